This design comes from an exercise in tuning for small area on the open sky130 flow, not from production work. The RTL was checked by simulation tests, not by an equivalence proof against the original design. Runs are listed by start time; runs that overlapped did not see each other's results, and the first one shown may already differ from the original design. Not every run is shown, and edits may drop behaviour that the tests do not exercise. Power and IR drop assume default switching activity.

[flow/config.mk]
export PLATFORM = sky130hd
export DESIGN_NAME = DS18B20
export DESIGN_NICKNAME = DS18B20
export VERILOG_FILES = /design/flow/design.v
export SDC_FILE = /design/flow/constraint.sdc
export NUM_CORES = 4
export LEC_CHECK = 0
export CAP_MARGIN = 20
export CORE_MARGIN = 2
export CORE_UTILIZATION = 40
export SLEW_MARGIN = 20
[flow/constraint.sdc]
create_clock -name core_clock -period 20.0 [get_ports {clk}]
set_input_delay 4.0000 -clock core_clock [delete_from_list [all_inputs] [get_ports {clk}]]
set_output_delay 4.0000 -clock core_clock [all_outputs]
set_load 0.01 [all_outputs]
[flow/design.v]
module Binary_to_BCD(
   input[7:0] binary,
   output reg[3:0] Hundreds,
   output reg[3:0] Tens,
   output reg[3:0] Ones
   );
integer i;
always@(binary) begin
    Hundreds = 4'd0;
    Tens = 4'd0;
    Ones = 4'd0;
    for(i=7;i>=0;i=i-1) begin
        if(Hundreds >= 5)
           Hundreds = Hundreds + 3;
        if(Tens >=5 )
            Tens = Tens + 3;
        if(Ones >= 5)
            Ones = Ones + 3;
        Hundreds = Hundreds<<1;
        Hundreds[0] = Tens[3];
        Tens = Tens<<1;
        Tens[0]=Ones[3];
        Ones = Ones<<1;
        Ones[0] = binary[i];
    end
end
endmodule
module LCD(
		sys_clk,
		sys_rst_n,
		Num1,
		Num2,
		Num3,
		Num4,
		DIO,
		SCLK,
		RCLK
		);
input sys_clk,sys_rst_n;
input[7:0] Num1;
input[7:0] Num2;
input[7:0] Num3;
input[7:0] Num4;
output reg DIO;
output reg SCLK;
output reg RCLK;
reg[31:0] count_5us;
reg clk;
always@(posedge sys_clk or negedge sys_rst_n) begin
	if(!sys_rst_n) begin
		count_5us<='b0;
		clk<='b0;
	end
	else begin
		if(count_5us<='d500_000) begin
			count_5us<=count_5us+1'b1;
			clk<=~clk;
		end
		else begin
			count_5us<='b0;
		end
	end
end
wire lcd_en = (count_5us<='d500_000) && !clk;
localparam S00     = 5'h00;
localparam S01     = 5'h01;
localparam S10     = 5'h03;
localparam S11     = 5'h02;
localparam S20     = 5'h06;
localparam S21     = 5'h07;
localparam S30     = 5'h05;
localparam S31     = 5'h04;
localparam S7      = 5'h0C;
localparam WRITE0  = 5'h0D;
localparam WRITE1  = 5'h0F;
localparam WRITE2  = 5'h0E;
localparam WRITE3  = 5'h0A;
localparam WRITE4  = 5'h0B;
localparam WRITE5  = 5'h09;
localparam WRITE6  = 5'h08;
localparam WRITE7  = 5'h18;
function [7:0] lut;
	input [7:0] n;
	case(n)
	8'd0:  lut='hc0;
	8'd1:  lut='hf9;
	8'd2:  lut='ha4;
	8'd3:  lut='hb0;
	8'd4:  lut='h99;
	8'd5:  lut='h92;
	8'd6:  lut='h82;
	8'd7:  lut='hf8;
	8'd8:  lut='h80;
	8'd9:  lut='h90;
	8'd10: lut='hc6; 
	default: lut='hff;
	endcase
endfunction
reg[7:0] state;
reg[7:0] next_state,next_state2;
reg[7:0] write_data;
reg[7:0] write_data_cycle;
reg[7:0] write_cycle;
always @(posedge sys_clk or negedge sys_rst_n) begin
	if(!sys_rst_n) begin
		state<=S00;
		DIO<='b0;
		SCLK<='b0;
		RCLK<='b0;
		write_cycle<='b0;
		write_data_cycle<='d0;
		next_state<=S00;
		next_state2<=S00;
		write_data<='b0;
	end
	else if(lcd_en) begin
		case(state)
		S00: begin
			write_data<=lut(Num1);
			state<=WRITE0;
			next_state2<=S01;
		end
		S01: begin
			write_data<=1;
			state<=WRITE0;
			next_state2<=WRITE1;	 
			next_state<=S10;
		end
		S10: begin
			write_data<=lut(Num2);
			state<=WRITE0;
			next_state2<=S11;
		end
		S11: begin
			write_data<=2;
			state<=WRITE0;
			next_state2<=WRITE1;
			next_state<=S20;
		end
		S20: begin
			write_data<=lut(Num3) & (~'h80);
			state<=WRITE0;
			next_state2<=S21;
		end
		S21: begin
			write_data<=4;
			state<=WRITE0;
			next_state2<=WRITE1;
			next_state<=S30;
		end
		S30: begin
			write_data<=lut(Num4);
			state<=WRITE0;
			next_state2<=S31;
		end
		S31: begin
			write_data<=8;
			state<=WRITE0;
			next_state2<=WRITE1;
			next_state<=S00;
		end
		WRITE0: begin
			DIO<=write_data['d7-write_data_cycle];
			case(write_cycle)
				0: begin
					write_cycle<=write_cycle+1'b1;
				end
				1: begin
					SCLK<=1'b0;
					write_cycle<=write_cycle+1'b1;
				end
				2: begin
					SCLK<=1'b1;
					write_cycle<='b0;
					if(write_data_cycle=='d7) begin
						write_data_cycle<='b0;
						state<=next_state2;
					end
					else begin
						write_data_cycle<=write_data_cycle+1'b1;
					end
				end
			endcase
		end
		WRITE1: begin
			RCLK<=1'b0;
			state<=WRITE2;
		end
		WRITE2: begin
			RCLK<=1'b1;
			state<=WRITE3;
		end
		WRITE3: begin
			state<=next_state;
		end
		endcase
	end
end
endmodule
module DS18B20(
  input             clk,                 
  input             rst_n,               
  input             one_wire_in,         
  output reg        one_wire_oe,         
  output     [15:0] temperature,         
  output reg [7:0]  LED,
  output            DIO,
  output            SCLK,
  output            RCLK
);
wire sys_rst_n = rst_n;
wire sys_clk   = clk;
reg [31:0] led_cnt;
always @(negedge sys_rst_n or posedge sys_clk) begin
	if(!sys_rst_n) begin
		led_cnt<='b0;
	end
	else begin
		if(led_cnt<'d50_000_000) begin
			led_cnt<=led_cnt+1'b1;
		end
		else led_cnt<='b0;
	end
end
always @(negedge sys_rst_n or posedge sys_clk) begin
	if(!sys_rst_n) begin
		LED<='b10101010;
	end
	else begin
		if(led_cnt=='b1) begin
			LED<=LED+1'b1;
		end
	end
end
reg [5:0] cnt;
always @ (posedge clk, negedge rst_n)
  if (!rst_n)
    cnt <= 0;
  else
    if (cnt == 49)
      cnt <= 0;
    else
      cnt <= cnt + 1'b1;
wire tick_1us = (cnt == 25);
reg [19:0] cnt_1us;
reg cnt_1us_clear;
always @ (posedge clk, negedge rst_n)
  if (!rst_n)
    cnt_1us <= 0;
  else if (tick_1us)
  begin
    if (cnt_1us_clear)
      cnt_1us <= 0;
    else
      cnt_1us <= cnt_1us + 1'b1;
  end
parameter S00     = 5'h00;
parameter S0      = 5'h01;
parameter S1      = 5'h03;
parameter S2      = 5'h02;
parameter S3      = 5'h06;
parameter S4      = 5'h07;
parameter S5      = 5'h05;
parameter S6      = 5'h04;
parameter S7      = 5'h0C;
parameter WRITE0  = 5'h0D;
parameter WRITE1  = 5'h0F;
parameter WRITE00 = 5'h0E;
parameter WRITE01 = 5'h0A;
parameter READ0   = 5'h0B;
parameter READ1   = 5'h09;
parameter READ2   = 5'h08;
parameter READ3   = 5'h18;
reg [4:0] state;
reg [15:0] temperature_buf;             
reg [5:0] step;                         
reg [3:0] bit_valid;                    
always @(posedge clk, negedge rst_n)
begin
  if (!rst_n)
  begin
    one_wire_oe     <= 1'b0;
    step            <= 0;
    bit_valid       <= 0;
    state           <= S00;
    cnt_1us_clear   <= 1'b0;
    temperature_buf <= 16'h001F;
  end
  else if (tick_1us)
  begin
    case (state)
      S00 : begin
              temperature_buf <= 16'h001F;
              state           <= S0;
            end
      S0 :  begin
              cnt_1us_clear <= 1;
              one_wire_oe  <= 1'b1;
              state         <= S1;
            end
      S1 :  begin
              cnt_1us_clear <= 0;
              if (cnt_1us == 500)
              begin
                cnt_1us_clear <= 1;
                one_wire_oe  <= 1'b0;
                state         <= S2;
              end
            end
      S2 :  begin
              cnt_1us_clear <= 0;
              if (cnt_1us == 100)
              begin
                cnt_1us_clear <= 1;
                state         <= S3;
              end
            end
      S3 :  if (~one_wire_in)
              state <= S4;
            else if (one_wire_in)
              state <= S0;
      S4 :  begin
              cnt_1us_clear <= 0;
              if (cnt_1us == 400)
              begin
                cnt_1us_clear <= 1;
                state         <= S5;
              end
            end
      S5 :  begin
              if      (step == 0)        
              begin
                step  <= step + 1'b1;
                state <= WRITE0;
              end
              else if (step == 1)
              begin
                step  <= step + 1'b1;
                state <= WRITE0;
              end
              else if (step == 2)
              begin
                one_wire_oe <= 1'b1;
                step         <= step + 1'b1;
                state        <= WRITE01;
              end
              else if (step == 3)
              begin
                one_wire_oe <= 1'b1;
                step         <= step + 1'b1;
                state        <= WRITE01;
              end
              else if (step == 4)
              begin
                step  <= step + 1'b1;
                state <= WRITE0;
              end
              else if (step == 5)
              begin
                step  <= step + 1'b1;
                state <= WRITE0;
              end
              else if (step == 6)
              begin
                one_wire_oe <= 1'b1;
                step         <= step + 1'b1;
                state        <= WRITE01;
              end
              else if (step == 7)
              begin
                one_wire_oe <= 1'b1;
                step         <= step + 1'b1;
                state        <= WRITE01;
              end
              else if (step == 8)        
              begin
                step  <= step + 1'b1;
                state <= WRITE0;
              end
              else if (step == 9)
              begin
                step  <= step + 1'b1;
                state <= WRITE0;
              end
              else if (step == 10)
              begin
                one_wire_oe <= 1'b1;
                step         <= step + 1'b1;
                state        <= WRITE01;
              end
              else if (step == 11)
              begin
                step  <= step + 1'b1;
                state <= WRITE0;
              end
              else if (step == 12)
              begin
                step  <= step + 1'b1;
                state <= WRITE0;
              end
              else if (step == 13)
              begin
                step  <= step + 1'b1;
                state <= WRITE0;
              end
              else if (step == 14)
              begin
                one_wire_oe <= 1'b1;
                step         <= step + 1'b1;
                state        <= WRITE01;
              end
              else if (step == 15)
              begin
                step  <= step + 1'b1;
                state <= WRITE0;
              end
              else if (step == 16)
              begin
                one_wire_oe <= 1'b0;
                step         <= step + 1'b1;
                state        <= S6;
              end
              else if (step == 17)       
              begin
                step  <= step + 1'b1;
                state <= WRITE0;
              end
              else if (step == 18)
              begin
                step  <= step + 1'b1;
                state <= WRITE0;
              end
              else if (step == 19)
              begin
                one_wire_oe <= 1'b1;
                step         <= step + 1'b1;
                state        <= WRITE01;
              end
              else if (step == 20)
              begin
                step  <= step + 1'b1;
                state <= WRITE01;
                one_wire_oe <= 1'b1;
              end
              else if (step == 21)
              begin
                step  <= step + 1'b1;
                state <= WRITE0;
              end
              else if (step == 22)
              begin
                step  <= step + 1'b1;
                state <= WRITE0;
              end
              else if (step == 23)
              begin
                one_wire_oe <= 1'b1;
                step         <= step + 1'b1;
                state        <= WRITE01;
              end
              else if (step == 24)
              begin
                one_wire_oe <= 1'b1;
                step         <= step + 1'b1;
                state        <= WRITE01;
              end
              else if (step == 25)       
              begin
                step  <= step + 1'b1;
                state <= WRITE0;
              end
              else if (step == 26)
              begin
                one_wire_oe <= 1'b1;
                step         <= step + 1'b1;
                state        <= WRITE01;
              end
              else if (step == 27)
              begin
                one_wire_oe <= 1'b1;
                step         <= step + 1'b1;
                state        <= WRITE01;
              end
              else if (step == 28)
              begin
                one_wire_oe <= 1'b1;
                step         <= step + 1'b1;
                state        <= WRITE01;
              end
              else if (step == 29)
              begin
                one_wire_oe <= 1'b1;
                step         <= step + 1'b1;
                state        <= WRITE01;
              end
              else if (step == 30)
              begin
                one_wire_oe <= 1'b1;
                step         <= step + 1'b1;
                state        <= WRITE01;
              end
              else if (step == 31)
              begin
                step  <= step + 1'b1;
                state <= WRITE0;
              end
              else if (step == 32)
              begin
                one_wire_oe <= 1'b1;
                step         <= step + 1'b1;
                state        <= WRITE01;
              end
              else if (step == 33)
              begin
                step  <= step + 1'b1;
                state <= S7;
              end
            end
      S6 :  begin
              cnt_1us_clear <= 0;
              if (cnt_1us == 750000 | one_wire_in)
              begin
                cnt_1us_clear <= 1;
                state         <= S0;
              end
            end
      S7 :  begin
              if      (step == 34)
              begin
                bit_valid    <= 0;
                one_wire_oe <= 1'b1;
                step         <= step + 1'b1;
                state        <= READ0;
              end
              else if (step == 35)
              begin
                bit_valid    <= bit_valid + 1'b1;
                one_wire_oe <= 1'b1;
                step         <= step + 1'b1;
                state        <= READ0;
              end
              else if (step == 36)
              begin
                bit_valid    <= bit_valid + 1'b1;
                one_wire_oe <= 1'b1;
                step         <= step + 1'b1;
                state        <= READ0;
              end
              else if (step == 37)
              begin
                bit_valid    <= bit_valid + 1'b1;
                one_wire_oe <= 1'b1;
                step         <= step + 1'b1;
                state        <= READ0;
              end
              else if (step == 38)
              begin
                bit_valid    <= bit_valid + 1'b1;
                one_wire_oe <= 1'b1;
                step         <= step + 1'b1;
                state        <= READ0;
              end
              else if (step == 39)
              begin
                bit_valid    <= bit_valid + 1'b1;
                one_wire_oe <= 1'b1;
                step         <= step + 1'b1;
                state        <= READ0;
              end
              else if (step == 40)
              begin
                bit_valid    <= bit_valid + 1'b1;
                one_wire_oe <= 1'b1;
                step         <= step + 1'b1;
                state        <= READ0;
              end
              else if (step == 41)
              begin
                bit_valid    <= bit_valid + 1'b1;
                one_wire_oe <= 1'b1;
                step         <= step + 1'b1;
                state        <= READ0;
              end
              else if (step == 42)
              begin
                bit_valid    <= bit_valid + 1'b1;
                one_wire_oe <= 1'b1;
                step         <= step + 1'b1;
                state        <= READ0;
              end
              else if (step == 43)
              begin
                bit_valid    <= bit_valid + 1'b1;
                one_wire_oe <= 1'b1;
                step         <= step + 1'b1;
                state        <= READ0;
              end
              else if (step == 44)
              begin
                bit_valid    <= bit_valid + 1'b1;
                one_wire_oe <= 1'b1;
                step         <= step + 1'b1;
                state        <= READ0;
              end
              else if (step == 45)
              begin
                bit_valid    <= bit_valid + 1'b1;
                one_wire_oe <= 1'b1;
                step         <= step + 1'b1;
                state        <= READ0;
              end
              else if (step == 46)
              begin
                bit_valid    <= bit_valid + 1'b1;
                one_wire_oe <= 1'b1;
                step         <= step + 1'b1;
                state        <= READ0;
              end
              else if (step == 47)
              begin
                bit_valid    <= bit_valid + 1'b1;
                one_wire_oe <= 1'b1;
                step         <= step + 1'b1;
                state        <= READ0;
              end
              else if (step == 48)
              begin
                bit_valid    <= bit_valid + 1'b1;
                one_wire_oe <= 1'b1;
                step         <= step + 1'b1;
                state        <= READ0;
              end
              else if (step == 49)
              begin
                bit_valid    <= bit_valid + 1'b1;
                one_wire_oe <= 1'b1;
                step         <= step + 1'b1;
                state        <= READ0;
              end
              else if (step == 50)
              begin
                step  <= 0;
                state <= S0;
              end
            end
      WRITE0 :
            begin
              cnt_1us_clear <= 0;
              one_wire_oe  <= 1'b1;
              if (cnt_1us == 80)
              begin
                cnt_1us_clear <= 1;
                one_wire_oe  <= 1'b0;
                state         <= WRITE00;
              end
            end
      WRITE00 :
              state <= S5;
      WRITE01 :
              state <= WRITE1;
      WRITE1 :
            begin
              cnt_1us_clear <= 0;
              one_wire_oe  <= 1'b0;
              if (cnt_1us == 80)
              begin
                cnt_1us_clear <= 1;
                state         <= S5;
              end
            end
      READ0 : state <= READ1;
      READ1 :
            begin
              cnt_1us_clear <= 0;
              one_wire_oe  <= 1'b0;
              if (cnt_1us == 10)
              begin
                cnt_1us_clear <= 1;
                state         <= READ2;
              end
            end
      READ2 :
            begin
              temperature_buf[bit_valid] <= one_wire_in;
              state                      <= READ3;
            end
      READ3 :
            begin
              cnt_1us_clear <= 0;
              if (cnt_1us == 55)
              begin
                cnt_1us_clear <= 1;
                state         <= S7;
              end
            end
      default : state <= S00;
    endcase
  end
end
wire [15:0] t_buf = temperature_buf & 16'h07FF;
assign temperature[3:0]   = ((t_buf[3:0]>=10)?(t_buf[3:0]-10):t_buf[3:0])>>1;
Binary_to_BCD U_Binary_to_BCD_1(.binary(t_buf[11:4]),
											.Hundreds(),
											.Tens(temperature[11:8]),
											.Ones(temperature[7:4])
											);
assign temperature[15:12] = temperature_buf[12] ? 1 : 0;    
LCD U_LCD_1(
		.sys_clk(sys_clk),
		.sys_rst_n(sys_rst_n),
		.Num1(8'd10),
		.Num2({4'd0, temperature[3:0]}),
		.Num3({4'd0, temperature[7:4]}),
		.Num4({4'd0, temperature[11:8]}),
		.DIO(DIO),
		.SCLK(SCLK),
		.RCLK(RCLK)
		);
endmodule
[flow/run.sh]
#!/bin/bash
# synth_recipe.tcl (not shown) runs the flow's synth.tcl, then flattens the netlist and writes it again
# the make line also repeats each setting of config.mk as NAME=value (left out here)
make -C /OpenROAD-flow-scripts/flow DESIGN_CONFIG=/design/flow/config.mk WORK_HOME=/design/flow/orfs CLKGATE_MAP_FILE= SYNTH_SCRIPT=/design/flow/synth_recipe.tcl finish
==> flow_summary.ini, run 1 <==
[sta]
fin_setup_tns_ps = 0
setup_ws_ps = 10520
rsz0062_at_grt = false
min_period_ps = 9480
period_share_pct = 47.4
worst_pin_slew_ps = 1000
setup_viol = 0
hold_viol = 0
max_slew_margin_pct = 32.9
skew_ps = 14.2
slew_violations = 0
max_freq_ghz = 0.105

[grt]
grt_max_degree = 97
antenna_found_initial = 0
grt_pass1_vias = 7694
overflow = 0
grt_use_total_pct = 16.4
grt_pass1_wl_um = 36800

[status]
status = finished clean

[finish]
syn_to_final_growth_pct = 10.9
layout-drive-gt1-share_pct = 6.78
antenna_cells = 0
final_common_cell = dfrtp_1
mostFrequentLayoutCells = dfrtp_1 (157), nor2_1 (147), nand2_1 (111)
final_nets = 1253

[synth]
synth_edf_count = 0
synth_cell_types = 80
yosysWarningCount = 3
synth-main-ff-cell = dfrtp_1
synthCells = 1186
ys_seq_area_share_pct = 40.4
syn_avg_cell_area_um2 = 8.69
ys_seq_elements = 166
synthArstFlopShare_pct = 100
syn_area_um2 = 10300

[placed_design]
gp_congestion = 0.879
pre_cts_ws_ps = 10960
io_buffers = 27
dp_hpwl_um = 15000

[routing]
via_per_inst = 5.35
drt-total-wl_um = 21400
drt-initial-drc-count = 617
first_pass_iters = 7
wl_per_cell_um = 13.9
drc = 0
vias = 8234
ant_nets = 0

[critical_path]
cp.required_ps = 16000
cp_max_fo = 8
arrival_ps = 5480
startpoint_type = flop
worst_path_most_repeated_cell = ha_1
critPathCaptureType = output port
critPathMaxStageDelay_ps = 490
critical_path_class = flop to output port
cp_num_buf_inv = 4
crit_chain = inv_1, ha_1, o21ai_0, xnor2_1, ha_1, nand2b_1, a32oi_4, xnor2_1, inv_1, ha_1, nand2b_1, a21oi_2, xnor2_1, ha_1, nand2b_1, a221oi_1, o32ai_2, a21oi_2, and2_4, inv_1, clkdlybuf4s50_1
crit_family = compound AO/OA/AOI/OAI gates
critPathSlowestCell = clkdlybuf4s50_1

[floorplan]
core_area_um2 = 25300
io_pins = 31
num_rows = 58
die_area_um2 = 27100
fp.dieW_um = 164
initial_core_util_pct = 40.8
die_y_um = 164

[clock_tree]
cts_resized = 0
numCtsBuffers = 17
postCtsHoldBufs = 0
clock_latency_ps = 440
cts_tree = built
post_cts.repair.setup_buffers = 0
cts-root-buf = clkbuf_16
clkTransAtPathRegs_ps = 70
cts.sink_count = 166
htreeDepth = 4
ctsLongestPathBuffers = 2

[min_path]
holdCritPathClass = flop to flop

[flow_run]
cap_viol_max_count = 0
==> cells in the mapped netlist, types with 4 or more instances <==
cell | n | share of area (%)
mux2i_1 | 10 | 0.97
o21ai_0 | 88 | 4.3
nand3b_1 | 7 | 0.51
nor2b_1 | 11 | 0.67
and3_1 | 19 | 1.2
nor3_1 | 35 | 1.7
o22ai_1 | 6 | 0.36
nor3b_1 | 4 | 0.29
mux2_2 | 12 | 1.3
dfrtp_1 | 157 | 38
o31ai_1 | 7 | 0.51
a31oi_1 | 19 | 1.2
a22oi_1 | 6 | 0.44
nand4b_1 | 6 | 0.51
nand2b_1 | 13 | 0.79
or3_1 | 12 | 0.73
and2_1 | 5 | 0.30
a21oi_1 | 58 | 2.8
dfstp_2 | 9 | 2.3
nand4_1 | 18 | 1.1
o221ai_1 | 5 | 0.43
a32oi_1 | 4 | 0.34
nand3_1 | 56 | 2.7
buf_4 | 4 | 0.29
nand2_1 | 111 | 4.0
xnor2_1 | 38 | 3.2
or2_2 | 8 | 0.49
xor2_1 | 37 | 3.1
or4_1 | 5 | 0.36
a211oi_1 | 5 | 0.36
clkbuf_1 | 50 | 1.8
and4_1 | 4 | 0.34
ha_1 | 54 | 6.6
nor4_1 | 20 | 1.2
a21o_1 | 7 | 0.51
inv_1 | 56 | 2.0
nor2_1 | 147 | 5.4
==> path summary, 6_finish.rpt <==
kind,from,end,slack (ps),cells after the start
max,temperature_buf[9]$_DFFE_PN0P_,temperature[6],10520,21
min,U_LCD_1.write_cycle[7]$_DFFE_PN0P_,U_LCD_1.write_cycle[7]$_DFFE_PN0P_,370,0
max reg2reg,temperature_buf[9]$_DFFE_PN0P_,U_LCD_1.write_data[3]$_DFFE_PN0P_,14710,22
min reg2reg,U_LCD_1.write_cycle[7]$_DFFE_PN0P_,U_LCD_1.write_cycle[7]$_DFFE_PN0P_,370,0
max in group asynchronous,rst_n,temperature_buf[12]$_DFFE_PN0P_,14920,2
min in group asynchronous,rst_n,U_LCD_1.write_cycle[3]$_DFFE_PN0P_,3650,1
==> flip-flops by register name, indices dropped and copies added, names as in the netlist, 3 cells and up <==
| signal | flops |
|---|---|
| state | 5 |
| led_cnt | 32 |
| LED | 8 |
| step | 6 |
| bit_valid | 4 |
| cnt_1us | 20 |
| U_LCD_1.write_cycle | 8 |
| U_LCD_1.write_data | 8 |
| U_LCD_1.next_state2 | 4 |
| U_LCD_1.state | 4 |
| U_LCD_1.next_state | 3 |
| U_LCD_1.write_data_cycle | 8 |
| cnt | 6 |
| temperature_buf | 12 |
| U_LCD_1.count_5us | 32 |
==> per-stage QoR <==
| step | utilization, % | area, um2 | instances | hold WS, ps |
|---|---|---|---|---|
| after detailed placement | 42.9 | 10800 | 1507 | 359 |
| final | 45.2 | 11400 | 1539 | 370 |
| after global placement | 42.9 | 10800 | 1507 | 357 |
| after global routing | 45.2 | 11400 | 1539 | 385 |
| after CTS | 45.2 | 11400 | 1539 | 377 |
| after floorplan | - | 10400 | 1207 | 421 |
==> metal layers <==
layer	up-vias	share of wire, %	global-route usage [%]
li1	4183	-	-
met1	3906	50	23.1
met2	127	46	26.2
met3	18	2.9	2.91
met4	0	1.1	4.07
met5	-	0	0
==> logic make-up after synthesis <==
family                   after synthesis  synth area share, %
AND/OR/NAND/NOR                      490                 23.0
AO/OA/AOI/OAI                        254                 15.7
flip-flops                           166                 40.4
buffers and inverters                118                 4.61
XOR/XNOR                              75                 6.38
adder cells (fa/ha/maj)               54                 6.56
multiplexers                          28                 3.28
other                                  1               0.0364
==> final cells by class <==
type,count,area (um2)
Fill cell,2421,13800
Multi-Input combinational cell,923,5740
Sequential cell,166,4170
Clock buffer,17,425
Tap cell,330,413
Timing Repair Buffer,29,287
Inverter,59,221
Clock inverter,15,175
Power of run 1 is not shown: the default activity estimate is doubtful for this run.
==> inputs of run 2 (changes only) <==
==> flow/design.v (replaced) <==
module Binary_to_BCD(
   input[7:0] binary,
   output reg[3:0] Hundreds,
   output reg[3:0] Tens,
   output reg[3:0] Ones
   );
integer i;
always@(binary) begin
    Hundreds = 4'd0;
    Tens = 4'd0;
    Ones = 4'd0;
    for(i=7;i>=0;i=i-1) begin
        if(Hundreds >= 5)
           Hundreds = Hundreds + 3;
        if(Tens >=5 )
            Tens = Tens + 3;
        if(Ones >= 5)
            Ones = Ones + 3;
        Hundreds = Hundreds<<1;
        Hundreds[0] = Tens[3];
        Tens = Tens<<1;
        Tens[0]=Ones[3];
        Ones = Ones<<1;
        Ones[0] = binary[i];
    end
end
endmodule
module LCD(
		sys_clk,
		sys_rst_n,
		Num2,
		Num3,
		Num4,
		DIO,
		SCLK,
		RCLK
		);
input sys_clk,sys_rst_n;
input[3:0] Num2;
input[3:0] Num3;
input[3:0] Num4;
output reg DIO;
output reg SCLK;
output reg RCLK;
localparam [18:0] LFSR_RST   = 19'h56192;   
localparam [18:0] LFSR_PAUSE = 19'h2b0c9;   
reg [18:0] lfsr;
reg clk;
wire pause = (lfsr == LFSR_PAUSE);
always @(posedge sys_clk or negedge sys_rst_n) begin
	if(!sys_rst_n) begin
		lfsr <= LFSR_RST;
		clk  <= 1'b0;
	end
	else begin
		lfsr <= {lfsr[17:0], lfsr[18] ^ lfsr[6] ^ pause};
		if (!pause)
			clk <= ~clk;
	end
end
wire lcd_en = !pause && !clk;
function [7:0] lut;
	input [3:0] n;
	case(n)
	4'd0:  lut=8'hc0;
	4'd1:  lut=8'hf9;
	4'd2:  lut=8'ha4;
	4'd3:  lut=8'hb0;
	4'd4:  lut=8'h99;
	4'd5:  lut=8'h92;
	4'd6:  lut=8'h82;
	4'd7:  lut=8'hf8;
	4'd8:  lut=8'h80;
	4'd9:  lut=8'h90;
	4'd10: lut=8'hc6; 
	default: lut=8'hff;
	endcase
endfunction
reg [1:0] d;
reg       b;
reg [2:0] k;
reg [1:0] wc;
reg [3:0] dv;      
wire [7:0] seg = lut(dv);
wire dbit = b ? (k == ~{1'b0, d}) : (seg[~k] & !(d == 2'd2 && k == 3'd0));
always @(posedge sys_clk or negedge sys_rst_n) begin
	if(!sys_rst_n) begin
		d  <= 2'd0;
		b  <= 1'b1;
		k  <= 3'd3;
		wc <= 2'd3;
		DIO  <= 1'b0;
		SCLK <= 1'b0;
		RCLK <= 1'b0;
	end
	else if(lcd_en) begin
		if (wc != 2'd3) begin
			DIO <= dbit;
			if (wc == 2'd1) SCLK <= 1'b0;
			if (wc == 2'd2) SCLK <= 1'b1;
			if (wc == 2'd2) begin
				wc <= (k == 3'd7) ? 2'd3 : 2'd0;
				k  <= k + 1'b1;
			end
			else
				wc <= wc + 1'b1;
		end
		else begin
			if (!b || k == 3'd3) begin
				b  <= ~b;
				k  <= 3'd0;
				wc <= 2'd0;
			end
			else
				k <= k + 1'b1;
			if (b && k == 3'd0) RCLK <= 1'b0;
			if (b && k == 3'd1) RCLK <= 1'b1;
			if (b && k == 3'd2) d <= d + 1'b1;
		end
	end
end
always @(posedge sys_clk)
	if (lcd_en && wc == 2'd3 && b && k == 3'd3)
		case (d)
		2'd0: dv <= 4'd10;
		2'd1: dv <= Num2;
		2'd2: dv <= Num3;
		default: dv <= Num4;
		endcase
endmodule
module DS18B20(
  input             clk,                 
  input             rst_n,               
  input             one_wire_in,         
  output reg        one_wire_oe,         
  output     [15:0] temperature,         
  output reg [7:0]  LED,
  output            DIO,
  output            SCLK,
  output            RCLK
);
reg [25:0] led_lfsr;
wire led_step = (led_lfsr == 26'ha97ac3);
always @(posedge clk, negedge rst_n)
  if (!rst_n) begin
    led_lfsr <= 26'h254bd61;
    LED      <= 8'b10101010;
  end
  else begin
    led_lfsr <= {led_lfsr[24:0], led_lfsr[25] ^ led_lfsr[4] ^ led_step};
    if (led_step)
      LED <= LED + 1'b1;
  end
reg [5:0] div;
wire tick_1us = (div == 6'h0e);
always @(posedge clk, negedge rst_n)
  if (!rst_n)
    div <= 6'h04;
  else
    div <= {div[4:0], div[5] ^ div[4] ^ tick_1us};
localparam KP = 2'd0, KW = 2'd1, K6 = 2'd2, KR = 2'd3;
reg [1:0]  kind;
reg [1:0]  sub;
reg [3:0]  idx;         
reg        ph;          
reg [19:0] cnt;
reg [12:0] tbuf;        
function hit;
  input [19:0] c;
  input [19:0] k;
  hit = ((c & k) == k);
endfunction
wire [15:0] wword = ph ? 16'hBECC : 16'h44CC;
wire        wb    = wword[idx];
wire        last  = (idx == 4'd15);
wire        slow0 = (kind == KW) && !wb;      
always @(posedge clk, negedge rst_n)
begin
  if (!rst_n)
  begin
    kind        <= KR;           
    sub         <= 2'd3;
    idx         <= 4'd15;
    ph          <= 1'b0;
    cnt         <= 20'd72;
    one_wire_oe <= 1'b0;
    tbuf        <= 13'h001F;
  end
  else if (tick_1us)
  begin
    cnt <= cnt + 1'b1;
    case (kind)
      KP: case (sub)
            2'd0: begin one_wire_oe <= 1'b1; sub <= 2'd1; end
            2'd1: if (hit(cnt, 502)) begin one_wire_oe <= 1'b0; sub <= 2'd2; end
            2'd2: if (hit(cnt, 605)) begin
                    if (one_wire_in) begin cnt <= 0; sub <= 2'd0; end
                    else sub <= 2'd3;
                  end
            2'd3: if (hit(cnt, 1007)) begin kind <= KW; cnt <= 0; sub <= 2'd0; end
          endcase
      K6: if (one_wire_in || hit(cnt, 750001)) begin kind <= KP; cnt <= 0; end
      default:   
          case (sub)
            2'd0: if (!slow0 || cnt[0]) begin one_wire_oe <= 1'b1; sub <= 2'd1; end
            2'd1: if (slow0 ? hit(cnt, 82) : cnt[1]) begin
                    one_wire_oe <= 1'b0;
                    sub <= (kind == KR) ? 2'd2 : 2'd3;
                  end
            2'd2: if (hit(cnt, 14)) begin
                    case (idx)
                      4'd0:  tbuf[0]  <= one_wire_in;
                      4'd1:  tbuf[1]  <= one_wire_in;
                      4'd2:  tbuf[2]  <= one_wire_in;
                      4'd3:  tbuf[3]  <= one_wire_in;
                      4'd4:  tbuf[4]  <= one_wire_in;
                      4'd5:  tbuf[5]  <= one_wire_in;
                      4'd6:  tbuf[6]  <= one_wire_in;
                      4'd7:  tbuf[7]  <= one_wire_in;
                      4'd8:  tbuf[8]  <= one_wire_in;
                      4'd9:  tbuf[9]  <= one_wire_in;
                      4'd10: tbuf[10] <= one_wire_in;
                      4'd12: tbuf[12] <= one_wire_in;
                      default: ;
                    endcase
                    sub <= 2'd3;
                  end
            2'd3: if (kind == KR ? (last ? hit(cnt, 72) : hit(cnt, 71))
                                 : (last ? hit(cnt, 84) : hit(cnt, 83))) begin
                    idx <= idx + 1'b1;
                    cnt <= 0;
                    sub <= 2'd0;
                    if (last) begin
                      if (kind == KR) kind <= KP;
                      else begin
                        kind <= ph ? KR : K6;
                        ph   <= ~ph;
                      end
                    end
                  end
          endcase
    endcase
  end
end
wire [3:0] lo = tbuf[3:0];
assign temperature[3:0]   = ((lo>=10)?(lo-4'd10):lo)>>1;
Binary_to_BCD U_Binary_to_BCD_1(.binary({1'b0, tbuf[10:4]}),
                                .Hundreds(),
                                .Tens(temperature[11:8]),
                                .Ones(temperature[7:4])
                                );
assign temperature[15:12] = {3'b000, tbuf[12]};    
LCD U_LCD_1(
    .sys_clk(clk),
    .sys_rst_n(rst_n),
    .Num2(temperature[3:0]),
    .Num3(temperature[7:4]),
    .Num4(temperature[11:8]),
    .DIO(DIO),
    .SCLK(SCLK),
    .RCLK(RCLK)
    );
endmodule
==> flow_summary.ini, run 2 <==
[status]
status = finished clean

[grt]
grt_pass1_vias = 4658
antenna_found_initial = 0
grt_max_degree = 86
grt_use_total_pct = 15.3
overflow = 0
grt_pass1_wl_um = 21700

[synth]
synth_top_area_share_pct = 25.9
ys_seq_elements = 123
yosysWarningCount = 3
synth_edf_count = 4
synthAdderAreaFrac_pct = 8.11
yosys.area.top_type = dfrtp_1
ys_top_cells_by_area = dfrtp_1 (26%), dfstp_2 (18%), ha_1 (8.1%)
synth_cell_types = 69
synth-compound-area-share_pct = 12.6
synthTopCellsByCount = dfrtp_1 (67), nand2_1 (57), dfstp_2 (45)
synth_top_family_by_area = simple AND/OR/NAND/NOR gates
syn_area_um2 = 6480
synth-simple-area-share_pct = 17.7
yosysMostFrequentCell = dfrtp_1
synth-main-ff-cell = dfrtp_1
synth_xor_area_share_pct = 4.05
synthArstFlopShare_pct = 91.1
syn_avg_cell_area_um2 = 10.3
synth_mux_area_share_pct = 5.73
ys_seq_area_share_pct = 48.1
synthCells = 629

[routing]
drt-total-wl_um = 12600
ant_nets = 0
via_per_inst = 5.22
wl_per_cell_um = 14.2
vias = 4649
drt-initial-drc-count = 283
drc = 0
first_pass_iters = 4

[floorplan]
die_y_um = 131
num_rows = 46
fp.dieW_um = 131
io_pins = 31
initial_core_util_pct = 40.8
die_area_um2 = 17200
core_area_um2 = 15900

[critical_path]
r2r_start = tbuf[9]$_DFFE_PN0P_
critPathCaptureType = output port
worst_r2r_path_depth = 28
critical_path_class = flop to output port
cp_max_fo = 6
startpoint_type = flop
arrival_ps = 6200
r2r-end = U_LCD_1.seg[0]$_DFF_P_
rrSetupSlack_ps = 13250
cp.required_ps = 16000

[pwr]
p_total_uw = 657
peakVddDrop_v = 0.0000648
leakagePower_nw = 3.19
p_per_area_nw_per_um2 = 86.4

[clock_tree]
ctsLongestPathBuffers = 2
clock_latency_ps = 410
postCtsHoldBufs = 0
cts-root-buf = clkbuf_16
post_cts.repair.setup_buffers = 0
cts_resized = 0
clkTransAtPathRegs_ps = 50
htreeDepth = 4
cts_tree = built
cts.sink_count = 123
numCtsBuffers = 17

[finish]
largest_reg_flops = 26
antenna_cells = 0
stdcell_count = 890
final_common_cell = dfrtp_1
layout-drive-gt1-share_pct = 16.6
largest-register = led_lfsr
final_nets = 706
mostFrequentLayoutCells = dfrtp_1 (67), nand2_1 (57), dfstp_2 (45)
multi_input_area_um2 = 3140
syn_to_final_growth_pct = 17.3
seq_area_um2 = 3120
fillers = 1437
top_regs = led_lfsr x26, cnt x20, U_LCD_1.lfsr x19

[sta]
setup_ws_ps = 9800
max_freq_ghz = 0.0980
skew_ps = 7.70
rsz0062_at_grt = false
min_period_ps = 10200
max_slew_margin_pct = 31.9
slew_violations = 0
fin_setup_tns_ps = 0
period_share_pct = 51.0
setup_viol = 0
worst_pin_slew_ps = 1020
hold_viol = 0

[placed_design]
pre_cts_ws_ps = 10290
post-place-cells = 858
gp_congestion = 0.874
io_buffers = 26
dp_hpwl_um = 8810

[min_path]
min_to = led_lfsr[6]$_DFF_PN1_
holdCritPathClass = flop to flop
min_delay_path_depth = 0
holdCritStartpoint = led_lfsr[5]$_DFF_PN1_

[flow_run]
cap_viol_max_count = 0
-- run 2: where the power goes --
part,internal (mW),switching (mW),total [mW],leakage [nW]
logic,0.0314,0.0365,0.0680,1.46
registers,0.252,0.00192,0.254,1.41
clock network,0.227,0.108,0.335,0.317
total,0.510,0.147,0.657,3.19
-- run 2: cell families after synthesis --
logic type                 Yosys count
AOI/OAI and AO/OA                  122
xor gates and xnor gates            30
adders and majority gates           42
buffers and inverters               57
DFF                                123
muxes                               33
other                                1
and+or+nand+nor                    221
-- run 2: worst max-delay path by stage --
stage / from / to
2_1_floorplan: tbuf[9]$_DFFE_PN0P_ / temperature[5]
3_3_place_gp: tbuf[9]$_DFFE_PN0P_ / temperature[5]
3_5_place_dp: tbuf[9]$_DFFE_PN0P_ / temperature[5]
4_1_cts: tbuf[9]$_DFFE_PN0P_ / temperature[5]
5_1_grt: tbuf[9]$_DFFE_PN0P_ / temperature[5]
6_report: tbuf[9]$_DFFE_PN0P_ / temperature[5]
-- run 2: area by class of cell --
| class | instances | area share [%] |
|---|---|---|
| multi-input cells | 452 | 41.3 |
| well taps | 216 | 3.55 |
| clock buffers | 24 | 6.61 |
| clock inverters | 8 | 2.02 |
| repair buffers | 27 | 3.54 |
| inverters | 40 | 1.97 |
| flip-flops and latches | 123 | 41.0 |
-- run 2: worst max-delay path, cell delays in order, from the launching register on --
cell,delay [ps]
dfrtp_1,380
inv_1,150
ha_1,170
inv_1,40
ha_1,250
a21oi_1,290
xnor2_1,210
inv_1,130
ha_1,290
and2b_1,220
nor3_1,360
nor3_1,180
xnor2_1,230
ha_1,280
nor2b_1,340
nor2_1,130
o31a_1,130
a211oi_1,250
xnor2_1,210
ha_1,310
nand2b_1,90
and4_1,240
nand2b_1,200
xnor2_1,160
clkdlybuf4s50_1,550
-- run 2: layer usage --
layer / track usage [%] / up-vias / part of all wire, %
met3: 4.13 / 23 / 3.7
met5: 0 / - / 0
met4: 5.92 / 0 / 1.8
met2: 25.6 / 86 / 47
met1: 18.7 / 2252 / 47
li1: - / 2288 / -
-- run 2: through the flow --
step | utilization (%) | cell area, um2 | hold slack, ps
after global placement | 43.7 | 6940 | 352
after CTS | 47.8 | 7600 | 368
after global routing | 47.9 | 7600 | 369
after floorplan | - | 6490 | 347
final | 47.9 | 7600 | 366
after detailed placement | 43.7 | 6940 | 352
==> inputs of run 3 (changes only) <==
--- a/flow/design.v
+++ b/flow/design.v
@@ -1,29 +1,40 @@
 module Binary_to_BCD(
-   input[7:0] binary,
-   output reg[3:0] Hundreds,
-   output reg[3:0] Tens,
-   output reg[3:0] Ones
+   input  [6:0] binary,
+   output [3:0] Tens,
+   output [3:0] Ones
    );
-integer i;
-always@(binary) begin
-    Hundreds = 4'd0;
-    Tens = 4'd0;
-    Ones = 4'd0;
-    for(i=7;i>=0;i=i-1) begin
-        if(Hundreds >= 5)
-           Hundreds = Hundreds + 3;
-        if(Tens >=5 )
-            Tens = Tens + 3;
-        if(Ones >= 5)
-            Ones = Ones + 3;
-        Hundreds = Hundreds<<1;
-        Hundreds[0] = Tens[3];
-        Tens = Tens<<1;
-        Tens[0]=Ones[3];
-        Ones = Ones<<1;
-        Ones[0] = binary[i];
-    end
-end
+wire [5:0] y = binary[6:1];
+wire [2:0] r;
+wire [3:0] q;
+assign r[0] = (y==6'd1) | (y==6'd3) | (y==6'd6) | (y==6'd8) | (y==6'd11) | (y==6'd13) |
+    (y==6'd16) | (y==6'd18) | (y==6'd21) | (y==6'd23) | (y==6'd26) | (y==6'd28) |
+    (y==6'd31) | (y==6'd33) | (y==6'd36) | (y==6'd38) | (y==6'd41) | (y==6'd43) |
+    (y==6'd46) | (y==6'd48) | (y==6'd51) | (y==6'd53) | (y==6'd56) | (y==6'd58) |
+    (y==6'd61) | (y==6'd63);
+assign r[1] = (y==6'd2) | (y==6'd3) | (y==6'd7) | (y==6'd8) | (y==6'd12) | (y==6'd13) |
+    (y==6'd17) | (y==6'd18) | (y==6'd22) | (y==6'd23) | (y==6'd27) | (y==6'd28) |
+    (y==6'd32) | (y==6'd33) | (y==6'd37) | (y==6'd38) | (y==6'd42) | (y==6'd43) |
+    (y==6'd47) | (y==6'd48) | (y==6'd52) | (y==6'd53) | (y==6'd57) | (y==6'd58) |
+    (y==6'd62) | (y==6'd63);
+assign r[2] = (y==6'd4) | (y==6'd9) | (y==6'd14) | (y==6'd19) | (y==6'd24) | (y==6'd29) |
+    (y==6'd34) | (y==6'd39) | (y==6'd44) | (y==6'd49) | (y==6'd54) | (y==6'd59);
+assign q[0] = (y==6'd5) | (y==6'd6) | (y==6'd7) | (y==6'd8) | (y==6'd9) | (y==6'd15) |
+    (y==6'd16) | (y==6'd17) | (y==6'd18) | (y==6'd19) | (y==6'd25) | (y==6'd26) |
+    (y==6'd27) | (y==6'd28) | (y==6'd29) | (y==6'd35) | (y==6'd36) | (y==6'd37) |
+    (y==6'd38) | (y==6'd39) | (y==6'd45) | (y==6'd46) | (y==6'd47) | (y==6'd48) |
+    (y==6'd49) | (y==6'd55) | (y==6'd56) | (y==6'd57) | (y==6'd58) | (y==6'd59);
+assign q[1] = (y==6'd10) | (y==6'd11) | (y==6'd12) | (y==6'd13) | (y==6'd14) | (y==6'd15) |
+    (y==6'd16) | (y==6'd17) | (y==6'd18) | (y==6'd19) | (y==6'd30) | (y==6'd31) |
+    (y==6'd32) | (y==6'd33) | (y==6'd34) | (y==6'd35) | (y==6'd36) | (y==6'd37) |
+    (y==6'd38) | (y==6'd39) | (y==6'd60) | (y==6'd61) | (y==6'd62) | (y==6'd63);
+assign q[2] = (y==6'd20) | (y==6'd21) | (y==6'd22) | (y==6'd23) | (y==6'd24) | (y==6'd25) |
+    (y==6'd26) | (y==6'd27) | (y==6'd28) | (y==6'd29) | (y==6'd30) | (y==6'd31) |
+    (y==6'd32) | (y==6'd33) | (y==6'd34) | (y==6'd35) | (y==6'd36) | (y==6'd37) |
+    (y==6'd38) | (y==6'd39);
+assign q[3] = (y==6'd40) | (y==6'd41) | (y==6'd42) | (y==6'd43) | (y==6'd44) | (y==6'd45) |
+    (y==6'd46) | (y==6'd47) | (y==6'd48) | (y==6'd49);
+assign Ones = {r, binary[0]};
+assign Tens = q;
 endmodule
 module LCD(
 		sys_clk,
@@ -61,20 +72,9 @@
 wire lcd_en = !pause && !clk;
 function [7:0] lut;
 	input [3:0] n;
-	case(n)
-	4'd0:  lut=8'hc0;
-	4'd1:  lut=8'hf9;
-	4'd2:  lut=8'ha4;
-	4'd3:  lut=8'hb0;
-	4'd4:  lut=8'h99;
-	4'd5:  lut=8'h92;
-	4'd6:  lut=8'h82;
-	4'd7:  lut=8'hf8;
-	4'd8:  lut=8'h80;
-	4'd9:  lut=8'h90;
-	4'd10: lut=8'hc6; 
-	default: lut=8'hff;
-	endcase
+	lut = n[3] ? (n[1] ? 8'hc6 : n[0] ? 8'h90 : 8'h80) :     
+	      n[2] ? (n[1] ? (n[0] ? 8'hf8 : 8'h82) : (n[0] ? 8'h92 : 8'h99)) :
+	             (n[1] ? (n[0] ? 8'hb0 : 8'ha4) : (n[0] ? 8'hf9 : 8'hc0));
 endfunction
 reg [1:0] d;
 reg       b;
@@ -132,7 +132,7 @@
   input             clk,                 
   input             rst_n,               
   input             one_wire_in,         
-  output reg        one_wire_oe,         
+  output            one_wire_oe,         
   output     [15:0] temperature,         
   output reg [7:0]  LED,
   output            DIO,
@@ -183,7 +183,6 @@
     idx         <= 4'd15;
     ph          <= 1'b0;
     cnt         <= 20'd72;
-    one_wire_oe <= 1'b0;
     tbuf        <= 13'h001F;
   end
   else if (tick_1us)
@@ -191,8 +190,8 @@
     cnt <= cnt + 1'b1;
     case (kind)
       KP: case (sub)
-            2'd0: begin one_wire_oe <= 1'b1; sub <= 2'd1; end
-            2'd1: if (hit(cnt, 502)) begin one_wire_oe <= 1'b0; sub <= 2'd2; end
+            2'd0: sub <= 2'd1;
+            2'd1: if (hit(cnt, 502)) sub <= 2'd2;
             2'd2: if (hit(cnt, 605)) begin
                     if (one_wire_in) begin cnt <= 0; sub <= 2'd0; end
                     else sub <= 2'd3;
@@ -202,11 +201,9 @@
       K6: if (one_wire_in || hit(cnt, 750001)) begin kind <= KP; cnt <= 0; end
       default:   
           case (sub)
-            2'd0: if (!slow0 || cnt[0]) begin one_wire_oe <= 1'b1; sub <= 2'd1; end
-            2'd1: if (slow0 ? hit(cnt, 82) : cnt[1]) begin
-                    one_wire_oe <= 1'b0;
+            2'd0: if (!slow0 || cnt[0]) sub <= 2'd1;
+            2'd1: if (slow0 ? hit(cnt, 82) : cnt[1])
                     sub <= (kind == KR) ? 2'd2 : 2'd3;
-                  end
             2'd2: if (hit(cnt, 14)) begin
                     case (idx)
                       4'd0:  tbuf[0]  <= one_wire_in;
@@ -242,10 +239,10 @@
     endcase
   end
 end
+assign one_wire_oe = (sub == 2'd1);
 wire [3:0] lo = tbuf[3:0];
 assign temperature[3:0]   = ((lo>=10)?(lo-4'd10):lo)>>1;
-Binary_to_BCD U_Binary_to_BCD_1(.binary({1'b0, tbuf[10:4]}),
-                                .Hundreds(),
+Binary_to_BCD U_Binary_to_BCD_1(.binary(tbuf[10:4]),
                                 .Tens(temperature[11:8]),
                                 .Ones(temperature[7:4])
                                 );
==> flow/flow/run.sh (new file) <==
#!/bin/bash
# Layout flow: the standard layout (standard.sh) with two changes.
# 1. Synthesis skips ORFS's adder extraction (extract_fa, which also turns
#    the XOR/AND pairs of decoders into half-adder cells that ABC cannot
#    optimise) and ABC maps with the area-oriented script flow/area.abc
#    (deep AIG resynthesis, then area-only mapping) instead of the speed
#    script. The registers are the same as in the standard synthesis.
# 2. Ports are buffered with buf_1 cells (buffer_ports -buffer_cell).
# Logs: flow_synth.log (script generation), standard_flow.log (make), and
# ORFS's per-step logs under orfs/logs/.
set -euo pipefail
W=$(cd "$(dirname "${BASH_SOURCE[0]}")/.." && pwd)
cd "$W"
mkdir -p "$W/flow_synth"
python3 - "$W" > "$W/flow_synth.log" 2>&1 <<'P'
import os, sys
w = sys.argv[1]
src = open(os.path.join(os.environ["FLOW_HOME"], "scripts", "synth.tcl")).read()
old = '[dont_use_adder_kinds] ne "none"\n}'
assert src.count(old) == 1, "adder step not found"
src = src.replace(old, '[dont_use_adder_kinds] ne "none" && 0\n}')
pre = "source $::env(SCRIPTS_DIR)/synth_preamble.tcl"
assert src.count(pre) == 1, "preamble not found"
src = src.replace(pre, pre + "\nlset abc_args 1 %s/flow/area.abc" % w)
open(os.path.join(w, "flow_synth", "synth.tcl"), "w").write(src)
b = open(os.path.join(w, "synth_recipe.tcl")).read()
line = "source $::env(SCRIPTS_DIR)/synth.tcl"
assert b.count(line) == 1, "synth_recipe.tcl changed"
b = b.replace(line, "source %s/flow_synth/synth.tcl" % w)
open(os.path.join(w, "flow_synth", "synth_recipe.tcl"), "w").write(b)
print("synthesis scripts written")
P
bash standard.sh SYNTH_SCRIPT="$W/flow_synth/synth_recipe.tcl" \
  BUFFER_PORTS_ARGS="-buffer_cell sky130_fd_sc_hd__buf_1" \
  finish > "$W/standard_flow.log" 2>&1
==> flow/flow/area.abc (new file) <==
&get -n
&st
&deepsyn -J 150 -T 240
&nf -a -R 1000
&put
==> flow/standard.sh (new file) <==
#!/bin/bash
# synth_recipe.tcl (not shown) runs the flow's synth.tcl, then flattens the netlist and writes it again
# the make line also repeats each setting of config.mk as NAME=value (left out here)
make -C /OpenROAD-flow-scripts/flow DESIGN_CONFIG=/design/flow/config.mk WORK_HOME=/design/flow/orfs CLKGATE_MAP_FILE= SYNTH_SCRIPT=/design/flow/synth_recipe.tcl "${@:-finish}"
--- a/flow/config.mk
+++ b/flow/config.mk
@@ -8,4 +8,5 @@
 export CAP_MARGIN = 20
 export CORE_MARGIN = 2
 export CORE_UTILIZATION = 40
+export CTS_BUF_LIST = sky130_fd_sc_hd__clkbuf_4
 export SLEW_MARGIN = 20
removed: flow/run.sh
==> flow_summary.ini, run 3 <==
[finish]
design_area_um2 = 5520
final_core_util_pct = 45.9
largest-register = led_lfsr
antenna_cells = 0
final_common_cell = dfrtp_1
top_regs = led_lfsr x26, cnt x20, U_LCD_1.lfsr x19
fillers = 1137
syn_to_final_growth_pct = 12.3
final_nets = 502
stdcell_count = 659
layout-drive-gt1-share_pct = 14.8
largest_reg_flops = 26
mostFrequentLayoutCells = dfrtp_1 (66), nor2_1 (60), nand2_1 (48)

[clock_tree]
cts_resized = 0
post_cts.repair.setup_buffers = 0
numCtsBuffers = 17
cts.sink_count = 115
htreeDepth = 4
clkTransAtPathRegs_ps = 100
cts_tree = built
ctsLongestPathBuffers = 2
postCtsHoldBufs = 0
cts-root-buf = clkbuf_4
clock_latency_ps = 500

[pwr]
leakagePower_nw = 2.30
p_per_area_nw_per_um2 = 80.3
p_total_uw = 443
peakVddDrop_v = 0.0000457

[synth]
syn_area_um2 = 4910
synth-main-ff-cell = dfrtp_1
synth_mux_area_share_pct = 2.52
synthAdderAreaFrac_pct = 0
synth-compound-area-share_pct = 10.1
ys_seq_area_share_pct = 60.1
yosysWarningCount = 2
yosys.area.top_type = dfrtp_1
synthTopCellsByCount = dfrtp_1 (66), nor2_1 (60), nand2_1 (48)
synth_edf_count = 4
ys_top_cells_by_area = dfrtp_1 (34%), dfstp_2 (24%), nor2_1 (4.6%)
synth_cell_types = 50
synth_top_family_by_area = simple AND/OR/NAND/NOR gates
synthCells = 455
ys_seq_elements = 115
yosysMostFrequentCell = dfrtp_1
synth-simple-area-share_pct = 20.9
syn_avg_cell_area_um2 = 10.8
synth_xor_area_share_pct = 4.28
synth_top_area_share_pct = 33.6
synthArstFlopShare_pct = 96.5

[placed_design]
io_buffers = 26
pre_cts_ws_ps = 13150
post_dp_cell_area_um2 = 5180
dp_hpwl_um = 5920
post-place-cells = 627
gp_congestion = 0.825

[status]
status = finished clean

[sta]
whs_ps = 370
skew_ps = 13.4
max_freq_ghz = 0.135
rsz0062_at_grt = false
fin_setup_tns_ps = 0
slew_violations = 0
setup_ws_ps = 12610
max_slew_margin_pct = 33.1
setup_viol = 0
period_share_pct = 36.9
worst_pin_slew_ps = 1000
min_period_ps = 7390
hold_viol = 0

[floorplan]
io_pins = 31
num_rows = 40
initial_core_util_pct = 40.9
die_y_um = 115
fp.dieW_um = 115
die_area_um2 = 13200
core_area_um2 = 12000

[critical_path]
crit_chain = nor2b_1, nor2_1, nand3_1, nand2_1, a21oi_1, a311oi_1, clkinv_1, nor4b_1, o311ai_0, a31oi_1, xnor2_1, buf_1
crit_family = simple AND/OR/NAND/NOR gates
cp_max_fo = 8
critical_path_class = flop to output port
critPathSlowestCell = dfrtp_1
startpoint_type = flop
critPathMaxStageDelay_ps = 450
critPathCaptureType = output port
cp_num_buf_inv = 2
arrival_ps = 3390
cp.required_ps = 16000

[routing]
first_pass_iters = 4
vias = 3440
wl_per_cell_um = 13.1
drc = 0
via_per_inst = 5.22
ant_nets = 0
drt-total-wl_um = 8660
drt-initial-drc-count = 198

[grt]
grt_max_degree = 67
grt_use_total_pct = 14.6
grt_pass1_vias = 3347
grt_pass1_wl_um = 15300
antenna_found_initial = 0
overflow = 0

[min_path]
holdCritPathClass = flop to flop

[flow_run]
cap_viol_max_count = 0
run 3: cell types whose count changed after synthesis, moves of 12 or more:
cell,previous run,this run
inv_1,40,0
clkinv_1,0,16
nand3_1,24,12
mux2_2,20,0
ha_1,42,0
nor2_1,42,60
o21ai_0,38,16
run 3: cell type report:
type / instances / area [um2] / share of cell area (%)
clock buffers: 20 / 150 / 2.72
repair buffers: 27 / 109 / 1.97
flip-flops and latches: 115 / 2950 / 53.6
clock inverters: 12 / 186 / 3.38
well taps: 147 / 184 / 3.33
inverters: 16 / 60.1 / 1.09
multi-input cells: 322 / 1870 / 33.9
run 3: routing by layer:
metal / part of all wire (%) / up-vias / GRT usage (%)
li1: - / 1698 / -
met2: 48 / 45 / 23.0
met5: 0 / - / 0
met1: 47 / 1682 / 18.9
met3: 3.9 / 15 / 4.85
met4: 1.5 / 0 / 5.86
run 3: path summary, 6_finish.rpt:
check,from,to,slack (ps),cells past startpoint
max in group asynchronous,rst_n,led_lfsr[17]$_DFF_PN0_,15260,2
worst min register to register,led_lfsr[11]$_DFF_PN1_,led_lfsr[12]$_DFF_PN1_,370,0
worst max register to register,div[2]$_DFF_PN1_,cnt[19]$_DFFE_PN0N_,15880,15
min in group asynchronous,rst_n,U_LCD_1.SCLK$_DFFE_PN0P_,3530,1
worst min-delay path,led_lfsr[11]$_DFF_PN1_,led_lfsr[12]$_DFF_PN1_,370,0
worst max-delay path,tbuf[9]$_DFFE_PN0P_,temperature[5],12610,12
run 3: power by group:
part | switching (mW) | internal [mW] | leakage (nW)
Clock | 0.0820 | 0.114 | 0.175
Combinational | 0.00853 | 0.00262 | 0.766
Sequential | 0.000854 | 0.235 | 1.36
Total | 0.0914 | 0.352 | 2.30
run 3: cell families after synthesis:
family,Yosys count
simple gates,207
flops,115
compound gates,76
xor+xnor,24
buf+inv,21
mux,11
other cells,1
==> inputs of run 4 (changes only) <==
--- a/flow/design.v
+++ b/flow/design.v
@@ -163,11 +163,11 @@
 reg [1:0]  sub;
 reg [3:0]  idx;         
 reg        ph;          
-reg [19:0] cnt;
+reg [12:0] cnt;         
 reg [12:0] tbuf;        
 function hit;
-  input [19:0] c;
-  input [19:0] k;
+  input [12:0] c;
+  input [12:0] k;
   hit = ((c & k) == k);
 endfunction
 wire [15:0] wword = ph ? 16'hBECC : 16'h44CC;
@@ -182,7 +182,7 @@
     sub         <= 2'd3;
     idx         <= 4'd15;
     ph          <= 1'b0;
-    cnt         <= 20'd72;
+    cnt         <= 13'd72;
     tbuf        <= 13'h001F;
   end
   else if (tick_1us)
@@ -198,7 +198,17 @@
                   end
             2'd3: if (hit(cnt, 1007)) begin kind <= KW; cnt <= 0; sub <= 2'd0; end
           endcase
-      K6: if (one_wire_in || hit(cnt, 750001)) begin kind <= KP; cnt <= 0; end
+      K6: if (one_wire_in || ((idx & 4'hB) == 4'hB && sub[0] && ph && hit(cnt, 13'h11B1))) begin    
+            kind <= KP; cnt <= 0; sub <= 2'd0; idx <= 4'd0; ph <= 1'b1;
+          end
+          else if (cnt == 13'h1FFF) begin
+            ph <= ~ph;
+            if (ph) begin
+              sub <= sub + 1'b1;
+              if (sub == 2'd3)
+                idx <= idx + 1'b1;
+            end
+          end
       default:   
           case (sub)
             2'd0: if (!slow0 || cnt[0]) sub <= 2'd1;
@@ -231,7 +241,7 @@
                       if (kind == KR) kind <= KP;
                       else begin
                         kind <= ph ? KR : K6;
-                        ph   <= ~ph;
+                        ph   <= 1'b0;      
                       end
                     end
                   end
@@ -239,7 +249,7 @@
     endcase
   end
 end
-assign one_wire_oe = (sub == 2'd1);
+assign one_wire_oe = (sub == 2'd1) && (kind != K6);
 wire [3:0] lo = tbuf[3:0];
 assign temperature[3:0]   = ((lo>=10)?(lo-4'd10):lo)>>1;
 Binary_to_BCD U_Binary_to_BCD_1(.binary(tbuf[10:4]),
--- a/flow/flow/run.sh
+++ b/flow/flow/run.sh
@@ -6,6 +6,8 @@
 #    (deep AIG resynthesis, then area-only mapping) instead of the speed
 #    script. The registers are the same as in the standard synthesis.
 # 2. Ports are buffered with buf_1 cells (buffer_ports -buffer_cell).
+# 3. Clock tree synthesis uses clkbuf_8 buffers and inserts no dummy loads
+#    (CTS's skew-balancing load cells); its other options are ORFS's.
 # Logs: flow_synth.log (script generation), standard_flow.log (make), and
 # ORFS's per-step logs under orfs/logs/.
 set -euo pipefail
@@ -32,4 +34,5 @@
 P
 bash standard.sh SYNTH_SCRIPT="$W/flow_synth/synth_recipe.tcl" \
   BUFFER_PORTS_ARGS="-buffer_cell sky130_fd_sc_hd__buf_1" \
+  CTS_ARGS="-sink_clustering_enable -repair_clock_nets -buf_list sky130_fd_sc_hd__clkbuf_8 -dont_use_dummy_load" \
   finish > "$W/standard_flow.log" 2>&1
==> flow/flow/area.abc (replaced) <==
&get -n
&st
&deepsyn -J 300 -T 400
&nf -a -R 1000
&put
--- a/flow/config.mk
+++ b/flow/config.mk
@@ -8,5 +8,4 @@
 export CAP_MARGIN = 20
 export CORE_MARGIN = 2
 export CORE_UTILIZATION = 40
-export CTS_BUF_LIST = sky130_fd_sc_hd__clkbuf_4
 export SLEW_MARGIN = 20
==> flow_summary.ini, run 4 <==
[placed_design]
post-place-cells = 603
dp_hpwl_um = 6180
io_buffers = 26
gp_congestion = 0.862
post_dp_cell_area_um2 = 4970
pre_cts_ws_ps = 13510

[synth]
synth_top_area_share_pct = 31.4
yosysWarningCount = 2
synth-simple-area-share_pct = 21.0
ys_top_cells_by_area = dfrtp_1 (31%), dfstp_2 (25%), nand2_1 (3.6%)
synth_top_family_by_area = simple AND/OR/NAND/NOR gates
synth-compound-area-share_pct = 11.6
yosys.area.top_type = dfrtp_1
yosysMostFrequentCell = dfrtp_1
synth_cell_types = 51
synth_edf_count = 4
synthArstFlopShare_pct = 96.3
synth_mux_area_share_pct = 2.87
ys_seq_elements = 108
syn_avg_cell_area_um2 = 10.8
syn_area_um2 = 4700
ys_seq_area_share_pct = 59.1
synthAdderAreaFrac_pct = 0
synthCells = 434
synthTopCellsByCount = dfrtp_1 (59), dfstp_2 (45), nand2_1 (45)
synth-main-ff-cell = dfrtp_1
synth_xor_area_share_pct = 3.35

[critical_path]
r2r_start = div[2]$_DFF_PN1_
crit_start = tbuf[8]$_DFFE_PN0P_
crit_end = temperature[6]
cp.required_ps = 16000
cp_max_fo = 8
r2r-end = idx[3]$_DFFE_PN1P_
startpoint_type = flop
critical_path_class = flop to output port
arrival_ps = 2920
rrSetupSlack_ps = 16300
critPathCaptureType = output port
worst_r2r_path_depth = 15

[finish]
fillers = 1069
final_nets = 474
syn_to_final_growth_pct = 8.36
design_area_um2 = 5090
final_common_cell = dfrtp_1
largest-register = led_lfsr
stdcell_count = 612
top_regs = led_lfsr x26, U_LCD_1.lfsr x19, cnt x13
layout-drive-gt1-share_pct = 12.2
mostFrequentLayoutCells = dfrtp_1 (59), dfstp_2 (45), nand2_1 (45)
antenna_cells = 0
final_core_util_pct = 44.4
largest_reg_flops = 26

[pwr]
p_per_area_nw_per_um2 = 64.7
peakVddDrop_v = 0.0000322
leakagePower_nw = 2.03
p_total_uw = 330

[floorplan]
num_rows = 39
io_pins = 31
die_area_um2 = 12600
die_y_um = 112
initial_core_util_pct = 41.0
core_area_um2 = 11500
fp.dieW_um = 112

[flow_run]
cap_viol_max_count = 0

[min_path]
holdCritPathClass = flop to flop

[sta]
period_share_pct = 34.6
skew_ps = 28.8
slew_violations = 0
worst_pin_slew_ps = 746
setup_ws_ps = 13080
min_period_ps = 6920
max_slew_margin_pct = 50.3
fin_setup_tns_ps = 0
setup_viol = 0
max_freq_ghz = 0.145
whs_ps = 367
hold_viol = 0
rsz0062_at_grt = false

[routing]
wl_per_cell_um = 14.4
vias = 3328
ant_nets = 0
first_pass_iters = 5
via_per_inst = 5.44
drc = 0
drt-total-wl_um = 8820
drt-initial-drc-count = 272

[clock_tree]
post_cts.repair.setup_buffers = 0
postCtsHoldBufs = 0
cts-root-buf = clkbuf_8
ctsLongestPathBuffers = 2
clock_latency_ps = 360
htreeDepth = 3
cts_tree = built
cts.sink_count = 108
clkTransAtPathRegs_ps = 90
numCtsBuffers = 9
cts_resized = 0

[grt]
grt_max_degree = 63
overflow = 0
antenna_found_initial = 0
grt_pass1_vias = 3301
grt_pass1_wl_um = 15100
grt_use_total_pct = 14.6

[status]
status = finished clean
[run 4: cell types whose count changed in the layout (fill, tap and decap cells not counted), moves of 5 or more]
cell       change
clkbuf_4      -20
bufinv_16      -5
clkbuf_8       +9
clkinv_1       -5
dfrtp_1        -7
xor2_1         -5
nor2_1        -16
[run 4: logic make-up after synthesis]
kind of cell,Yosys count
flip-flops,108
buffers and inverters,19
other,1
AND/OR/NAND/NOR,192
multiplexers,12
XOR/XNOR,18
AO/OA/AOI/OAI,84
[run 4: worst min-delay path by stage]
stage	startpoint	end	slack, ps	cells after the start
finish	div[0]$_DFF_PN0_	div[1]$_DFF_PN0_	370	0
global placement	U_LCD_1.lfsr[10]$_DFF_PN0_	U_LCD_1.lfsr[11]$_DFF_PN0_	350	0
CTS	U_LCD_1.lfsr[13]$_DFF_PN1_	U_LCD_1.lfsr[14]$_DFF_PN1_	370	0
floorplan	div[0]$_DFF_PN0_	div[1]$_DFF_PN0_	350	0
global route	U_LCD_1.lfsr[13]$_DFF_PN1_	U_LCD_1.lfsr[14]$_DFF_PN1_	380	0
detailed placement	U_LCD_1.lfsr[11]$_DFF_PN0_	U_LCD_1.lfsr[12]$_DFF_PN0_	360	0
[run 4: area by class of cell]
class | instances | area, um2 | area share, %
Clock buffer | 9 | 124 | 2.43
Inverter | 14 | 52.6 | 1.03
Multi-Input combinational cell | 310 | 1840 | 36.2
Sequential cell | 108 | 2780 | 54.6
Tap cell | 143 | 179 | 3.51
Timing Repair Buffer | 28 | 116 | 2.28
[run 4: power breakdown]
group          internal [mW]  leakage [nW]  switching (mW)
clock                 0.0406        0.0647          0.0640
combinational       0.000454         0.699         0.00485
sequential             0.220          1.27               0
[run 4: per-layer routing]
layer	part of all wire, %	GRT usage [%]
met1	49	19.8
met2	45	22.5
met3	4.2	3.35
met4	2.1	6.34
met5	0	0
[run 4: critical path, cell delays in order, from the launching register on]
cell	delay [ps]
dfrtp_1	450
nor2b_1	320
o211ai_1	150
o311a_1	140
a21boi_0	200
o221ai_1	230
xnor2_1	340
o311a_1	240
a21oi_1	50
mux2_1	310
buf_1	140
==> inputs of run 5 (changes only) <==
--- a/flow/config.mk
+++ b/flow/config.mk
@@ -5,7 +5,7 @@
 export SDC_FILE = /design/flow/constraint.sdc
 export NUM_CORES = 4
 export LEC_CHECK = 0
-export CAP_MARGIN = 20
+export CAP_MARGIN = 0
 export CORE_MARGIN = 2
 export CORE_UTILIZATION = 40
-export SLEW_MARGIN = 20
+export SLEW_MARGIN = 0
==> flow_summary.ini, run 5 <==
[critical_path]
startpoint_type = flop
r2r-end = idx[3]$_DFFE_PN1P_
critPathSlowestCell = dfrtp_1
cp_max_fo = 8
worst_path_most_repeated_cell = o311a_1
rrSetupSlack_ps = 16300
cp.required_ps = 16000
crit_family = compound AO/OA/AOI/OAI gates
r2r_start = div[2]$_DFF_PN1_
worst_r2r_path_depth = 15
arrival_ps = 2920
cp_num_buf_inv = 1
critPathMaxStageDelay_ps = 450
crit_chain = nor2b_1, o211ai_1, o311a_1, a21boi_0, o221ai_1, xnor2_1, o311a_1, a21oi_1, mux2_1, buf_1
critPathCaptureType = output port
critical_path_class = flop to output port

[min_path]
holdCritPathClass = flop to flop
min_delay_path_depth = 0
min_to = div[1]$_DFF_PN0_
holdCritStartpoint = div[0]$_DFF_PN0_

[synth]
synth_top_area_share_pct = 31.4
yosysMostFrequentCell = dfrtp_1
syn_area_um2 = 4700
synth-compound-area-share_pct = 11.6
synth_mux_area_share_pct = 2.87
synthArstFlopShare_pct = 96.3
synth_edf_count = 4
syn_avg_cell_area_um2 = 10.8
synthAdderAreaFrac_pct = 0
ys_top_cells_by_area = dfrtp_1 (31%), dfstp_2 (25%), nand2_1 (3.6%)
synth_cell_types = 51
ys_seq_elements = 108
synthTopCellsByCount = dfrtp_1 (59), dfstp_2 (45), nand2_1 (45)
synth-simple-area-share_pct = 21.0
synthCells = 434
synth_xor_area_share_pct = 3.35
yosysWarningCount = 2
synth-main-ff-cell = dfrtp_1
synth_top_family_by_area = simple AND/OR/NAND/NOR gates
ys_seq_area_share_pct = 59.1
yosys.area.top_type = dfrtp_1

[finish]
top_regs = led_lfsr x26, U_LCD_1.lfsr x19, cnt x13
mostFrequentLayoutCells = dfrtp_1 (59), dfstp_2 (45), nand2_1 (45)
final_core_util_pct = 44.4
layout-drive-gt1-share_pct = 12.2
final_nets = 474
final_common_cell = dfrtp_1
syn_to_final_growth_pct = 8.36
antenna_cells = 0
fillers = 1069
largest-register = led_lfsr
largest_reg_flops = 26

[clock_tree]
ctsLongestPathBuffers = 2
post_cts.repair.setup_buffers = 0
clkTransAtPathRegs_ps = 90
clock_latency_ps = 360
numCtsBuffers = 9
cts-root-buf = clkbuf_8
cts_tree = built
cts_resized = 0
htreeDepth = 3
postCtsHoldBufs = 0
cts.sink_count = 108

[sta]
max_freq_ghz = 0.145
hold_viol = 0
max_slew_margin_pct = 50.3
skew_ps = 28.8
fin_setup_tns_ps = 0
period_share_pct = 34.6
worst_pin_slew_ps = 746
slew_violations = 0
setup_ws_ps = 13080
whs_ps = 367
setup_viol = 0
min_period_ps = 6920
rsz0062_at_grt = false

[floorplan]
fp.dieW_um = 112
die_y_um = 112
die_area_um2 = 12600
num_rows = 39
initial_core_util_pct = 41.0
io_pins = 31
core_area_um2 = 11500

[routing]
vias = 3328
ant_nets = 0
via_per_inst = 5.44
drt-total-wl_um = 8820
drc = 0
drt-initial-drc-count = 272
wl_per_cell_um = 14.4
first_pass_iters = 5

[placed_design]
io_buffers = 26
gp_congestion = 0.862
pre_cts_ws_ps = 13510
dp_hpwl_um = 6180

[pwr]
leakagePower_nw = 2.03
peakVddDrop_v = 0.0000322
p_per_area_nw_per_um2 = 64.7

[grt]
grt_pass1_wl_um = 15100
grt_max_degree = 63
grt_use_total_pct = 14.6
antenna_found_initial = 0
overflow = 0
grt_pass1_vias = 3301

[flow_run]
cap_viol_max_count = 0

[status]
status = finished clean
-- run 5: cell counts in the layout (fill, tap and decap cells not counted) --
No cell type changed its count.
-- run 5: metrics by stage --
stage,instances,area (um2),total power [mW]
final,612,5090,0.330
after detailed placement,603,4970,0.229
after floorplan,437,4710,0.225
after global placement,603,4970,0.229
after CTS,612,5090,0.334
after global routing,612,5090,0.342
-- run 5: area by class of cell --
cell class,count,area (um2),share of cell area [%]
well taps,143,179,3.51
multi-input cells,310,1840,36.2
inverters,14,52.6,1.03
repair buffers,28,116,2.28
flip-flops and latches,108,2780,54.6
clock buffers,9,124,2.43
-- run 5: metal layers --
layer	vias to the layer above	global-route usage, %	part of all wire [%]
li1	1618	-	-
met1	1609	19.8	49
met2	83	22.5	45
met3	18	3.35	4.2
met4	0	6.34	2.1
met5	-	0	0
-- run 5: report_power, final --
group | leakage, nW | switching [mW] | internal, mW
clock network | 0.0647 | 0.0640 | 0.0406
logic | 0.699 | 0.00485 | 0.000454
registers | 1.27 | 0 | 0.220
-- run 5: logic make-up after synthesis --
logic type / count (synthesis)
and+or+nand+nor: 192
DFF: 108
AOI/OAI and AO/OA: 84
buffers and inverters: 19
xor gates and xnor gates: 18
muxes: 12
other: 1
-- run 5: worst max-delay path by stage --
stage | slack [ps] | to | cells past startpoint | startpoint
floorplan | 13840 | temperature[6] | 9 | tbuf[8]$_DFFE_PN0P_
global placement | 13670 | temperature[6] | 10 | tbuf[8]$_DFFE_PN0P_
detailed placement | 13510 | temperature[6] | 10 | tbuf[8]$_DFFE_PN0P_
CTS | 13110 | temperature[6] | 10 | tbuf[8]$_DFFE_PN0P_
global route | 12900 | temperature[6] | 10 | tbuf[8]$_DFFE_PN0P_
finish | 13080 | temperature[6] | 10 | tbuf[8]$_DFFE_PN0P_
==> inputs of run 6 (changes only) <==
==> flow/flow/area.abc (replaced) <==
&get -n
&st
&deepsyn -J 300 -T 3000
&nf -a -R 1000
&put
==> flow_summary.ini, run 6 <==
[grt]
grt_pass1_wl_um = 15100
overflow = 0
grt_pass1_vias = 3301
grt_use_total_pct = 14.6
grt_max_degree = 63
antenna_found_initial = 0

[critical_path]
cp_num_buf_inv = 1
r2r-end = idx[3]$_DFFE_PN1P_
r2r_start = div[2]$_DFF_PN1_
critPathSlowestCell = dfrtp_1
crit_chain = nor2b_1, o211ai_1, o311a_1, a21boi_0, o221ai_1, xnor2_1, o311a_1, a21oi_1, mux2_1, buf_1
startpoint_type = flop
cp.required_ps = 16000
worst_r2r_path_depth = 15
rrSetupSlack_ps = 16300
cp_max_fo = 8
crit_family = compound AO/OA/AOI/OAI gates
worst_path_most_repeated_cell = o311a_1
critPathCaptureType = output port
critical_path_class = flop to output port
critPathMaxStageDelay_ps = 450
arrival_ps = 2920

[routing]
via_per_inst = 5.44
top_layer = met4
wl_per_cell_um = 14.4
dr_wl_met2_um = 3960
ant_nets = 0
drt-total-wl_um = 8820
m1WireLength_um = 4300
drt-initial-drc-count = 272
drc = 0
first_pass_iters = 5
vias = 3328
wl_met3_um = 373

[synth]
synth-main-ff-cell = dfrtp_1
synthArstFlopShare_pct = 96.3
syn_area_um2 = 4700
yosysMostFrequentCell = dfrtp_1
synthTopCellsByCount = dfrtp_1 (59), dfstp_2 (45), nand2_1 (45)
synth_top_area_share_pct = 31.4
yosysWarningCount = 2
ys_seq_elements = 108
yosys.area.top_type = dfrtp_1
ys_seq_area_share_pct = 59.1
synth_edf_count = 4
ys_top_cells_by_area = dfrtp_1 (31%), dfstp_2 (25%), nand2_1 (3.6%)
synth_cell_types = 51
synthCells = 434
syn_avg_cell_area_um2 = 10.8

[finish]
layout-drive-gt1-share_pct = 12.2
antenna_cells = 0
final_core_util_pct = 44.4
syn_to_final_growth_pct = 8.36
stdcell_count = 612
final_nets = 474
largest_reg_flops = 26
mostFrequentLayoutCells = dfrtp_1 (59), dfstp_2 (45), nand2_1 (45)
largest-register = led_lfsr
top_regs = led_lfsr x26, U_LCD_1.lfsr x19, cnt x13
fillers = 1069
design_area_um2 = 5090
multi_input_area_um2 = 1840
final_common_cell = dfrtp_1
seq_area_um2 = 2780

[status]
status = finished clean

[floorplan]
num_rows = 39
fp.dieW_um = 112
core_area_um2 = 11500
die_area_um2 = 12600
initial_core_util_pct = 41.0
io_pins = 31
die_y_um = 112

[sta]
max_freq_ghz = 0.145
slew_violations = 0
setup_viol = 0
worst_pin_slew_ps = 746
hold_viol = 0
period_share_pct = 34.6
max_slew_margin_pct = 50.3
setup_ws_ps = 13080
skew_ps = 28.8
fin_setup_tns_ps = 0
rsz0062_at_grt = false
min_period_ps = 6920

[placed_design]
io_buffers = 26
gp_congestion = 0.862
pre_cts_ws_ps = 13510
post-place-cells = 603
post_dp_cell_area_um2 = 4970
dp_hpwl_um = 6180

[clock_tree]
cts.sink_count = 108
clkTransAtPathRegs_ps = 90
cts-root-buf = clkbuf_8
ctsLongestPathBuffers = 2
cts_resized = 0
postCtsHoldBufs = 0
numCtsBuffers = 9
htreeDepth = 3
clock_latency_ps = 360
cts_tree = built
post_cts.repair.setup_buffers = 0

[min_path]
min_to = div[1]$_DFF_PN0_
holdCritPathClass = flop to flop
min_delay_path_depth = 0
holdCritStartpoint = div[0]$_DFF_PN0_

[pwr]
leakagePower_nw = 2.03
p_comb_share_pct = 1.6
clkPwrFrac_pct = 31.7
p_per_area_nw_per_um2 = 64.7
p_sw_uw = 68.9
power.share.sequential_pct = 66.7
p_int_uw = 261
peakVddDrop_v = 0.0000322
sw_frac_of_total_pct = 20.9

[flow_run]
cap_viol_max_count = 0
==> run 6: kinds of logic after synthesis <==
family	share of synthesized area, %
buf+inv	1.92
simple gates	21.0
compound gates	11.6
other cells	0.0798
flops	59.1
mux	2.87
xor+xnor	3.35
==> run 6: worst max path at each step <==
| stage | startpoint | depth (start not counted) | endpoint | slack [ps] |
|---|---|---|---|---|
| detailed placement | tbuf[8]$_DFFE_PN0P_ | 10 | temperature[6] | 13510 |
| global placement | tbuf[8]$_DFFE_PN0P_ | 10 | temperature[6] | 13670 |
| CTS | tbuf[8]$_DFFE_PN0P_ | 10 | temperature[6] | 13110 |
| global route | tbuf[8]$_DFFE_PN0P_ | 10 | temperature[6] | 12900 |
| finish | tbuf[8]$_DFFE_PN0P_ | 10 | temperature[6] | 13080 |
| floorplan | tbuf[8]$_DFFE_PN0P_ | 9 | temperature[6] | 13840 |
==> run 6: area by class of cell <==
| type | instances | area share, % |
|---|---|---|
| Tap cell | 143 | 3.51 |
| Sequential cell | 108 | 54.6 |
| Timing Repair Buffer | 28 | 2.28 |
| Multi-Input combinational cell | 310 | 36.2 |
| Inverter | 14 | 1.03 |
| Clock buffer | 9 | 2.43 |
==> run 6: power groups by stage <==
| stage | Clock (mW) | Combinational, mW | Sequential (mW) |
|---|---|---|---|
| after floorplan | 0 | 0.00135 | 0.224 |
| after global placement | 0 | 0.00552 | 0.224 |
| after detailed placement | 0 | 0.00564 | 0.224 |
| after CTS | 0.108 | 0.00563 | 0.220 |
| after global routing | 0.115 | 0.00635 | 0.220 |
| final | 0.105 | 0.00530 | 0.220 |
==> run 6: stage by stage <==
step                      hold slack (ps)  total power [mW]
after floorplan                       345             0.225
after CTS                             372             0.334
after global placement                352             0.229
final                                 367             0.330
after detailed placement              358             0.229
after global routing                  377             0.342
==> run 6: worst reg2reg max path: cells and delay by family, from the launching register on <==
kind	cells	cell delay (ps)
AOI/OAI and AO/OA	2	270
DFF	1	540
and+or+nand+nor	12	2600
buffers and inverters	1	190
==> run 6: per-layer routing <==
layer / track usage (%) / up-vias
met5: 0 / -
met4: 6.34 / 0
met3: 3.35 / 18
met2: 22.5 / 83
met1: 19.8 / 1609
li1: - / 1618
==> inputs of run 7 (changes only) <==
--- a/flow/flow/run.sh
+++ b/flow/flow/run.sh
@@ -1,15 +1,18 @@
 #!/bin/bash
-# Layout flow: the standard layout (standard.sh) with two changes.
+# Layout flow: the standard layout (standard.sh) with three changes.
 # 1. Synthesis skips ORFS's adder extraction (extract_fa, which also turns
 #    the XOR/AND pairs of decoders into half-adder cells that ABC cannot
-#    optimise) and ABC maps with the area-oriented script flow/area.abc
-#    (deep AIG resynthesis, then area-only mapping) instead of the speed
-#    script. The registers are the same as in the standard synthesis.
+#    optimise). ABC maps with area-oriented scripts instead of the speed
+#    script: deep AIG resynthesis (&deepsyn) then area-only mapping (&nf -a).
+#    It is run from the same netlist with the four scripts flow/area_N.abc
+#    (deepsyn seeds 0..3) and the mapping with the smallest cell area is
+#    kept. The registers are the same as in the standard synthesis.
 # 2. Ports are buffered with buf_1 cells (buffer_ports -buffer_cell).
 # 3. Clock tree synthesis uses clkbuf_8 buffers and inserts no dummy loads
 #    (CTS's skew-balancing load cells); its other options are ORFS's.
 # Logs: flow_synth.log (script generation), standard_flow.log (make), and
-# ORFS's per-step logs under orfs/logs/.
+# ORFS's per-step logs under orfs/logs/ (1_2_yosys.log lists each ABC run's
+# area).
 set -euo pipefail
 W=$(cd "$(dirname "${BASH_SOURCE[0]}")/.." && pwd)
 cd "$W"
@@ -21,9 +24,29 @@
 old = '[dont_use_adder_kinds] ne "none"\n}'
 assert src.count(old) == 1, "adder step not found"
 src = src.replace(old, '[dont_use_adder_kinds] ne "none" && 0\n}')
-pre = "source $::env(SCRIPTS_DIR)/synth_preamble.tcl"
-assert src.count(pre) == 1, "preamble not found"
-src = src.replace(pre, pre + "\nlset abc_args 1 %s/flow/area.abc" % w)
+abc = "  log_cmd abc {*}$abc_args\n"
+assert src.count(abc) == 1, "abc call not found"
+multi = """  design -save my_pre_abc
+  set my_best 1e30
+  foreach my_s {0 1 2 3} {
+    design -load my_pre_abc
+    set my_args $abc_args
+    lset my_args 1 %s/flow/area_$my_s.abc
+    log_cmd abc {*}$my_args
+    set my_out [tee -q -s result.string stat {*}$lib_args]
+    if { ![regexp {Chip area for module [^:]*: ([0-9.]+)} $my_out -> my_a] } {
+      error "no area from stat"
+    }
+    puts "ABC run $my_s: area $my_a"
+    if { $my_a < $my_best } {
+      set my_best $my_a
+      design -save my_best
+    }
+  }
+  design -load my_best
+  puts "kept ABC mapping with area $my_best"
+""" % w
+src = src.replace(abc, multi)
 open(os.path.join(w, "flow_synth", "synth.tcl"), "w").write(src)
 b = open(os.path.join(w, "synth_recipe.tcl")).read()
 line = "source $::env(SCRIPTS_DIR)/synth.tcl"
==> flow/flow/area_0.abc (new file) <==
&get -n
&st
&deepsyn -J 300 -T 3000 -S 0
&nf -a -R 1000
&put
==> flow/flow/area_1.abc (new file) <==
&get -n
&st
&deepsyn -J 300 -T 3000 -S 1
&nf -a -R 1000
&put
==> flow/flow/area_2.abc (new file) <==
&get -n
&st
&deepsyn -J 300 -T 3000 -S 2
&nf -a -R 1000
&put
==> flow/flow/area_3.abc (new file) <==
&get -n
&st
&deepsyn -J 300 -T 3000 -S 3
&nf -a -R 1000
&put
removed: flow/flow/area.abc
==> flow_summary.ini, run 7 <==
[status]
status = finished clean

[finish]
layout-drive-gt1-share_pct = 11.9
final_common_cell = dfrtp_1
mostFrequentLayoutCells = dfrtp_1 (59), nor2_1 (52), dfstp_2 (45)
largest_reg_flops = 26
largest-register = led_lfsr
stdcell_count = 612
final_nets = 474
syn_to_final_growth_pct = 8.35
antenna_cells = 0
top_regs = led_lfsr x26, U_LCD_1.lfsr x19, cnt x13

[sta]
max_freq_ghz = 0.155
fin_setup_tns_ps = 0
slew_violations = 0
setup_viol = 0
skew_ps = 35.4
min_period_ps = 6430
period_share_pct = 32.2
rsz0062_at_grt = false
max_slew_margin_pct = 36.0
hold_viol = 0
worst_pin_slew_ps = 958

[grt]
overflow = 0
grt_use_total_pct = 14.6
grt_pass1_vias = 3148
antenna_found_initial = 0
grt_pass1_wl_um = 14800
grt_max_degree = 76

[critical_path]
cp.required_ps = 16000
critPathSlowestCell = dfrtp_1
worst_path_most_repeated_cell = nor3b_1
cp_max_fo = 6
critPathCaptureType = output port
crit_family = compound AO/OA/AOI/OAI gates
critical_path_class = flop to output port
cp_num_buf_inv = 1
critPathMaxStageDelay_ps = 430
arrival_ps = 2430
startpoint_type = flop
crit_chain = nand2_1, a21oi_1, nor3b_1, nor3b_1, a221o_1, xor2_1, buf_1

[synth]
synthArstFlopShare_pct = 96.3
yosysWarningCount = 2
synthCells = 435
synthTopCellsByCount = dfrtp_1 (59), nor2_1 (52), dfstp_2 (45)
synth-main-ff-cell = dfrtp_1
ys_seq_area_share_pct = 60.2
ys_top_cells_by_area = dfrtp_1 (32%), dfstp_2 (26%), nor2_1 (4.2%)
syn_avg_cell_area_um2 = 10.6
syn_area_um2 = 4610
synth_cell_types = 52
synth_edf_count = 4
synth_top_area_share_pct = 32.0
yosys.area.top_type = dfrtp_1
ys_seq_elements = 108
yosysMostFrequentCell = dfrtp_1

[flow_run]
cap_viol_max_count = 0

[clock_tree]
cts_resized = 0
ctsLongestPathBuffers = 2
cts.sink_count = 108
postCtsHoldBufs = 0
post_cts.repair.setup_buffers = 0
clkTransAtPathRegs_ps = 110
htreeDepth = 3
numCtsBuffers = 9
cts_tree = built
clock_latency_ps = 360
cts-root-buf = clkbuf_8

[routing]
drt-initial-drc-count = 243
via_per_inst = 5.34
first_pass_iters = 4
vias = 3270
drc = 0
drt-total-wl_um = 8590
wl_per_cell_um = 14.0
ant_nets = 0

[floorplan]
die_y_um = 111
num_rows = 39
core_area_um2 = 11300
io_pins = 31
fp.dieW_um = 111
initial_core_util_pct = 40.8
die_area_um2 = 12400

[pwr]
p_sw_uw = 65.9
leakagePower_nw = 1.94
p_comb_share_pct = 1.5
power.share.sequential_pct = 67.3
peakVddDrop_v = 0.0000320
p_per_area_nw_per_um2 = 65.3
p_int_uw = 261
clkPwrFrac_pct = 31.2
sw_frac_of_total_pct = 20.2

[min_path]
holdCritPathClass = flop to flop

[placed_design]
gp_congestion = 0.898
post-place-cells = 603
dp_hpwl_um = 6040
io_buffers = 26
-- run 7: cell types whose count changed in the layout (fill, tap and decap cells not counted), moves of 3 or more --
cell	change
nor2_1	+8
or3_1	+4
mux2_1	-9
o21ai_0	+7
xor2_1	+3
a31oi_1	+4
nor2b_1	-8
a21oi_1	+5
a22oi_1	-4
nor4b_1	-3
o211ai_1	-5
-- run 7: routing by layer --
metal  vias up  wire, um  track usage [%]
met5         -         0                0
met4         0       107             4.94
met3        10       352             3.92
met2        68      3800             21.7
met1      1578      4320             20.8
li1       1614         -                -
-- run 7: per-stage QoR --
stage / util (%) / setup WS [ps] / area, um2 / total power [mW] / hold slack (ps)
finish: 44.2 / 13570 / 5000 / 0.326 / 344
global route: 44.2 / 13300 / 5000 / 0.342 / 354
CTS: 44.2 / 13560 / 5000 / 0.332 / 347
detailed placement: 43.1 / 13690 / 4880 / 0.229 / 355
global placement: 43.1 / 13860 / 4880 / 0.228 / 353
floorplan: - / 14310 / 4630 / 0.225 / 345
-- run 7: kinds of logic after synthesis --
logic type	after synthesis	share of synthesized area (%)
compound gates	90	12.2
mux	3	0.732
xor+xnor	21	3.99
other cells	1	0.0813
buf+inv	19	1.95
flops	108	60.2
simple gates	193	20.9
-- run 7: power groups by stage --
| stage | Clock (mW) | Combinational (mW) | Sequential (mW) |
|---|---|---|---|
| finish | 0.102 | 0.00474 | 0.220 |
| global route | 0.116 | 0.00572 | 0.220 |
| CTS | 0.107 | 0.00509 | 0.220 |
| detailed placement | 0 | 0.00507 | 0.224 |
| global placement | 0 | 0.00488 | 0.224 |
| floorplan | 0 | 0.000981 | 0.224 |
-- run 7: final timing paths --
check	to	slack, ps	startpoint	cells after the start
worst min-delay path	led_lfsr[13]$_DFF_PN1_	340	led_lfsr[12]$_DFF_PN1_	0
worst max-delay path	temperature[8]	13570	tbuf[10]$_DFFE_PN0P_	7
worst max register to register	idx[3]$_DFFE_PN1P_	15780	div[2]$_DFF_PN1_	14
max in group asynchronous	div[5]$_DFF_PN0_	15160	rst_n	2
min in group asynchronous	U_LCD_1.RCLK$_DFFE_PN0P_	3580	rst_n	1
worst min register to register	led_lfsr[13]$_DFF_PN1_	340	led_lfsr[12]$_DFF_PN1_	0
-- run 7: cell type report --
cell class,count,area (um2)
well taps,143,179
inverters,14,52.6
fillers,1079,6320
repair buffers,27,109
clock buffers,9,124
flip-flops and latches,108,2780
multi-input cells,311,1760
==> inputs of run 8 (changes only) <==
--- a/flow/flow/run.sh
+++ b/flow/flow/run.sh
@@ -4,8 +4,8 @@
 #    the XOR/AND pairs of decoders into half-adder cells that ABC cannot
 #    optimise). ABC maps with area-oriented scripts instead of the speed
 #    script: deep AIG resynthesis (&deepsyn) then area-only mapping (&nf -a).
-#    It is run from the same netlist with the four scripts flow/area_N.abc
-#    (deepsyn seeds 0..3) and the mapping with the smallest cell area is
+#    It is run from the same netlist with the eight scripts flow/area_N.abc
+#    (deepsyn seeds 0..7) and the mapping with the smallest cell area is
 #    kept. The registers are the same as in the standard synthesis.
 # 2. Ports are buffered with buf_1 cells (buffer_ports -buffer_cell).
 # 3. Clock tree synthesis uses clkbuf_8 buffers and inserts no dummy loads
@@ -28,7 +28,7 @@
 assert src.count(abc) == 1, "abc call not found"
 multi = """  design -save my_pre_abc
   set my_best 1e30
-  foreach my_s {0 1 2 3} {
+  foreach my_s {0 1 2 3 4 5 6 7} {
     design -load my_pre_abc
     set my_args $abc_args
     lset my_args 1 %s/flow/area_$my_s.abc
==> flow/flow/area_4.abc (new file) <==
&get -n
&st
&deepsyn -J 300 -T 3000 -S 4
&nf -a -R 1000
&put
==> flow/flow/area_5.abc (new file) <==
&get -n
&st
&deepsyn -J 300 -T 3000 -S 5
&nf -a -R 1000
&put
==> flow/flow/area_6.abc (new file) <==
&get -n
&st
&deepsyn -J 300 -T 3000 -S 6
&nf -a -R 1000
&put
==> flow/flow/area_7.abc (new file) <==
&get -n
&st
&deepsyn -J 300 -T 3000 -S 7
&nf -a -R 1000
&put
==> flow_summary.ini, run 8 <==
[grt]
antenna_found_initial = 0
grt_pass1_wl_um = 14800
grt_max_degree = 76
grt_use_total_pct = 14.6
overflow = 0
grt_pass1_vias = 3148

[critical_path]
rrSetupSlack_ps = 15780
critical_path_class = flop to output port
cp_max_fo = 6
critPathSlowestCell = dfrtp_1
crit_chain = nand2_1, a21oi_1, nor3b_1, nor3b_1, a221o_1, xor2_1, buf_1
startpoint_type = flop
critPathMaxStageDelay_ps = 430
cp.required_ps = 16000
arrival_ps = 2430
critPathCaptureType = output port
worst_path_most_repeated_cell = nor3b_1

[pwr]
leakagePower_nw = 1.94
p_total_uw = 326
p_per_area_nw_per_um2 = 65.3
peakVddDrop_v = 0.0000320

[synth]
yosys.area.top_type = dfrtp_1
ys_seq_elements = 108
synth-simple-area-share_pct = 20.9
synth_cell_types = 52
synth-compound-area-share_pct = 12.2
ys_seq_area_share_pct = 60.2
syn_avg_cell_area_um2 = 10.6
synth_mux_area_share_pct = 0.732
yosysWarningCount = 2
syn_area_um2 = 4610
synth-main-ff-cell = dfrtp_1
synthAdderAreaFrac_pct = 0
synth_top_area_share_pct = 32.0
synthArstFlopShare_pct = 96.3
synth_xor_area_share_pct = 3.99
ys_top_cells_by_area = dfrtp_1 (32%), dfstp_2 (26%), nor2_1 (4.2%)
synthTopCellsByCount = dfrtp_1 (59), nor2_1 (52), dfstp_2 (45)
synthCells = 435
synth_top_family_by_area = simple AND/OR/NAND/NOR gates
yosysMostFrequentCell = dfrtp_1
synth_edf_count = 4

[finish]
final_nets = 474
largest_reg_flops = 26
final_core_util_pct = 44.2
largest-register = led_lfsr
layout-drive-gt1-share_pct = 11.9
mostFrequentLayoutCells = dfrtp_1 (59), nor2_1 (52), dfstp_2 (45)
top_regs = led_lfsr x26, U_LCD_1.lfsr x19, cnt x13
syn_to_final_growth_pct = 8.35
antenna_cells = 0
final_common_cell = dfrtp_1

[routing]
vias = 3270
drt-total-wl_um = 8590
via_per_inst = 5.34
drc = 0
wl_per_cell_um = 14.0
first_pass_iters = 4
drt-initial-drc-count = 243
ant_nets = 0

[min_path]
holdCritPathClass = flop to flop

[placed_design]
dp_hpwl_um = 6040
pre_cts_ws_ps = 13690
gp_congestion = 0.898
io_buffers = 26

[flow_run]
cap_viol_max_count = 0

[clock_tree]
clkTransAtPathRegs_ps = 110
post_cts.repair.setup_buffers = 0
cts-root-buf = clkbuf_8
ctsLongestPathBuffers = 2
postCtsHoldBufs = 0
cts_tree = built
htreeDepth = 3
numCtsBuffers = 9
cts.sink_count = 108
cts_resized = 0
clock_latency_ps = 360

[sta]
fin_setup_tns_ps = 0
max_freq_ghz = 0.155
period_share_pct = 32.2
skew_ps = 35.4
slew_violations = 0
max_slew_margin_pct = 36.0
setup_viol = 0
rsz0062_at_grt = false
whs_ps = 344
setup_ws_ps = 13570
worst_pin_slew_ps = 958
hold_viol = 0
min_period_ps = 6430

[floorplan]
num_rows = 39
core_area_um2 = 11300
fp.dieW_um = 111
die_area_um2 = 12400
die_y_um = 111
io_pins = 31
initial_core_util_pct = 40.8

[status]
status = finished clean
==> run 8: path summary, 6_finish.rpt <==
kind | start | endpoint | depth (start not counted)
setup / recovery | tbuf[10]$_DFFE_PN0P_ | temperature[8] | 7
hold / removal | led_lfsr[12]$_DFF_PN1_ | led_lfsr[13]$_DFF_PN1_ | 0
setup reg to reg | div[2]$_DFF_PN1_ | idx[3]$_DFFE_PN1P_ | 14
hold reg to reg | led_lfsr[12]$_DFF_PN1_ | led_lfsr[13]$_DFF_PN1_ | 0
max in group asynchronous | rst_n | div[5]$_DFF_PN0_ | 2
min in group asynchronous | rst_n | U_LCD_1.RCLK$_DFFE_PN0P_ | 1
==> run 8: critical path: cells and delay by family, from the launching register on <==
kind	cells	cell delay (ps)
AO/OA/AOI/OAI	2	710
XOR/XNOR	1	220
buffers and inverters	1	180
flip-flops	1	430
AND/OR/NAND/NOR	3	530
==> run 8: where the power goes <==
group	leakage (nW)	switching (mW)	internal, mW	total (mW)
combinational	0.633	0.00442	0.000317	0.00474
sequential	1.24	0	0.220	0.220
clock	0.0647	0.0614	0.0406	0.102
==> run 8: cell type report <==
type | count | area (um2)
inverter | 14 | 52.6
tap | 143 | 179
multi-input combinational | 311 | 1760
sequential | 108 | 2780
fill | 1079 | 6320
timing repair buffer | 27 | 109
clock buffer | 9 | 124
==> run 8: routing by layer <==
metal  wire [um]  global-route usage [%]  part of all wire [%]  vias to the layer above
met2        3800                    21.7                    44                       68
met1        4320                    20.8                    50                     1578
met4         107                    4.94                   1.2                        0
met3         352                    3.92                   4.1                       10
li1            -                       -                     -                     1614
met5           0                       0                     0                        -
==> run 8: logic make-up (layout without fill, tap and decap cells) <==
logic type	after synthesis	count (layout)
buffers and inverters	19	50
flip-flops	108	108
AO/OA/AOI/OAI	90	90
AND/OR/NAND/NOR	193	193
multiplexers	3	3
other	1	4
XOR/XNOR	21	21
==> run 8: per-stage QoR <==
stage	std cells	area, um2
floorplan	438	4630
global placement	603	4880
detailed placement	603	4880
CTS	612	5000
global route	612	5000
finish	612	5000

## separate check: timing with driven ports
In the flow no input, the clock included, has a driving cell. The finished layouts below were timed again as built, in two steps. Step 1 sets driving cells, clkbuf_16 on the clock port and buf_2 on the other inputs (assumed; they add their load-dependent delay and slew). Step 2 times the ports against the registers' clock, not the clock port: input delays grow and output delays shrink by t, the midpoint of the rising clock arrivals with the driver on. Three values: ideal ports, drivers, drivers and shift; two values: the first two.
run | t, ns | setup WS [ns] | hold slack, ns | worst data-port slew with drivers (ns)
run 1 | 0.475 | 10.518 / 10.471 / 10.946 | 0.370 / 0.370 / 0.370 | 0.04
run 2 | 0.447 | 9.798 / 9.759 / 10.206 | 0.366 / 0.366 / 0.366 | 0.03
run 3 | 0.530 | 12.614 / 12.582 / 13.113 | 0.370 / 0.370 / 0.370 | 0.03
run 4 | 0.386 | 13.081 / 13.046 / 13.432 | 0.367 / 0.367 / 0.367 | 0.03
run 5 | 0.386 | 13.081 / 13.046 / 13.432 | 0.367 / 0.367 / 0.367 | 0.03
run 6 | 0.386 | 13.081 / 13.046 / 13.432 | 0.367 / 0.367 / 0.367 | 0.03
run 7 | 0.381 | 13.569 / 13.536 / 13.622 | 0.344 / 0.344 / 0.344 | 0.03
run 8 | 0.381 | 13.569 / 13.536 / 13.622 | 0.344 / 0.344 / 0.344 | 0.03
After both steps every run listed still meets setup and hold.
